This design comes from an exercise in tuning for small area on the open sky130 flow, not from production work. Only simulation tests tie the RTL to the original design; equivalence was not proved. Runs are listed by start time; runs that overlapped did not see each other's results, and the first one shown may already differ from the original design. Not every run is shown, and edits may drop behaviour that the tests do not exercise. Power is estimated from default activity; no workload was simulated.

--- flow/config.mk ---
export PLATFORM = sky130hd
export DESIGN_NAME = video_output_ctrl
export DESIGN_NICKNAME = video_output_ctrl
export VERILOG_FILES = /design/flow/design.v
export SDC_FILE = /design/flow/constraint.sdc
export NUM_CORES = 4
export LEC_CHECK = 0
export CAP_MARGIN = 20
export CORE_MARGIN = 2
export CORE_UTILIZATION = 40
export SLEW_MARGIN = 20
--- flow/constraint.sdc ---
create_clock -name core_clock -period 6.0 [get_ports {clk_pix}]
set_input_delay 1.2000 -clock core_clock [delete_from_list [all_inputs] [get_ports {clk_pix}]]
set_output_delay 1.2000 -clock core_clock [all_outputs]
set_load 0.01 [all_outputs]
--- flow/design.v ---
`timescale 1ns / 1ps
module color_balance #(
	parameter INT_GAIN_RED = 4'd4,
	parameter INT_GAIN_GREEN = 4'd4,
	parameter INT_GAIN_BLUE = 4'd4,
	parameter SHIFT_DIV = 2'd2
 )(
	input clk,
	input [23:0] rgb_in,
	input rgb_in_valid,
	output reg [23:0] rgb_out,
	output reg rgb_out_valid
);
	reg valid_in_reg;	 
	wire[8:0] pre_red, pre_green, pre_blue;
	wire [7:0] red, green, blue;
	assign pre_red = (rgb_in[23:16] >> SHIFT_DIV) * INT_GAIN_RED;
	assign pre_green = (rgb_in[15:8] >> SHIFT_DIV) * INT_GAIN_GREEN;
	assign pre_blue = (rgb_in[7:0] >> SHIFT_DIV) * INT_GAIN_BLUE;
	assign red = (pre_red[8]) ? 8'hFF : pre_red;
	assign green = (pre_green[8]) ? 8'hFF : pre_green;
	assign blue = (pre_blue[8]) ? 8'hFF : pre_blue;
	always@(posedge clk) begin
		valid_in_reg <= rgb_in_valid;
		if (valid_in_reg) begin
			rgb_out <= {red, green, blue};
			rgb_out_valid <= 1;
		end
		else begin
			rgb_out <= 24'd0;
			rgb_out_valid <= 0;
		end		
	end
endmodule
module tmds_pre_encoder(
	input [7:0] i_data,
	output [8:0] qm_o
);
	wire [8:0] dat_xor_s, dat_xnor_s;
	assign dat_xor_s[0] = i_data[0];
	assign dat_xnor_s[0] = i_data[0];
	assign dat_xor_s[8] = 1'b1;
	assign dat_xnor_s[8] = 1'b0;
	genvar l_inst;
	generate
	for (l_inst = 1; l_inst < 8; l_inst = l_inst + 1) begin
		assign dat_xor_s[l_inst]  = i_data[l_inst] ^ dat_xor_s[l_inst-1];
		assign dat_xnor_s[l_inst] = ~(i_data[l_inst] ^ dat_xnor_s[l_inst-1]);
	end
	endgenerate	
	wire [3:0] N1_in = i_data[0] + i_data[1] + i_data[2] + i_data[3] +
					i_data[4] + i_data[5] + i_data[6] + i_data[7];
	wire [8:0] q_m = (N1_in > 4 || (N1_in == 4 && i_data[0] == 0))?dat_xnor_s : dat_xor_s;
	assign qm_o = q_m;
	endmodule
module vga_core #(
	parameter
		HSZ = 10,   
		VSZ = 9     
) (
	input  wire           clk_i,
	input  wire           rst_i,
	output wire [HSZ-1:0] hcount_o,
	output wire [VSZ-1:0] vcount_o,
	output reg            de_o,
	output reg            vsync_o,
	output reg            hsync_o
);
	localparam
		H_RES  = 640,
		H_FP   = 16,
		H_SYNC = 96,
		H_BP   = 48,
		V_RES  = 480,
		V_FP   = 10,
		V_SYNC = 2,
		V_BP   = 33;
	localparam
		H_START_SYNC = H_RES + H_FP,
		H_END_SYNC   = H_START_SYNC + H_SYNC,
		H_MAX_COUNT  = H_END_SYNC + H_BP,
		HMAX_SZ      = $clog2(H_MAX_COUNT),
		V_START_SYNC = V_RES + V_FP,
		V_END_SYNC   = V_START_SYNC + V_SYNC,
		V_MAX_COUNT  = V_END_SYNC + V_BP,
		VMAX_SZ      = $clog2(V_MAX_COUNT);
	reg  [HMAX_SZ-1:0] hcount_s;
	wire hsync_s        = ~(hcount_s >= H_START_SYNC && hcount_s < H_END_SYNC);
	wire clear_hcount_s = (hcount_s == H_MAX_COUNT-1);
	reg  [VMAX_SZ-1:0] vcount_s;
	wire vsync_s        = ~(vcount_s >= V_START_SYNC && vcount_s < V_END_SYNC);
	wire clear_vcount_s = (vcount_s == V_MAX_COUNT-1);
	wire de_s           = (hcount_s <= H_RES-1 && vcount_s <= V_RES-1);
	always @(posedge clk_i) begin
		hsync_o <= hsync_s;
		vsync_o <= vsync_s;
		de_o    <= de_s;
		hcount_s <= hcount_s + 1'b1;
		if (rst_i || clear_hcount_s)
			hcount_s <= 0;
		if (clear_hcount_s)
			vcount_s <= (clear_vcount_s) ? 0 : vcount_s + 1'b1;
		if (rst_i)
			vcount_s <= 0;
	end
	assign hcount_o = hcount_s[HSZ-1:0];
	assign vcount_o = vcount_s[VSZ-1:0];
endmodule
module TMDS_encoder (
	input  wire       i_clk,
	input  wire       i_rst_n,
	input  wire [8:0] i_qm,
	input  wire       i_c0,
	input  wire       i_c1,
	input  wire       i_de,
	output reg  [9:0] o_data
);
	wire [8:0] q_m;
	assign q_m = i_qm;
	wire [8:0] q_m_n = ~q_m;
	wire signed [4:0] N1 = q_m[0] + q_m[1]
			+ q_m[2] + q_m[3] + q_m[4]
			+ q_m[5] + q_m[6] + q_m[7];
	wire signed [4:0] disparity = (N1 << 1) - 5'b0100;
	reg signed [4:0] cntTm;
	always @(posedge i_clk) begin
		if (cntTm == 5'b0 || disparity == 5'b0) begin		
			if (q_m[8] == 1'b1) begin
				o_data <= {2'b01, q_m[7:0]};
				cntTm <= cntTm + disparity;					
			end else begin
				o_data <= {2'b10, q_m_n[7:0]};
				cntTm <= cntTm - disparity;
			end
		end else if (cntTm[4] ^ disparity[4]) begin			
			o_data <= {1'b0, q_m};
			cntTm <= cntTm - $signed({3'b0, q_m_n[8], 1'b0})
					+ disparity;								
		end else begin
			o_data <= {1'b1, q_m[8], q_m_n[7:0]};
			cntTm <= cntTm + {3'b0, q_m[8], 1'b0}
					- disparity;							
		end
		if (!i_de) begin
			case ({i_c1,i_c0})
			2'b00:
				o_data <= 10'b1101010100;  
			2'b01:
				o_data <= 10'b0010101011;  
			2'b10:
				o_data <= 10'b0101010100;  
			2'b11:
				o_data <= 10'b1010101011;  
			endcase
			cntTm <= 5'b0;
		end
		if (!i_rst_n)
			cntTm <= 5'b0;
	end
endmodule
`timescale 1ns / 1ps
module video_output_ctrl (
	input clk_pix,
	input RST_N,
	input[23:0] RGB_data_in,
	input RGB_in_valid,
	output pixel_request,
	output hsync_s, vsync_s,
	output [9:0] tmds_r, tmds_g, tmds_b
);	
    wire[8:0] r_qm, g_qm, b_qm;
    wire de_s;
    wire rst;
    wire [8:0] v_count;
	wire [9:0] h_count;
	reg soft_rst;
	assign rst = (soft_rst | !RST_N);
	reg startup_hold;
	reg [8:0] qm_r, qm_g, qm_b;
	assign pixel_request = de_s;	 
	wire[23:0] RGB_data_cor;
	wire rgb_out_vld;
	color_balance #(
		.INT_GAIN_RED(4'h6),	 
		.INT_GAIN_GREEN(4'h4),	 
		.INT_GAIN_BLUE(4'h6),	 
		.SHIFT_DIV(2'h2)		 
	) color_correct (
		.clk(clk_pix),
		.rgb_in(RGB_data_in),
		.rgb_in_valid(RGB_in_valid),
		.rgb_out(RGB_data_cor),
		.rgb_out_valid(rgb_out_vld)
	);
	tmds_pre_encoder pre_encod_r(
		.i_data(RGB_data_cor[23:16]),
		.qm_o(r_qm)
	);
	tmds_pre_encoder pre_encod_g(
		.i_data(RGB_data_cor[15:8]),
		.qm_o(g_qm)
	);
	tmds_pre_encoder pre_encod_b(
		.i_data(RGB_data_cor[7:0]),
		.qm_o(b_qm)
	);
	localparam
		HRES = 640,
		HSZ  = $clog2(HRES),
		VRES = 480,
		VSZ  = $clog2(VRES);
   vga_core #(
		.HSZ(HSZ), .VSZ(VSZ)
	) vga_inst (.clk_i(clk_pix), .rst_i (rst),
		.hcount_o(h_count), .vcount_o(v_count),
		.de_o(de_s),
		.vsync_o(vsync_s), .hsync_o(hsync_s)
	);
	TMDS_encoder encod_blue (
		.i_clk(clk_pix), .i_rst_n(RST_N), .i_de(de_s),
		.i_qm(qm_b), .i_c0(hsync_s), .i_c1(vsync_s), .o_data(tmds_b));
	TMDS_encoder encod_green (
		.i_clk(clk_pix), .i_rst_n(RST_N), .i_de(de_s),
		.i_qm(qm_g), .i_c0(1'b0), .i_c1(1'b0), .o_data(tmds_g));
	TMDS_encoder encod_red (
		.i_clk(clk_pix), .i_rst_n(RST_N), .i_de(de_s),
		.i_qm(qm_r), .i_c0(1'b0), .i_c1(1'b0), .o_data(tmds_r));
always@(posedge clk_pix) begin
	if (!RST_N) begin
		startup_hold <= 0;
		soft_rst <= 1;
		qm_r <= 0;
		qm_g <= 0;
		qm_b <= 0;
	end
	else if (startup_hold) begin
		qm_r <= r_qm;
		qm_g <= g_qm;
		qm_b <= b_qm;
	end	 
	else begin  
		soft_rst <= 1;
		if (RGB_in_valid) begin
			startup_hold <= 1;
			soft_rst <= 0;
		end
	end
end
endmodule
--- flow/run.sh ---
#!/bin/bash
# synth_recipe.tcl (not shown) runs the flow's synth.tcl, then flattens the netlist and writes it again
# the make line also repeats each setting of config.mk as NAME=value (left out here)
make -C /OpenROAD-flow-scripts/flow DESIGN_CONFIG=/design/flow/config.mk WORK_HOME=/design/flow/orfs CLKGATE_MAP_FILE= SYNTH_SCRIPT=/design/flow/synth_recipe.tcl finish
==> results.sh, run 1 <==
export IMPL_dr_pass1_iters=4
export IMPL_initial_utilization_pct=40.4
export IMPL_post_route_util_pct=47.8
export IMPL_status="no timing/DRC/antenna violations"
export IMPL_ant_nets=0
export IMPL_synth_ff_type="dfxtp_1"
export IMPL_critPathCaptureType="register"
export IMPL_diodes=0
export IMPL_avgSynthCellArea_sq_um=9.51
export IMPL_hp_start="soft_rst$_SDFFE_PN1N_"
export IMPL_port_buffers=53
export IMPL_final_common_cell="dfxtp_1"
export IMPL_vias=5202
export IMPL_rr_worst_depth=14
export IMPL_largest_register_ffs=22
export IMPL_synthesis_nets=928
export IMPL_fin_setup_tns_ns=0
export IMPL_p_leak_nw=3.99
export IMPL_cap_violations=0
export IMPL_top_register="color_correct.rgb_out"
export IMPL_clkTransAtPathRegs_ns=0.06
export IMPL_vias_per_cell=4.75
export IMPL_cts_resized=0
export IMPL_synth_top_family_by_area="adder cells"
export IMPL_hold_path_class="register to register"
export IMPL_place_hpwl_um=10600
export IMPL_synth_xor_area_share_pct=10.4
export IMPL_tightestPinTransition_ns=0.821
export IMPL_whs_path_depth=2
export IMPL_async_reset_ff_share_pct=0
export IMPL_syn_inst=790
export IMPL_wl_um=13700
export IMPL_crit_path_start_kind="register"
export IMPL_p_per_area_nw_per_um2=593
export IMPL_synthSimpleGateAreaFrac_pct=13.4
export IMPL_grt_pass1_vias=5146
export IMPL_layout_common_cells="116 x dfxtp_1, 104 x inv_1, 72 x ha_1"
export IMPL_max_freq_mhz=214
export IMPL_slew_headroom_pct=44.9
export IMPL_finalPower_mw=5.26
export IMPL_path_buf_inv=2
export IMPL_numCtsBuffers=17
export IMPL_dieArea_sq_um=19900
export IMPL_critPathMaxStageDelay_ns=0.60
export IMPL_ir_drop_mv=0.256
export IMPL_setup_viol_count_final=0
export IMPL_hold_path_end="soft_rst$_SDFFE_PN1N_"
export IMPL_synth_edf_count=0
export IMPL_synthToLayoutAreaGrowth_pct=18.2
export IMPL_path_delay_family="adder cells"
export IMPL_fin_crit_ns=4.68
export IMPL_cp_common_cell="fa_1"
export IMPL_placementRows=50
export IMPL_seq_area_frac_synth_pct=30.9
export IMPL_cts_tree="built"
export IMPL_post_synth_mux_area_share_pct=5.18
export IMPL_track_usage_pct=15.1
export IMPL_clk_path_buf_depth=2
export IMPL_critical_path_max_fanout=17
export IMPL_reg2reg_setup_slack_ns=1.32
export IMPL_critical_path_arrival_ns=4.96
export IMPL_place_congestion=0.793
export IMPL_hold_buffers=0
export IMPL_yosysUniqueCellTypes=59
export IMPL_yosys_register_bits=116
export IMPL_synthAdderAreaFrac_pct=22.4
export IMPL_clock_sinks=116
export IMPL_grt_overflow_total=0
export IMPL_antenna_found_initial=0
export IMPL_rsz0062_at_grt="false"
export IMPL_yosysWarnings=4
export IMPL_skew_ns=0.00673
export IMPL_grt_pass1_wl_um=24400
export IMPL_drv_slew=0
export IMPL_clock_tree_root_cell="clkbuf_16"
export IMPL_drc=0
export IMPL_crit_slowest_cell="a21oi_2"
export IMPL_htreeDepth=4
export IMPL_period_share_pct=78.0
export IMPL_fp_dieH_um=141
export IMPL_cts_setup_buffers=0
export IMPL_ios=60
export IMPL_syn_area_sq_um=7510
export IMPL_crit_start="qm_b[0]$_SDFFE_PN0P_"
export IMPL_timing_rr_end="encod_blue.o_data[6]$_DFF_P_"
export IMPL_worstPathCellList="ha_1 -> inv_1 -> fa_1 -> fa_1 -> fa_1 -> fa_1 -> inv_1 -> ha_1 -> nor2b_1 -> nor2_1 -> nand3_1 -> a21oi_2 -> nor3_1 -> o31ai_1"
export IMPL_drt_iter0_drc=159
export IMPL_detail_route_wl_per_cell_um=12.5
export IMPL_fin_nets=986
export IMPL_required_ns=6.28
export IMPL_drive_gt1_share_pct=6.97
export IMPL_hold_viol=0
export IMPL_crit_type="register to register"
export IMPL_grt_max_degree=32
export IMPL_r2r_start="qm_b[0]$_SDFFE_PN0P_"
export IMPL_die_w_um=141
export IMPL_synth_compound_area_share_pct=11.4
export IMPL_core_area_sq_um=18600
export IMPL_clock_latency_ns=0.42
==> worst register-to-register path, cell delays in order (launching register included) <==
cell	delay (ns)
dfxtp_1	0.34
ha_1	0.28
inv_1	0.04
fa_1	0.51
fa_1	0.43
fa_1	0.46
fa_1	0.55
inv_1	0.10
ha_1	0.38
nor2b_1	0.12
nor2_1	0.10
nand3_1	0.09
a21oi_2	0.61
nor3_1	0.11
o31ai_1	0.41
==> worst max path at each step <==
stage | endpoint | slack (ns) | cells after the start
after floorplan | encod_red.cntTm[4]$_SDFF_PN0_ | 1.71 | 16
after global placement | encod_red.cntTm[4]$_SDFF_PN0_ | 1.43 | 16
after detailed placement | encod_blue.o_data[4]$_DFF_P_ | 1.36 | 14
after CTS | encod_blue.o_data[4]$_DFF_P_ | 1.35 | 14
after global routing | encod_blue.o_data[4]$_DFF_P_ | 1.06 | 14
final | encod_blue.o_data[6]$_DFF_P_ | 1.32 | 14
==> cell usage after synthesis (12+ instances only) <==
master | number | area share [%]
xnor2_1 | 51 | 5.9
nor3_1 | 15 | 1.0
a21oi_1 | 27 | 1.8
fa_1 | 39 | 10
nor2_1 | 41 | 2.0
nor2b_1 | 22 | 1.8
dfxtp_1 | 116 | 31
mux2i_1 | 31 | 4.1
ha_1 | 72 | 12
a211oi_1 | 12 | 1.2
xor2_1 | 31 | 3.6
inv_1 | 104 | 5.2
o21ai_0 | 28 | 1.9
nand2_1 | 62 | 3.1
==> power by group <==
group          total [mW]  internal, mW  switching (mW)
sequential           1.10         0.974           0.129
clock                1.03         0.656           0.372
combinational        3.13          1.51            1.62
==> cell families (layout without fill, tap and decap cells) <==
kind of cell / after synthesis / after routing
AOI/OAI and AO/OA: 125 / 125
xor gates and xnor gates: 85 / 85
adders and majority gates: 111 / 111
buffers and inverters: 121 / 192
DFF: 116 / 116
muxes: 37 / 37
and+or+nand+nor: 195 / 195
==> per-layer routing <==
| metal | wire, um | vias to the layer above | share of wire, % | global-route usage [%] |
|---|---|---|---|---|
| met5 | 0 | - | 0 | 0 |
| li1 | - | 2724 | - | - |
| met1 | 7090 | 2404 | 52 | 20.5 |
| met4 | 222 | 0 | 1.6 | 5.37 |
| met3 | 378 | 16 | 2.8 | 3.40 |
| met2 | 6020 | 58 | 44 | 23.8 |
==> stage by stage <==
stage	instance area [sq um]	worst slack, ns	hold WS [ns]	instances
finish	8880	1.32	0.480	1095
global route	8880	1.06	0.494	1095
CTS	8880	1.35	0.474	1095
detailed placement	8270	1.36	0.458	1063
global placement	8270	1.43	0.456	1063
floorplan	7510	1.71	0.440	790
==> cell type report <==
cell class	instances	area, sq um
inverter	104	390
clock inverter	14	175
sequential	116	2320
clock buffer	18	429
fill	1801	9700
tap	234	293
timing repair buffer	56	553
multi-input combinational	553	4720
==> run 2: changes to the inputs <==
==> flow/design.v (replaced) <==
module tmds_dec_rb(
	input  [5:0] a,
	output [8:0] qm,
	output [3:0] n1
);
	localparam [63:0] Q0 = 64'hfffff80000000000;
	localparam [63:0] Q1 = 64'hfffffd544c940c8a;
	localparam [63:0] Q2 = 64'hfffffccccccccccc;
	localparam [63:0] Q3 = 64'hffffff869e46de58;
	localparam [63:0] Q4 = 64'hffffff40bf40bf40;
	localparam [63:0] Q5 = 64'hffffff7ea1411ea0;
	localparam [63:0] Q6 = 64'hffffff7f47404080;
	localparam [63:0] Q7 = 64'hffffff7e5ebee6a0;
	localparam [63:0] Q8 = 64'h0000000119c159df;
	localparam [63:0] N0 = 64'h0000062119e119de;
	localparam [63:0] N1 = 64'h000005e4359a3468;
	localparam [63:0] N2 = 64'h0000075ece44ce80;
	localparam [63:0] N3 = 64'hfffff80000000000;
	assign qm = {Q8[a], Q7[a], Q6[a], Q5[a], Q4[a], Q3[a], Q2[a], Q1[a], Q0[a]};
	assign n1 = {N3[a], N2[a], N1[a], N0[a]};
endmodule
module tmds_dec_g(
	input  [5:0] a,
	output [8:0] qm,
	output [3:0] n1
);
	localparam [63:0] Q0 = 64'h0000000000000000;
	localparam [63:0] Q1 = 64'hfee8e880e8808000;
	localparam [63:0] Q2 = 64'haaaaaaaaaaaaaaaa;
	localparam [63:0] Q3 = 64'h988e8ee68ee6e666;
	localparam [63:0] Q4 = 64'h9696969696969696;
	localparam [63:0] Q5 = 64'h977e81168116e996;
	localparam [63:0] Q6 = 64'h9669699696696996;
	localparam [63:0] Q7 = 64'h977e7ee97ee9e996;
	localparam [63:0] Q8 = 64'h0117177f177f7fff;
	localparam [63:0] N0 = 64'hcc33cc3333cc33cc;
	localparam [63:0] N1 = 64'hbb1855f8f05d8722;
	localparam [63:0] N2 = 64'h96eeaa868ea2e896;
	localparam [63:0] N3 = 64'h0000000000000000;
	assign qm = {Q8[a], Q7[a], Q6[a], Q5[a], Q4[a], Q3[a], Q2[a], Q1[a], Q0[a]};
	assign n1 = {N3[a], N2[a], N1[a], N0[a]};
endmodule
module vga_core (
	input  wire clk_i,
	input  wire rst_i,       
	output wire de_o,
	output wire vsync_o,
	output wire hsync_o
);
	reg [9:0] h, v;
	wire hend = h[9] & h[8] & h[4] & h[3] & h[2] & h[1] & h[0];       
	wire vend = v[9] & v[3] & v[2];                                   
	always @(posedge clk_i) begin
		if (rst_i || hend) h <= 10'd0;
		else h <= h + 10'd1;
		if (rst_i || (hend && vend)) v <= 10'd0;
		else v <= v + {9'd0, hend};
	end
	assign de_o = ~(h[9] & (h[8] | h[7])) & ~(v[9] | (v[8] & v[7] & v[6] & v[5]));
	assign hsync_o = ~(h[9] & ~h[8] & h[7] & (h[6] | h[5] | h[4]) & ~(h[6] & h[5] & h[4]));
	assign vsync_o = ~(v[8] & v[7] & v[6] & v[5] & ~v[4] & v[3] & ~v[2] & v[1]);
endmodule
module TMDS_encoder (
	input  wire       i_clk,
	input  wire       i_cnt_en,    
	input  wire [8:0] i_qm,
	input  wire [3:0] i_n1,        
	input  wire       i_c0,
	input  wire       i_c1,
	input  wire       i_de,
	output wire [9:0] o_data
);
	wire [3:0] d = i_n1 - 4'd2;           
	reg  [3:0] cnt;
	wire inv = (cnt == 4'd0 || i_n1 == 4'd2) ? ~i_qm[8] : ~(cnt[3] ^ d[3]);
	assign o_data = i_de ? {inv, i_qm[8], i_qm[7:0] ^ {8{inv}}}
	                     : {~(i_c1 ^ i_c0), ~i_c0, 8'h54 ^ {8{i_c0}}};
	always @(posedge i_clk) begin
		if (!i_cnt_en)
			cnt <= 4'd0;
		else
			cnt <= inv ? cnt + {3'd0, i_qm[8]} - d : cnt + d - {3'd0, ~i_qm[8]};
	end
endmodule
module video_output_ctrl (
	input clk_pix,
	input RST_N,
	input[23:0] RGB_data_in,
	input RGB_in_valid,
	output pixel_request,
	output hsync_s, vsync_s,
	output [9:0] tmds_r, tmds_g, tmds_b
);
	reg vreg, g1, g2;
	reg sh;                  
	reg qz, qz3;             
	reg de1, hs1, vs1;       
	reg cnt_en;
	reg [5:0] s1r, s1g, s1b, s2r, s2g, s2b, ar, ag, ab;
	wire de, hs, vs;
	wire load = g2 & ~qz;
	always @(posedge clk_pix) begin
		vreg <= RGB_in_valid;
		g1 <= vreg;
		g2 <= g1;
		s1r <= RGB_data_in[23:18];
		s1g <= RGB_data_in[15:10];
		s1b <= RGB_data_in[7:2];
		s2r <= s1r;
		s2g <= s1g;
		s2b <= s1b;
		ar <= load ? s2r : 6'd0;
		ag <= load ? s2g : 6'd0;
		ab <= load ? s2b : 6'd0;
		sh <= RST_N & (sh | RGB_in_valid);
		qz <= ~(RST_N & sh);
		qz3 <= qz;
		de1 <= de;
		hs1 <= hs;
		vs1 <= vs;
		cnt_en <= RST_N & de;
	end
	vga_core vga_inst (.clk_i(clk_pix), .rst_i(qz), .de_o(de), .vsync_o(vs), .hsync_o(hs));
	assign pixel_request = de;
	assign hsync_s = hs;
	assign vsync_s = vs;
	wire [8:0] qr, qg, qb;
	wire [3:0] nr, ng, nb;
	tmds_dec_rb dr (.a(ar), .qm(qr), .n1(nr));
	tmds_dec_g  dg (.a(ag), .qm(qg), .n1(ng));
	tmds_dec_rb db (.a(ab), .qm(qb), .n1(nb));
	TMDS_encoder encod_blue (.i_clk(clk_pix), .i_cnt_en(cnt_en), .i_de(de1),
		.i_qm({qb[8] & ~qz3, qb[7:0]}), .i_n1(nb), .i_c0(hs1), .i_c1(vs1), .o_data(tmds_b));
	TMDS_encoder encod_green (.i_clk(clk_pix), .i_cnt_en(cnt_en), .i_de(de1),
		.i_qm({qg[8] & ~qz3, qg[7:0]}), .i_n1(ng), .i_c0(1'b0), .i_c1(1'b0), .o_data(tmds_g));
	TMDS_encoder encod_red (.i_clk(clk_pix), .i_cnt_en(cnt_en), .i_de(de1),
		.i_qm({qr[8] & ~qz3, qr[7:0]}), .i_n1(nr), .i_c0(1'b0), .i_c1(1'b0), .o_data(tmds_r));
endmodule
==> results.sh, run 2 <==
export IMPL_status="no timing/DRC/antenna violations"
export IMPL_die_w_um=133
export IMPL_cts_resized=0
export IMPL_synthToLayoutAreaGrowth_pct=13.9
export IMPL_cts_tree="built"
export IMPL_numCtsBuffers=9
export IMPL_synth_ff_type="dfxtp_1"
export IMPL_grt_overflow_total=0
export IMPL_required_ns=4.80
export IMPL_slew_headroom_pct=43.7
export IMPL_clkTransAtPathRegs_ns=0.07
export IMPL_drc=0
export IMPL_detail_route_wl_per_cell_um=13.2
export IMPL_seq_area_frac_synth_pct=28.8
export IMPL_diodes=0
export IMPL_crit_slowest_cell="dfxtp_1"
export IMPL_hold_buffers=0
export IMPL_rsz0062_at_grt="false"
export IMPL_clockPowerShare_pct=22.3
export IMPL_ant_nets=0
export IMPL_skew_ns=0.0122
export IMPL_async_reset_ff_share_pct=0
export IMPL_synth_most_common_cell="dfxtp_1"
export IMPL_hold_path_class="register to register"
export IMPL_hold_viol=0
export IMPL_dieArea_sq_um=17800
export IMPL_period_share_pct=92.2
export IMPL_placementRows=47
export IMPL_pwr_share_comb_pct=48.2
export IMPL_yosys_register_bits=96
export IMPL_critPathMaxStageDelay_ns=0.61
export IMPL_p_leak_nw=3.09
export IMPL_placed_area_sq_um=7330
export IMPL_cp_common_cell="xnor2_1"
export IMPL_grt_max_degree=26
export IMPL_critical_path_arrival_ns=4.33
export IMPL_crit_path_start_kind="register"
export IMPL_syn_inst=808
export IMPL_p_per_area_nw_per_um2=329
export IMPL_power_switching_uw=882
export IMPL_tightestPinTransition_ns=0.843
export IMPL_fin_nets=925
export IMPL_synth_area_leaders="dfxtp_1 29%, ha_1 11%, xnor2_1 5.8%, nor2_1 4.3%, a21oi_1 4.1%"
export IMPL_clock_tree_root_cell="clkbuf_16"
export IMPL_vias_per_cell=5.13
export IMPL_ir_drop_mv=0.160
export IMPL_p_seq_share_pct=29.5
export IMPL_place_congestion=0.853
export IMPL_synth_top_cells_by_count="96 x dfxtp_1, 77 x nor2_1, 63 x nand2_1, 58 x ha_1"
export IMPL_drt_iter0_drc=373
export IMPL_synth_edf_count=0
export IMPL_p_int_mw=1.62
export IMPL_syn_area_sq_um=6680
export IMPL_drv_slew=0
export IMPL_clock_latency_ns=0.35
export IMPL_critPathCaptureType="output pin"
export IMPL_grt_pass1_wl_um=23700
export IMPL_yosysWarnings=3
export IMPL_drive_gt1_share_pct=6.78
export IMPL_htreeDepth=3
export IMPL_max_freq_mhz=181
export IMPL_vias=5443
export IMPL_ios=60
export IMPL_fin_crit_ns=5.53
export IMPL_cts_setup_buffers=0
export IMPL_clk_path_buf_depth=2
export IMPL_cap_violations=0
export IMPL_core_area_sq_um=16500
export IMPL_synthesis_nets=897
export IMPL_crit_type="register to output pin"
export IMPL_finalPower_mw=2.51
export IMPL_dr_pass1_iters=5
export IMPL_wl_um=14000
export IMPL_switching_share_pct=35.2
export IMPL_track_usage_pct=16.0
export IMPL_yosysUniqueCellTypes=76
export IMPL_port_buffers=53
export IMPL_fin_area_sq_um=7620
export IMPL_clock_sinks=96
export IMPL_setup_viol_count_final=0
export IMPL_fp_dieH_um=133
export IMPL_final_common_cell="dfxtp_1"
export IMPL_place_hpwl_um=10100
export IMPL_layout_common_cells="96 x dfxtp_1, 77 x nor2_1, 63 x nand2_1"
export IMPL_netlist_top_cell_by_area="dfxtp_1"
export IMPL_critical_path_max_fanout=12
export IMPL_avgSynthCellArea_sq_um=8.27
export IMPL_grt_pass1_vias=4919
export IMPL_antenna_found_initial=0
export IMPL_worstPathCellList="inv_1 -> ha_1 -> nand2_2 -> o21ai_0 -> a221oi_2 -> o22a_2 -> inv_2 -> ha_1 -> xnor2_1 -> xnor2_1 -> mux2i_2 -> buf_4 -> xnor2_1 -> mux2_2 -> clkdlybuf4s50_1"
export IMPL_top_regs="vga_inst.h: 10 flops, vga_inst.v: 10 flops"
export IMPL_fin_setup_tns_ns=0
export IMPL_yosys_area_top_type_share_pct=28.8
export IMPL_initial_utilization_pct=40.6
-- run 2: stage by stage --
step	util [%]	hold WS, ns	cells	worst slack [ns]
final	46.3	0.325	1061	0.470
after global routing	46.3	0.331	1061	0.0827
after CTS	46.3	0.328	1061	0.425
after detailed placement	44.5	0.312	1045	0.812
after global placement	44.5	0.310	1045	0.810
after floorplan	-	0.310	808	1.83
-- run 2: cell families after synthesis --
logic type | count (synthesis) | share of synthesized area [%]
and+or+nand+nor | 258 | 18.5
AOI/OAI and AO/OA | 180 | 18.2
buffers and inverters | 109 | 7.30
DFF | 96 | 28.8
xor gates and xnor gates | 70 | 9.17
adders and majority gates | 66 | 12.7
muxes | 29 | 5.39
-- run 2: area by class of cell --
cell class,instances,area [sq um]
Clock inverter,6,58.8
Inverter,59,221
Timing Repair Buffer,67,636
Fill cell,1632,8850
Tap cell,220,275
Sequential cell,96,1920
Multi-Input combinational cell,603,4270
Clock buffer,10,229
-- run 2: worst paths after layout --
path | endpoint | startpoint | slack, ns | cells after the start
worst max-delay path | tmds_b[1] | ab[0]$_SDFF_PN0_ | 0.47 | 15
worst min-delay path | s2g[2]$_DFF_P_ | s1g[2]$_DFF_P_ | 0.33 | 0
worst max register to register | encod_red.cnt[3]$_SDFF_PN0_ | ar[0]$_SDFF_PN0_ | 1.74 | 15
worst min register to register | s2g[2]$_DFF_P_ | s1g[2]$_DFF_P_ | 0.33 | 0
-- run 2: per-layer routing --
layer	share of wire, %	vias up	GRT usage (%)
met4	1.2	0	4.43
met5	0	-	0
met2	47	115	26.1
li1	-	2830	-
met3	3.7	12	2.36
met1	48	2486	22.2
-- run 2: worst max-delay path, delay by kind of cell (launching register included) --
family	cells	cell delay (ns)
simple gates	1	0.10
compound gates	3	0.61
buf+inv	4	0.98
xor+xnor	3	0.40
flops	1	0.61
mux	2	0.70
fa+ha+maj	2	0.58
-- run 2: power groups by stage --
stage	clock (mW)	combinational, mW	sequential (mW)
after floorplan	0	0.838	0.732
after global placement	0	1.21	0.755
after global routing	0.606	1.35	0.749
after detailed placement	0	1.22	0.755
after CTS	0.579	1.23	0.740
final	0.559	1.21	0.740
==> run 3: changes to the inputs <==
==> flow/flow/run.sh (new file) <==
#!/bin/bash
# Own layout flow: the standard layout (standard.sh) with
#  - synthesis through flow/synth.tcl (area-oriented abc script flow/area.abc),
#  - port buffers of sky130_fd_sc_hd__buf_1.
# make's full output goes to flow_make.log in the work folder; ORFS keeps each
# step's log under orfs/logs/.
set -euo pipefail
W=$(pwd)
export MY_ABC_SCRIPT=$W/flow/area.abc
bash standard.sh SYNTH_SCRIPT=$W/flow/synth.tcl \
  "BUFFER_PORTS_ARGS=-buffer_cell sky130_fd_sc_hd__buf_1" finish > $W/flow_make.log 2>&1
==> flow/flow/area.abc (new file) <==
strash; &get -n; &deepsyn -T 30; &put; dch -f; map -a; topo; stime
==> flow/flow/synth.tcl (new file) <==
# synth_recipe.tcl (the standard synthesis) with two changes: abc maps the logic
# with the area script in flow/area.abc instead of ORFS's speed script, and
# adders are left to abc instead of being mapped to ha/fa cells first.
# Registers are mapped by dfflibmap before abc, exactly as in the standard
# synthesis, so their names and cells are unchanged.
proc synth {args} { yosys synth -nofsm -noshare {*}$args }
proc abc {args} {
  set i [lsearch -exact $args -script]
  if {$i >= 0} {
    set args [lreplace $args $i [expr {$i + 1}] -script $::env(MY_ABC_SCRIPT)]
  }
  yosys abc {*}$args
}
unset -nocomplain ::env(ADDER_MAP_FILE)
source $::env(SCRIPTS_DIR)/synth.tcl
# left out here: clear keep_hierarchy, flatten, clean up, hide names made inside functions, write 1_2_yosys.v
==> flow/standard.sh (new file) <==
#!/bin/bash
# synth_recipe.tcl (not shown) runs the flow's synth.tcl, then flattens the netlist and writes it again
# the make line also repeats each setting of config.mk as NAME=value (left out here)
make -C /OpenROAD-flow-scripts/flow DESIGN_CONFIG=/design/flow/config.mk WORK_HOME=/design/flow/orfs CLKGATE_MAP_FILE= SYNTH_SCRIPT=/design/flow/synth_recipe.tcl "${@:-finish}"
removed: flow/run.sh
==> results.sh, run 3 <==
export IMPL_skew_ns=0.00474
export IMPL_seq_area_frac_synth_pct=40.5
export IMPL_clk_path_buf_depth=2
export IMPL_layout_common_cells="153 x nor2_1, 122 x clkinv_1, 96 x dfxtp_1"
export IMPL_numCtsBuffers=9
export IMPL_critical_path_arrival_ns=4.14
export IMPL_fin_nets=803
export IMPL_cts_tree="built"
export IMPL_top_regs="vga_inst.h: 10 flops, vga_inst.v: 10 flops"
export IMPL_place_hpwl_um=9300
export IMPL_avgSynthCellArea_sq_um=6.67
export IMPL_yosys_register_bits=96
export IMPL_drt_iter0_drc=219
export IMPL_drv_slew=0
export IMPL_rsz0062_at_grt="false"
export IMPL_placementRows=39
export IMPL_cts_resized=0
export IMPL_yosysWarnings=3
export IMPL_switching_share_pct=35.6
export IMPL_cap_violations=0
export IMPL_fin_setup_tns_ns=0
export IMPL_period_share_pct=89.0
export IMPL_final_common_cell="nor2_1"
export IMPL_vias=4845
export IMPL_crit_path_start_kind="register"
export IMPL_setup_viol_count_final=0
export IMPL_required_ns=4.80
export IMPL_drive_gt1_share_pct=3.07
export IMPL_slew_headroom_pct=39.6
export IMPL_synthToLayoutAreaGrowth_pct=15.8
export IMPL_clock_latency_ns=0.33
export IMPL_dr_wl_met3_um=834
export IMPL_power_switching_uw=780
export IMPL_hold_buffers=0
export IMPL_yosysUniqueCellTypes=34
export IMPL_async_reset_ff_share_pct=0
export IMPL_synth_area_leaders="dfxtp_1 41%, nor2_1 12%, clkinv_1 9.7%, nand2_1 7.4%, o21ai_0 6.1%"
export IMPL_crit_type="register to output pin"
export IMPL_detail_route_wl_per_cell_um=12.9
export IMPL_antenna_found_initial=0
export IMPL_wl_um=11900
export IMPL_clkTransAtPathRegs_ns=0.06
export IMPL_grt_pass1_wl_um=20300
export IMPL_drt_met1_wl_um=5250
export IMPL_dieArea_sq_um=12700
export IMPL_tightestPinTransition_ns=0.895
export IMPL_synth_top_cells_by_count="154 x nor2_1, 122 x clkinv_1, 96 x dfxtp_1, 94 x nand2_1, 58 x o21ai_0"
export IMPL_p_leak_nw=2.05
export IMPL_synthesis_nets=738
export IMPL_initial_utilization_pct=41.2
export IMPL_holdWs_ns=0.322
export IMPL_routed_top_layer="met4"
export IMPL_die_w_um=113
export IMPL_critical_path_max_fanout=11
export IMPL_hold_viol=0
export IMPL_ios=60
export IMPL_hold_path_class="register to register"
export IMPL_p_int_mw=1.41
export IMPL_syn_inst=711
export IMPL_port_buffers=53
export IMPL_routed_wl_met2_um=5590
export IMPL_max_freq_mhz=187
export IMPL_fin_crit_ns=5.34
export IMPL_grt_overflow_total=0
export IMPL_core_area_sq_um=11500
export IMPL_yosys_area_top_type_share_pct=40.5
export IMPL_synth_ff_type="dfxtp_1"
export IMPL_clock_sinks=96
export IMPL_cts_setup_buffers=0
export IMPL_p_per_area_nw_per_um2=398
export IMPL_dr_pass1_iters=16
export IMPL_diodes=0
export IMPL_pre_cts_slack_ns=0.940
export IMPL_ant_nets=0
export IMPL_status="no timing/DRC/antenna violations"
export IMPL_pwr_share_comb_pct=35.3
export IMPL_clockPowerShare_pct=30.7
export IMPL_ir_drop_mv=0.222
export IMPL_fp_dieH_um=113
export IMPL_track_usage_pct=19.1
export IMPL_vias_per_cell=5.24
export IMPL_drc=0
export IMPL_grt_pass1_vias=4491
export IMPL_p_seq_share_pct=34.0
export IMPL_synth_edf_count=0
export IMPL_critPathCaptureType="output pin"
export IMPL_synth_most_common_cell="nor2_1"
export IMPL_fin_ws_ns=0.658
export IMPL_grt_max_degree=19
export IMPL_place_congestion=0.953
export IMPL_netlist_top_cell_by_area="dfxtp_1"
export IMPL_htreeDepth=3
export IMPL_clock_tree_root_cell="clkbuf_16"
export IMPL_syn_area_sq_um=4740
==> run 3: worst max-delay path, cell delays in order (launching register included) <==
cell and delay [ns]:
dfxtp_1 0.43, nor2_1 0.44, clkinv_1 0.18, nor2_1 0.22, a21oi_1 0.11, nor2_1 0.16
nand3_1 0.13, o2111ai_1 0.14, nand2_1 0.14, clkinv_1 0.08, nor2_1 0.06, nand4_1 0.12
nand3_1 0.19, nand3b_1 0.14, nand3_1 0.08, nand2_1 0.16, clkinv_1 0.13, nor2_2 0.28
clkinv_1 0.14, a21oi_1 0.13, a21oi_1 0.07, o211ai_1 0.10, buf_1 0.17
==> run 3: cell families (layout without fill, tap and decap cells) <==
kind of cell,count (synthesis),count (layout),share of synthesized area (%)
compound gates,158,158,19.3
simple gates,321,321,27.9
buf+inv,122,192,9.65
flops,96,96,40.5
xor+xnor,14,14,2.58
==> run 3: power groups by stage <==
stage / clock network [mW] / registers (mW) / logic, mW
finish: 0.672 / 0.743 / 0.773
detailed placement: 0 / 0.756 / 0.769
CTS: 0.691 / 0.742 / 0.773
global placement: 0 / 0.756 / 0.755
global route: 0.715 / 0.750 / 0.886
floorplan: 0 / 0.744 / 0.562
==> run 3: per-stage QoR <==
| step | instances | cell area [sq um] | total power [mW] | utilization, % |
|---|---|---|---|---|
| final | 924 | 5490 | 2.19 | 47.7 |
| after floorplan | 711 | 4740 | 1.31 | - |
| after global placement | 908 | 5130 | 1.51 | 44.5 |
| after CTS | 924 | 5490 | 2.21 | 47.7 |
| after detailed placement | 908 | 5130 | 1.53 | 44.5 |
| after global routing | 924 | 5490 | 2.35 | 47.7 |
==> run 3: final timing paths <==
kind                    start                          end  slack (ns)  cells past startpoint
max          ar[0]$_SDFF_PN0_                    tmds_r[7]        0.66                     22
min            s1b[5]$_DFF_P_               s2b[5]$_DFF_P_        0.32                      0
max reg2reg  ar[0]$_SDFF_PN0_  encod_red.cnt[3]$_SDFF_PN0_        1.81                     23
min reg2reg    s1b[5]$_DFF_P_               s2b[5]$_DFF_P_        0.32                      0
==> run 3: cell type report <==
cell class,count,area (sq um)
clock buffer,11,233
clock inverter,5,129
fill,1196,6020
inverter,122,458
multi-input combinational,493,2370
timing repair buffer,54,206
tap,143,179
sequential,96,1920
==> run 3: layer usage <==
| layer | vias to the layer above | global-route usage, % |
|---|---|---|
| met2 | 182 | 31.6 |
| met3 | 28 | 2.79 |
| met5 | - | 0 |
| met4 | 0 | 9.02 |
| li1 | 2481 | - |
| met1 | 2154 | 24.8 |
==> run 4: changes to the inputs <==
==> flow/design.v (replaced) <==
module tmds_pre_encoder #(
	parameter GAIN6 = 1      
) (
	input  [5:0] a,
	output [8:0] qm,
	output [3:0] m
);
	wire [8:0] p = GAIN6 ? {a, 2'b0} + {1'b0, a, 1'b0} : {1'b0, a, 2'b0};
	wire [7:0] v = p[8] ? 8'hFF : p[7:0];
	wire [7:0] x;
	assign x[0] = v[0];
	genvar i;
	generate for (i = 1; i < 8; i = i + 1) begin : g_x
		assign x[i] = v[i] ^ x[i-1];
	end endgenerate
	wire [3:0] nv = v[0] + v[1] + v[2] + v[3] + v[4] + v[5] + v[6] + v[7];
	wire sel = nv > 4 || (nv == 4 && v[0] == 0);
	assign qm = {~sel, x ^ {4{sel, 1'b0}}};
	assign m = 4'd2 - qm[0] - qm[1] - qm[2] - qm[3] - qm[4] - qm[5] - qm[6] - qm[7];
endmodule
module vga_core (
	input  wire clk_i,
	input  wire rst_i,       
	output wire de_o,
	output wire vsync_o,
	output wire hsync_o
);
	reg [9:0] h, v;
	wire hend = h[9] & h[8] & h[4] & h[3] & h[2] & h[1] & h[0];       
	wire vend = v[9] & v[3] & v[2];                                   
	always @(posedge clk_i) begin
		if (rst_i || hend) h <= 10'd0;
		else h <= h + 10'd1;
		if (rst_i || (hend && vend)) v <= 10'd0;
		else v <= v + {9'd0, hend};
	end
	assign de_o = ~(h[9] & (h[8] | h[7])) & ~(v[9] | (v[8] & v[7] & v[6] & v[5]));
	assign hsync_o = ~(h[9] & ~h[8] & h[7] & (h[6] | h[5] | h[4]) & ~(h[6] & h[5] & h[4]));
	assign vsync_o = ~(v[8] & v[7] & v[6] & v[5] & ~v[4] & v[3] & ~v[2] & v[1]);
endmodule
module TMDS_encoder (
	input  wire       i_clk,
	input  wire       i_cnt_en,    
	input  wire [8:0] i_qm,
	input  wire [3:0] i_m,
	input  wire       i_c0,
	input  wire       i_c1,
	input  wire       i_de,
	output wire [9:0] o_data
);
	reg  [3:0] cnt;
	wire inv = (cnt == 4'd0 || i_m == 4'd0) ? ~i_qm[8]
	         : ~(cnt[3] ^ (~i_m[3] & (i_m[1] | i_m[0])));
	assign o_data = i_de ? {inv, i_qm[8], i_qm[7:0] ^ {8{inv}}}
	                     : {~(i_c1 ^ i_c0), ~i_c0, 8'h54 ^ {8{i_c0}}};
	always @(posedge i_clk) begin
		if (!i_cnt_en)
			cnt <= 4'd0;
		else
			cnt <= cnt + (i_m ^ {4{~inv}}) + {3'd0, i_qm[8]};
	end
endmodule
module video_output_ctrl (
	input clk_pix,
	input RST_N,
	input[23:0] RGB_data_in,
	input RGB_in_valid,
	output pixel_request,
	output hsync_s, vsync_s,
	output [9:0] tmds_r, tmds_g, tmds_b
);
	reg vreg, g1, g2;
	reg sh;                  
	reg qz, qz3;             
	reg de1, hs1, vs1;       
	reg cnt_en;
	reg [5:0] s1r, s1g, s1b, s2r, s2g, s2b, ar, ag, ab;
	wire de, hs, vs;
	wire load = g2 & ~qz;
	always @(posedge clk_pix) begin
		vreg <= RGB_in_valid;
		g1 <= vreg;
		g2 <= g1;
		s1r <= RGB_data_in[23:18];
		s1g <= RGB_data_in[15:10];
		s1b <= RGB_data_in[7:2];
		s2r <= s1r;
		s2g <= s1g;
		s2b <= s1b;
		ar <= load ? s2r : 6'd0;
		ag <= load ? s2g : 6'd0;
		ab <= load ? s2b : 6'd0;
		sh <= RST_N & (sh | RGB_in_valid);
		qz <= ~(RST_N & sh);
		qz3 <= qz;
		de1 <= de;
		hs1 <= hs;
		vs1 <= vs;
		cnt_en <= RST_N & de;
	end
	vga_core vga_inst (.clk_i(clk_pix), .rst_i(qz), .de_o(de), .vsync_o(vs), .hsync_o(hs));
	assign pixel_request = de;
	assign hsync_s = hs;
	assign vsync_s = vs;
	wire [8:0] qr, qg, qb;
	wire [3:0] nr, ng, nb;
	tmds_pre_encoder #(.GAIN6(1)) dr (.a(ar), .qm(qr), .m(nr));
	tmds_pre_encoder #(.GAIN6(0)) dg (.a(ag), .qm(qg), .m(ng));
	tmds_pre_encoder #(.GAIN6(1)) db (.a(ab), .qm(qb), .m(nb));
	TMDS_encoder encod_blue (.i_clk(clk_pix), .i_cnt_en(cnt_en), .i_de(de1),
		.i_qm({qb[8] & ~qz3, qb[7:0]}), .i_m(nb), .i_c0(hs1), .i_c1(vs1), .o_data(tmds_b));
	TMDS_encoder encod_green (.i_clk(clk_pix), .i_cnt_en(cnt_en), .i_de(de1),
		.i_qm({qg[8] & ~qz3, qg[7:0]}), .i_m(ng), .i_c0(1'b0), .i_c1(1'b0), .o_data(tmds_g));
	TMDS_encoder encod_red (.i_clk(clk_pix), .i_cnt_en(cnt_en), .i_de(de1),
		.i_qm({qr[8] & ~qz3, qr[7:0]}), .i_m(nr), .i_c0(1'b0), .i_c1(1'b0), .o_data(tmds_r));
endmodule
==> flow/flow/run.sh (replaced) <==
#!/bin/bash
# Own layout flow: the standard layout (standard.sh) with
#  - synthesis through flow/synth.tcl: abc maps the logic with the
#    area-oriented script flow/area.abc; registers are mapped as in the
#    standard synthesis,
#  - port buffers of sky130_fd_sc_hd__buf_1,
#  - a clock tree of sky130_fd_sc_hd__clkbuf_8 without dummy loads.
# make's full output goes to flow_make.log in the work folder; ORFS keeps each
# step's own log under orfs/logs/.
set -euo pipefail
W=$(pwd)
export MY_ABC_SCRIPT=$W/flow/area.abc
bash standard.sh SYNTH_SCRIPT=$W/flow/synth.tcl \
  "BUFFER_PORTS_ARGS=-buffer_cell sky130_fd_sc_hd__buf_1" \
  "CTS_ARGS=-sink_clustering_enable -repair_clock_nets -dont_use_dummy_load -buf_list sky130_fd_sc_hd__clkbuf_8 -root_buf sky130_fd_sc_hd__clkbuf_8 -tree_buf sky130_fd_sc_hd__clkbuf_8" \
  finish > $W/flow_make.log 2>&1
==> flow/flow/area.abc (replaced) <==
strash; &get -n; &deepsyn -T 60; &put; dch -f; amap; topo; stime
==> results.sh, run 4 <==
export IMPL_netlist_top_cell_by_area="dfxtp_1"
export IMPL_vias=4843
export IMPL_cts_tree="built"
export IMPL_fin_crit_ns=6.53
export IMPL_dieArea_sq_um=11300
export IMPL_crit_path_start_kind="register"
export IMPL_whs_path_depth=0
export IMPL_fin_cells=932
export IMPL_hold_viol=0
export IMPL_critPathMaxStageDelay_ns=0.40
export IMPL_layout_common_cells="151 x buf_4, 88 x dfxtp_1, 69 x nor2_1"
export IMPL_hold_buffers=0
export IMPL_dr_pass1_iters=4
export IMPL_async_reset_ff_share_pct=0
export IMPL_use_met2_pct=37.1
export IMPL_synth_edf_count=0
export IMPL_p_per_area_nw_per_um2=372
export IMPL_synthToLayoutAreaGrowth_pct=63.3
export IMPL_placed_area_sq_um=5500
export IMPL_diodes=0
export IMPL_cap_violations=0
export IMPL_r2r_start="ar[2]$_SDFF_PN0_"
export IMPL_critical_path_arrival_ns=5.33
export IMPL_fp_dieH_um=107
export IMPL_fin_ws_ns=-0.534
export IMPL_placementRows=37
export IMPL_htreeDepth=3
export IMPL_ant_nets=0
export IMPL_grtUsageMet1_pct=25.7
export IMPL_hold_path_class="register to register"
export IMPL_hp_start="s1b[2]$_DFF_P_"
export IMPL_seqCellArea_sq_um=1940
export IMPL_p_leak_nw=2.77
export IMPL_reg2reg_setup_slack_ns=0.23
export IMPL_antenna_found_initial=0
export IMPL_numCtsBuffers=9
export IMPL_clk_path_buf_depth=2
export IMPL_hold_path_end="s2b[2]$_DFF_P_"
export IMPL_place_inst=836
export IMPL_timing_rr_end="encod_red.cnt[2]$_SDFF_PN0_"
export IMPL_grt_pass1_wl_um=19600
export IMPL_clkTransAtPathRegs_ns=0.09
export IMPL_post_route_util_pct=66.8
export IMPL_fin_setup_tns_ns=-7.10
export IMPL_final_common_cell="buf_4"
export IMPL_fin_area_sq_um=6860
export IMPL_grt_max_degree=19
export IMPL_critPathCaptureType="output pin"
export IMPL_wl_um=12800
export IMPL_slew_headroom_pct=47.1
export IMPL_track_usage_pct=21.1
export IMPL_port_buffers=53
export IMPL_detail_route_wl_per_cell_um=13.7
export IMPL_avgSynthCellArea_sq_um=7.38
export IMPL_yosysUniqueCellTypes=32
export IMPL_synthesis_nets=597
export IMPL_drive_gt1_share_pct=43.6
export IMPL_skew_ns=0.0206
export IMPL_rr_worst_depth=43
export IMPL_ios=60
export IMPL_place_hpwl_um=7820
export IMPL_synth_area_leaders="dfxtp_1 46%, nor2_1 8.8%, o21ai_0 7.5%, clkinv_1 6.0%, a21oi_1 5.8%"
export IMPL_vias_per_cell=5.20
export IMPL_fin_nets=825
export IMPL_ir_drop_mv=0.263
export IMPL_crit_type="register to output pin"
export IMPL_clock_sinks=96
export IMPL_grt_busiest_layer="met2"
export IMPL_rsz0062_at_grt="true"
export IMPL_multi_input_area_sq_um=2800
export IMPL_max_freq_mhz=153
export IMPL_synth_top_cells_by_count="99 x nor2_1, 96 x dfxtp_1, 67 x clkinv_1, 63 x o21ai_0, 62 x nand2_1"
export IMPL_drv_slew=0
export IMPL_yosys_area_top_type_share_pct=45.7
export IMPL_fillCellCount=830
export IMPL_synth_most_common_cell="nor2_1"
export IMPL_crit_slowest_cell="dfxtp_4"
export IMPL_synth_ff_type="dfxtp_1"
export IMPL_syn_area_sq_um=4200
export IMPL_place_congestion=0.880
export IMPL_path_buf_inv=11
export IMPL_die_w_um=107
export IMPL_required_ns=4.80
export IMPL_cp_common_cell="clkinv_2"
export IMPL_seq_area_frac_synth_pct=45.7
export IMPL_grt_pass1_vias=4510
export IMPL_period_share_pct=109
export IMPL_drt_iter0_drc=241
export IMPL_yosys_register_bits=96
export IMPL_clock_tree_root_cell="clkbuf_8"
export IMPL_grt_overflow_total=0
export IMPL_use_met3_pct=2.88
export IMPL_setup_viol_count_final=18
export IMPL_tightestPinTransition_ns=0.794
export IMPL_so_faults="negative setup slack"
export IMPL_syn_inst=570
export IMPL_clock_latency_ns=0.35
export IMPL_core_area_sq_um=10300
export IMPL_path_delay_family="compound AO/OA/AOI/OAI gates"
export IMPL_drc=0
export IMPL_yosysWarnings=3
export IMPL_critical_path_max_fanout=7
export IMPL_initial_utilization_pct=40.9
export IMPL_top_regs="vga_inst.h: 10 flops, vga_inst.v: 10 flops"
export IMPL_status="finished with violations"
==> run 4: cell count changes after synthesis, moves of 19 or more <==
cell | previous run | this run
nand3_1 | 23 | 4
nand2_1 | 94 | 62
nor2b_1 | 0 | 22
o22ai_1 | 4 | 30
clkinv_1 | 122 | 67
nor2_1 | 154 | 99
==> run 4: report_power, final <==
group | internal, mW | switching, mW | total (mW)
Clock | 0.135 | 0.179 | 0.313
Combinational | 0.726 | 0.776 | 1.50
Sequential | 0.692 | 0.0447 | 0.737
Total | 1.55 | 0.999 | 2.55
==> run 4: cells by family after synthesis <==
logic type / Yosys count / synth area share [%]
and+or+nand+nor: 228 / 23.8
buffers and inverters: 67 / 5.98
DFF: 96 / 45.7
AOI/OAI and AO/OA: 179 / 24.5
==> run 4: worst max path at each step <==
stage / startpoint / end / slack [ns] / depth (start not counted)
floorplan: ar[1]$_SDFF_PN0_ / tmds_r[0] / 0.008 / 34
global placement: ab[2]$_SDFF_PN0_ / tmds_b[5] / -0.02 / 36
detailed placement: ab[2]$_SDFF_PN0_ / tmds_b[5] / -0.17 / 39
CTS: ab[2]$_SDFF_PN0_ / tmds_b[5] / -0.28 / 37
global route: ab[2]$_SDFF_PN0_ / tmds_b[5] / -0.82 / 38
finish: ab[2]$_SDFF_PN0_ / tmds_b[5] / -0.53 / 39
==> run 4: layout make-up <==
cell class	instances	area share, %
multi-input cells	407	40.8
flip-flops and latches	96	28.3
repair buffers	217	22.2
inverters	67	4.45
well taps	136	2.48
clock buffers	9	1.80
==> run 4: what timing repair did <==
item	CTS	global route
buffers inserted	82	19
pin swaps	46	35
endpoints found under the setup margin	27	32
gates resized for setup	79	97
==> run 4: metal layers <==
metal	up-vias	wire length [um]
met5	-	0
met4	0	254
met3	24	507
met2	134	6590
met1	2249	5400
li1	2436	-
==> run 4: through the flow <==
step / power (mW) / hold slack (ns) / setup WS [ns]
final: 2.55 / 0.314 / -0.534
after global routing: 2.72 / 0.326 / -0.818
after CTS: 2.38 / 0.321 / -0.278
after detailed placement: 1.82 / 0.312 / -0.170
after global placement: 1.79 / 0.310 / -0.0222
after floorplan: 1.45 / 0.310 / 0.00778
==> run 5: changes to the inputs <==
--- a/flow/design.v
+++ b/flow/design.v
@@ -41,5 +41,5 @@
 module TMDS_encoder (
 	input  wire       i_clk,
-	input  wire       i_cnt_en,    
+	input  wire       i_rst_n,
 	input  wire [8:0] i_qm,
 	input  wire [3:0] i_m,
@@ -47,16 +47,19 @@
 	input  wire       i_c1,
 	input  wire       i_de,
-	output wire [9:0] o_data
+	output reg  [9:0] o_data
 );
 	reg  [3:0] cnt;
 	wire inv = (cnt == 4'd0 || i_m == 4'd0) ? ~i_qm[8]
 	         : ~(cnt[3] ^ (~i_m[3] & (i_m[1] | i_m[0])));
-	assign o_data = i_de ? {inv, i_qm[8], i_qm[7:0] ^ {8{inv}}}
-	                     : {~(i_c1 ^ i_c0), ~i_c0, 8'h54 ^ {8{i_c0}}};
 	always @(posedge i_clk) begin
-		if (!i_cnt_en)
+		if (!i_de) begin
+			o_data <= {~(i_c1 ^ i_c0), ~i_c0, 8'h54 ^ {8{i_c0}}};
 			cnt <= 4'd0;
-		else
+		end else begin
+			o_data <= {inv, i_qm[8], i_qm[7:0] ^ {8{inv}}};
 			cnt <= cnt + (i_m ^ {4{~inv}}) + {3'd0, i_qm[8]};
+		end
+		if (!i_rst_n)
+			cnt <= 4'd0;
 	end
 endmodule
@@ -72,14 +75,10 @@
 	reg vreg, g1, g2;
 	reg sh;                  
-	reg qz, qz3;             
-	reg de1, hs1, vs1;       
-	reg cnt_en;
-	reg [5:0] s1r, s1g, s1b, s2r, s2g, s2b, ar, ag, ab;
-	wire de, hs, vs;
-	wire load = g2 & ~qz;
+	reg qz;                  
+	reg [5:0] s1r, s1g, s1b, s2r, s2g, s2b;
 	always @(posedge clk_pix) begin
 		vreg <= RGB_in_valid;
 		g1 <= vreg;
-		g2 <= g1;
+		g2 <= g1 & RST_N & sh;
 		s1r <= RGB_data_in[23:18];
 		s1g <= RGB_data_in[15:10];
@@ -88,15 +87,8 @@
 		s2g <= s1g;
 		s2b <= s1b;
-		ar <= load ? s2r : 6'd0;
-		ag <= load ? s2g : 6'd0;
-		ab <= load ? s2b : 6'd0;
 		sh <= RST_N & (sh | RGB_in_valid);
 		qz <= ~(RST_N & sh);
-		qz3 <= qz;
-		de1 <= de;
-		hs1 <= hs;
-		vs1 <= vs;
-		cnt_en <= RST_N & de;
 	end
+	wire de, hs, vs;
 	vga_core vga_inst (.clk_i(clk_pix), .rst_i(qz), .de_o(de), .vsync_o(vs), .hsync_o(hs));
 	assign pixel_request = de;
@@ -104,13 +96,13 @@
 	assign vsync_s = vs;
 	wire [8:0] qr, qg, qb;
-	wire [3:0] nr, ng, nb;
-	tmds_pre_encoder #(.GAIN6(1)) dr (.a(ar), .qm(qr), .m(nr));
-	tmds_pre_encoder #(.GAIN6(0)) dg (.a(ag), .qm(qg), .m(ng));
-	tmds_pre_encoder #(.GAIN6(1)) db (.a(ab), .qm(qb), .m(nb));
-	TMDS_encoder encod_blue (.i_clk(clk_pix), .i_cnt_en(cnt_en), .i_de(de1),
-		.i_qm({qb[8] & ~qz3, qb[7:0]}), .i_m(nb), .i_c0(hs1), .i_c1(vs1), .o_data(tmds_b));
-	TMDS_encoder encod_green (.i_clk(clk_pix), .i_cnt_en(cnt_en), .i_de(de1),
-		.i_qm({qg[8] & ~qz3, qg[7:0]}), .i_m(ng), .i_c0(1'b0), .i_c1(1'b0), .o_data(tmds_g));
-	TMDS_encoder encod_red (.i_clk(clk_pix), .i_cnt_en(cnt_en), .i_de(de1),
-		.i_qm({qr[8] & ~qz3, qr[7:0]}), .i_m(nr), .i_c0(1'b0), .i_c1(1'b0), .o_data(tmds_r));
+	wire [3:0] mr, mg, mb;
+	tmds_pre_encoder #(.GAIN6(1)) dr (.a(g2 ? s2r : 6'd0), .qm(qr), .m(mr));
+	tmds_pre_encoder #(.GAIN6(0)) dg (.a(g2 ? s2g : 6'd0), .qm(qg), .m(mg));
+	tmds_pre_encoder #(.GAIN6(1)) db (.a(g2 ? s2b : 6'd0), .qm(qb), .m(mb));
+	TMDS_encoder encod_blue (.i_clk(clk_pix), .i_rst_n(RST_N), .i_de(de),
+		.i_qm({qb[8] & ~qz, qb[7:0]}), .i_m(mb), .i_c0(hs), .i_c1(vs), .o_data(tmds_b));
+	TMDS_encoder encod_green (.i_clk(clk_pix), .i_rst_n(RST_N), .i_de(de),
+		.i_qm({qg[8] & ~qz, qg[7:0]}), .i_m(mg), .i_c0(1'b0), .i_c1(1'b0), .o_data(tmds_g));
+	TMDS_encoder encod_red (.i_clk(clk_pix), .i_rst_n(RST_N), .i_de(de),
+		.i_qm({qr[8] & ~qz, qr[7:0]}), .i_m(mr), .i_c0(1'b0), .i_c1(1'b0), .o_data(tmds_r));
 endmodule
==> flow/flow/area.abc (replaced) <==
strash; &get -n; &deepsyn -T 60; &put; dch -f; amap; topo; buffer -p; upsize -D 4500; dnsize -D 4500; stime
==> results.sh, run 5 <==
export IMPL_crit_path_start_kind="register"
export IMPL_clkTransAtPathRegs_ns=0.09
export IMPL_synthToLayoutAreaGrowth_pct=12.9
export IMPL_synthesis_nets=587
export IMPL_rr_worst_depth=30
export IMPL_crit_slowest_cell="a311oi_2"
export IMPL_ir_drop_mv=0.219
export IMPL_place_hpwl_um=6610
export IMPL_placementRows=37
export IMPL_wl_um=8770
export IMPL_diodes=0
export IMPL_synth_top_cells_by_count="113 x nor2_1, 103 x dfxtp_1, 75 x inv_1, 49 x o21ai_0"
export IMPL_status="no timing/DRC/antenna violations"
export IMPL_post_synth_mux_area_share_pct=0
export IMPL_critPathCaptureType="register"
export IMPL_yosys_area_top_type_share_pct=48.6
export IMPL_fin_setup_tns_ns=0
export IMPL_cts_tree="built"
export IMPL_whs_path_depth=0
export IMPL_synth_area_leaders="dfxtp_1 49%, nor2_1 10%, inv_1 6.6%, o21ai_0 5.8%, a21oi_1 5.2%"
export IMPL_dr_pass1_iters=4
export IMPL_grt_pass1_wl_um=15000
export IMPL_syn_inst=560
export IMPL_path_buf_inv=7
export IMPL_drt_iter0_drc=168
export IMPL_post_route_util_pct=46.4
export IMPL_cap_violations=0
export IMPL_fin_crit_ns=5.36
export IMPL_core_area_sq_um=10300
export IMPL_vias=3806
export IMPL_final_common_cell="nor2_1"
export IMPL_initial_utilization_pct=41.1
export IMPL_detail_route_wl_per_cell_um=11.6
export IMPL_finalPower_mw=1.94
export IMPL_max_freq_mhz=187
export IMPL_seq_area_frac_synth_pct=48.6
export IMPL_track_usage_pct=16.1
export IMPL_vias_per_cell=5.04
export IMPL_grt_max_degree=17
export IMPL_synth_top_family_by_area="compound AO/OA/AOI/OAI gates"
export IMPL_critical_path_arrival_ns=5.65
export IMPL_antenna_found_initial=0
export IMPL_skew_ns=0.0258
export IMPL_drv_slew=0
export IMPL_synth_most_common_cell="nor2_1"
export IMPL_port_buffers=53
export IMPL_die_w_um=107
export IMPL_clock_sinks=103
export IMPL_syn_area_sq_um=4240
export IMPL_place_congestion=0.857
export IMPL_synth_ff_type="dfxtp_1"
export IMPL_cts_setup_buffers=0
export IMPL_clk_path_buf_depth=2
export IMPL_setup_viol_count_final=0
export IMPL_hold_buffers=0
export IMPL_clock_latency_ns=0.36
export IMPL_fp_dieH_um=107
export IMPL_path_delay_family="compound AO/OA/AOI/OAI gates"
export IMPL_grt_pass1_vias=3545
export IMPL_yosysWarnings=3
export IMPL_drc=0
export IMPL_hold_viol=0
export IMPL_reg2reg_setup_slack_ns=0.64
export IMPL_timing_rr_end="encod_green.cnt[3]$_SDFF_PN0_"
export IMPL_clock_tree_root_cell="clkbuf_8"
export IMPL_critPathMaxStageDelay_ns=0.49
export IMPL_synth_compound_area_share_pct=23.8
export IMPL_synthAdderAreaFrac_pct=0
export IMPL_synthSimpleGateAreaFrac_pct=20.5
export IMPL_period_share_pct=89.3
export IMPL_ios=60
export IMPL_required_ns=6.29
export IMPL_avgSynthCellArea_sq_um=7.58
export IMPL_yosysUniqueCellTypes=36
export IMPL_crit_type="register to register"
export IMPL_slew_headroom_pct=56.3
export IMPL_grt_overflow_total=0
export IMPL_synth_edf_count=0
export IMPL_async_reset_ff_share_pct=0
export IMPL_drive_gt1_share_pct=4.20
export IMPL_dieArea_sq_um=11500
export IMPL_hold_path_class="register to register"
export IMPL_p_leak_nw=1.92
export IMPL_yosys_register_bits=103
export IMPL_tightestPinTransition_ns=0.652
export IMPL_r2r_start="s2g[1]$_DFF_P_"
export IMPL_critical_path_max_fanout=7
export IMPL_cp_common_cell="inv_1"
export IMPL_p_per_area_nw_per_um2=404
export IMPL_cts_resized=0
export IMPL_hold_path_end="g1$_DFF_P_"
export IMPL_numCtsBuffers=9
export IMPL_htreeDepth=3
export IMPL_hp_start="vreg$_DFF_P_"
export IMPL_layout_common_cells="111 x nor2_1, 103 x dfxtp_1, 75 x inv_1"
export IMPL_ant_nets=0
export IMPL_netlist_top_cell_by_area="dfxtp_1"
export IMPL_synth_xor_area_share_pct=0
export IMPL_fin_nets=648
run 5: changes by cell type in the layout (fill, tap and decap cells not counted), sizes merged, moves of 12 or more:
cell / previous run / this run
buf: 217 / 56
clkinv: 53 / 0
inv: 14 / 75
nand2: 62 / 44
nor2: 99 / 113
nor2b: 22 / 6
o21ai: 63 / 51
run 5: per-stage QoR:
stage / hold slack, ns / cells / worst slack [ns] / area [sq um]
2_1_floorplan: 0.310 / 560 / 1.33 / 4240
3_5_place_dp: 0.312 / 746 / 0.337 / 4610
4_1_cts: 0.323 / 755 / 0.295 / 4740
5_1_grt: 0.326 / 755 / -0.0196 / 4790
6_report: 0.317 / 755 / 0.642 / 4790
3_3_place_gp: 0.310 / 746 / 0.452 / 4610
run 5: how the worst max path moves through the flow:
stage / from / endpoint / slack (ns) / cells after the start
2_1_floorplan: s2b[1]$_DFF_P_ / encod_blue.cnt[3]$_SDFF_PN0_ / 1.33 / 32
3_3_place_gp: s2b[1]$_DFF_P_ / encod_blue.cnt[3]$_SDFF_PN0_ / 0.45 / 29
3_5_place_dp: s2b[1]$_DFF_P_ / encod_blue.cnt[2]$_SDFF_PN0_ / 0.34 / 32
4_1_cts: s2b[1]$_DFF_P_ / encod_blue.cnt[2]$_SDFF_PN0_ / 0.29 / 32
5_1_grt: s2r[1]$_DFF_P_ / encod_red.cnt[2]$_SDFF_PN0_ / -0.02 / 27
6_report: s2g[1]$_DFF_P_ / encod_green.cnt[3]$_SDFF_PN0_ / 0.64 / 30
run 5: cells by family after synthesis:
logic type / after synthesis
flops: 103
compound gates: 170
simple gates: 206
buf+inv: 81
run 5: area by class of cell:
class	count	area, sq um
timing repair buffer	56	221
fill	1067	5530
clock buffer	9	124
tap	136	170
inverter	75	282
sequential	103	2060
multi-input combinational	376	1930
run 5: layer usage:
metal	up-vias	global-route usage [%]	share of wire [%]	wire length [um]
met2	69	27.9	47	4140
met5	-	0	0	0
li1	2032	-	-	-
met3	14	4.44	4.4	389
met1	1691	19.1	47	4110
met4	0	5.38	1.5	133
run 5: power by group:
part / internal (mW) / switching, mW / total (mW)
clock: 0.135 / 0.196 / 0.330
combinational: 0.249 / 0.457 / 0.706
sequential: 0.839 / 0.0630 / 0.902
total: 1.22 / 0.716 / 1.94
==> run 6: changes to the inputs <==
--- a/flow/design.v
+++ b/flow/design.v
@@ -52,4 +52,6 @@
 	wire inv = (cnt == 4'd0 || i_m == 4'd0) ? ~i_qm[8]
 	         : ~(cnt[3] ^ (~i_m[3] & (i_m[1] | i_m[0])));
+	wire [3:0] cnt_i = cnt + i_m + {3'd0, i_qm[8]};
+	wire [3:0] cnt_n = cnt + ~i_m + {3'd0, i_qm[8]};
 	always @(posedge i_clk) begin
 		if (!i_de) begin
@@ -58,5 +60,5 @@
 		end else begin
 			o_data <= {inv, i_qm[8], i_qm[7:0] ^ {8{inv}}};
-			cnt <= cnt + (i_m ^ {4{~inv}}) + {3'd0, i_qm[8]};
+			cnt <= inv ? cnt_i : cnt_n;
 		end
 		if (!i_rst_n)
--- a/flow/flow/run.sh
+++ b/flow/flow/run.sh
@@ -2,6 +2,6 @@
 # Own layout flow: the standard layout (standard.sh) with
 #  - synthesis through flow/synth.tcl: abc maps the logic with the
-#    area-oriented script flow/area.abc; registers are mapped as in the
-#    standard synthesis,
+#    area-oriented script flow/area.abc (best of several &deepsyn seeds);
+#    registers are mapped as in the standard synthesis,
 #  - port buffers of sky130_fd_sc_hd__buf_1,
 #  - a clock tree of sky130_fd_sc_hd__clkbuf_8 without dummy loads.
@@ -11,4 +11,5 @@
 W=$(pwd)
 export MY_ABC_SCRIPT=$W/flow/area.abc
+export MY_ABC_SEEDS="1 2 3 4"
 bash standard.sh SYNTH_SCRIPT=$W/flow/synth.tcl \
   "BUFFER_PORTS_ARGS=-buffer_cell sky130_fd_sc_hd__buf_1" \
==> flow/flow/area.abc (replaced) <==
strash; &get -n; &deepsyn -T 40 -S @SEED@; &put; dch -f; amap; topo; buffer -p; upsize -D 4500; dnsize -D 4500; stime
==> flow/flow/synth.tcl (replaced) <==
# synth_recipe.tcl (the standard synthesis) with two changes: abc maps the logic
# with the area-oriented script flow/area.abc instead of ORFS's speed script,
# trying several random seeds of its &deepsyn step and keeping the smallest
# result; and adders are left to abc instead of being mapped to ha/fa cells
# first. Registers are mapped by dfflibmap before abc, exactly as in the
# standard synthesis, so their names and cells are unchanged.
proc synth {args} { yosys synth -nofsm -noshare {*}$args }
proc abc {args} {
  set i [lsearch -exact $args -script]
  if {$i < 0} { yosys abc {*}$args; return }
  set template [read [open $::env(MY_ABC_SCRIPT) r]]
  set lib [lindex $::env(LIB_FILES) 0]
  yosys design -save my_pre_abc
  set best -1
  foreach seed $::env(MY_ABC_SEEDS) {
    yosys design -load my_pre_abc
    set f $::env(RESULTS_DIR)/abc_seed$seed.script
    set fh [open $f w]
    puts $fh [string map [list @SEED@ $seed] $template]
    close $fh
    yosys abc {*}[lreplace $args $i [expr {$i + 1}] -script $f]
    yosys tee -q -o $::env(RESULTS_DIR)/abc_seed$seed.stat stat -liberty $lib
    set fh [open $::env(RESULTS_DIR)/abc_seed$seed.stat r]
    set area -1
    foreach line [split [read $fh] "\n"] {
      if {[regexp {Chip area for module .*: ([0-9.]+)} $line -> a]} { set area $a }
    }
    close $fh
    puts "abc seed $seed: area $area"
    if {$area > 0 && ($best < 0 || $area < $best)} {
      set best $area
      yosys design -save my_best_abc
    }
  }
  puts "abc: keeping area $best"
  yosys design -load my_best_abc
}
unset -nocomplain ::env(ADDER_MAP_FILE)
source $::env(SCRIPTS_DIR)/synth.tcl
# left out here: clear keep_hierarchy, flatten, clean up, hide names made inside functions, write 1_2_yosys.v
==> results.sh, run 6 <==
export IMPL_track_usage_pct=16.5
export IMPL_grt_pass1_wl_um=15400
export IMPL_setup_viol_count_final=0
export IMPL_p_seq_share_pct=46.9
export IMPL_clock_latency_ns=0.36
export IMPL_p_int_mw=1.21
export IMPL_async_reset_ff_share_pct=0
export IMPL_diodes=0
export IMPL_seq_area_frac_synth_pct=48.6
export IMPL_synth_top_cells_by_count="116 x nor2_1, 103 x dfxtp_1, 79 x inv_1, 55 x o21ai_0, 53 x nand2_1"
export IMPL_clock_tree_root_cell="clkbuf_8"
export IMPL_placementRows=37
export IMPL_hold_viol=0
export IMPL_pwr_share_comb_pct=35.5
export IMPL_fillCellCount=1056
export IMPL_drt_met1_wl_um=3970
export IMPL_netlist_top_cell_by_area="dfxtp_1"
export IMPL_place_hpwl_um=6810
export IMPL_cts_tree="built"
export IMPL_synth_area_leaders="dfxtp_1 49%, nor2_1 10%, inv_1 7.0%, o21ai_0 6.5%, a21oi_1 4.7%"
export IMPL_die_w_um=107
export IMPL_port_buffers=53
export IMPL_initial_utilization_pct=41.1
export IMPL_routed_wl_met2_um=4390
export IMPL_clkTransAtPathRegs_ns=0.09
export IMPL_post_route_util_pct=46.3
export IMPL_grt_overflow_total=0
export IMPL_drv_slew=0
export IMPL_clk_path_buf_depth=2
export IMPL_detail_route_wl_per_cell_um=11.7
export IMPL_multi_input_area_sq_um=1900
export IMPL_fp_dieH_um=107
export IMPL_critical_path_max_fanout=5
export IMPL_yosysUniqueCellTypes=36
export IMPL_dr_pass1_iters=5
export IMPL_ir_drop_mv=0.167
export IMPL_ios=60
export IMPL_layout_common_cells="115 x nor2_1, 103 x dfxtp_1, 79 x inv_1"
export IMPL_critPathCaptureType="register"
export IMPL_synth_ff_type="dfxtp_1"
export IMPL_status="no timing/DRC/antenna violations"
export IMPL_core_area_sq_um=10300
export IMPL_syn_area_sq_um=4240
export IMPL_hold_path_class="register to register"
export IMPL_vias_per_cell=5.13
export IMPL_max_freq_mhz=189
export IMPL_clock_sinks=103
export IMPL_cap_violations=0
export IMPL_avgSynthCellArea_sq_um=7.52
export IMPL_slew_headroom_pct=59.6
export IMPL_yosysWarnings=3
export IMPL_wl_um=8930
export IMPL_fin_nets=656
export IMPL_drc=0
export IMPL_synthesis_nets=591
export IMPL_critical_path_arrival_ns=5.55
export IMPL_crit_path_start_kind="register"
export IMPL_final_common_cell="nor2_1"
export IMPL_p_leak_nw=1.98
export IMPL_synth_edf_count=0
export IMPL_synthToLayoutAreaGrowth_pct=12.7
export IMPL_synth_most_common_cell="nor2_1"
export IMPL_fin_setup_tns_ns=0
export IMPL_ant_nets=0
export IMPL_drive_gt1_share_pct=3.35
export IMPL_power_switching_uw=694
export IMPL_drt_iter0_drc=189
export IMPL_period_share_pct=88.2
export IMPL_grt_max_degree=17
export IMPL_yosys_register_bits=103
export IMPL_routed_top_layer="met4"
export IMPL_clockPowerShare_pct=17.6
export IMPL_fin_crit_ns=5.29
export IMPL_numCtsBuffers=9
export IMPL_dieArea_sq_um=11500
export IMPL_required_ns=6.26
export IMPL_yosys_area_top_type_share_pct=48.6
export IMPL_grt_pass1_vias=3573
export IMPL_antenna_found_initial=0
export IMPL_holdWs_ns=0.310
export IMPL_crit_type="register to register"
export IMPL_place_congestion=0.903
export IMPL_p_per_area_nw_per_um2=397
export IMPL_htreeDepth=3
export IMPL_syn_inst=564
export IMPL_seqCellArea_sq_um=2060
export IMPL_switching_share_pct=36.5
export IMPL_vias=3918
export IMPL_skew_ns=0.0200
export IMPL_dr_wl_met3_um=444
export IMPL_tightestPinTransition_ns=0.604
export IMPL_hold_buffers=0
export IMPL_rsz0062_at_grt="false"
==> run 6: changes by cell type after synthesis, sizes merged, moves of 4 or more <==
cell,before,now
inv,75,79
nand2,44,53
a21oi,44,40
a31oi,8,4
o21ai,51,56
clkbuf,6,2
==> run 6: area by class of cell <==
cell class	instances	share of cell area [%]
clock buffer	9	2.59
sequential	103	43.1
timing repair buffer	56	4.63
inverter	80	6.28
tap	136	3.56
multi-input combinational	379	39.8
==> run 6: worst paths after layout <==
kind | from | end | slack [ns] | depth (start not counted)
hold / removal | s1b[4]$_DFF_P_ | s2b[4]$_DFF_P_ | 0.31 | 0
setup / recovery | s2b[1]$_DFF_P_ | encod_blue.cnt[2]$_SDFF_PN0_ | 0.71 | 27
setup reg to reg | s2b[1]$_DFF_P_ | encod_blue.cnt[2]$_SDFF_PN0_ | 0.71 | 27
hold reg to reg | s1b[4]$_DFF_P_ | s2b[4]$_DFF_P_ | 0.31 | 0
==> run 6: critical path, stage by stage (launching register included) <==
cell	delay, ns
dfxtp_1	0.41
inv_1	0.10
nor2_1	0.13
nor2_1	0.09
o21ai_0	0.24
nor2_1	0.07
a21oi_1	0.23
inv_1	0.11
o221ai_1	0.33
nor2_1	0.09
a21oi_1	0.31
o21ai_0	0.20
o21ai_0	0.39
inv_1	0.11
a32oi_1	0.20
nand2_1	0.09
nand2_1	0.11
nand2_1	0.09
o21ai_0	0.30
a22oi_1	0.14
o21ai_0	0.32
nor2_1	0.07
o21ai_0	0.25
nor2_1	0.10
a21oi_1	0.16
a21oi_1	0.10
or3_1	0.36
o21ai_0	0.10
==> run 6: logic make-up (layout without fill, tap and decap cells) <==
group | after synthesis | count (layout) | synth area share [%]
DFF | 103 | 103 | 48.6
AOI/OAI and AO/OA | 165 | 165 | 23.2
and+or+nand+nor | 214 | 214 | 21.0
buffers and inverters | 82 | 145 | 7.25
==> run 6: repair_timing <==
action                                  4_1_cts  5_1_grt
hold endpoints to repair                      0        0
setup buffers                                 0        0
endpoints found under the setup margin        0        5
gates resized for setup                       0        8
==> run 6: metal layers <==
layer,global-route usage (%),vias to the layer above
met1,19.8,1762
li1,-,2054
met5,0,-
met3,3.77,12
met4,5.66,0
met2,28.8,90
==> run 6: metrics by stage <==
stage               power [mW]  cell area (sq um)  setup slack (ns)  cells
floorplan                 1.39               4240              1.39    564
global placement          1.56               4630             0.600    754
detailed placement        1.57               4630             0.523    754
CTS                       1.91               4750             0.484    763
global route              2.06               4780           0.00915    763
finish                    1.90               4780             0.711    763
==> run 6: power groups by stage <==
stage | Combinational, mW | Clock [mW] | Sequential [mW]
after floorplan | 0.443 | 0 | 0.952
after global placement | 0.651 | 0 | 0.907
after detailed placement | 0.663 | 0 | 0.908
after CTS | 0.666 | 0.353 | 0.893
after global routing | 0.776 | 0.374 | 0.906
final | 0.673 | 0.334 | 0.892
==> run 7: changes to the inputs <==
--- a/flow/design.v
+++ b/flow/design.v
@@ -17,5 +17,7 @@
 	wire sel = nv > 4 || (nv == 4 && v[0] == 0);
 	assign qm = {~sel, x ^ {4{sel, 1'b0}}};
-	assign m = 4'd2 - qm[0] - qm[1] - qm[2] - qm[3] - qm[4] - qm[5] - qm[6] - qm[7];
+	wire [2:0] ne = x[0] + x[2] + x[4] + x[6];
+	wire [2:0] no = x[1] + x[3] + x[5] + x[7];
+	assign m = 4'd2 - ne - (sel ? 4'd4 - no : {1'b0, no});
 endmodule
 module vga_core (
--- a/flow/flow/run.sh
+++ b/flow/flow/run.sh
@@ -11,5 +11,5 @@
 W=$(pwd)
 export MY_ABC_SCRIPT=$W/flow/area.abc
-export MY_ABC_SEEDS="1 2 3 4"
+export MY_ABC_SEEDS="1 2 3 4 5 6"
 bash standard.sh SYNTH_SCRIPT=$W/flow/synth.tcl \
   "BUFFER_PORTS_ARGS=-buffer_cell sky130_fd_sc_hd__buf_1" \
==> results.sh, run 7 <==
export IMPL_status="no timing/DRC/antenna violations"
export IMPL_critical_path_max_fanout=6
export IMPL_clock_sinks=103
export IMPL_numCtsBuffers=9
export IMPL_synth_xor_area_share_pct=0
export IMPL_vias=3860
export IMPL_yosys_register_bits=103
export IMPL_max_freq_mhz=187
export IMPL_drt_iter0_drc=265
export IMPL_drc=0
export IMPL_port_buffers=53
export IMPL_synthesis_nets=578
export IMPL_fin_crit_ns=5.36
export IMPL_dieArea_sq_um=11300
export IMPL_clk_path_buf_depth=2
export IMPL_wl_um=8910
export IMPL_dr_pass1_iters=5
export IMPL_syn_area_sq_um=4200
export IMPL_holdWs_ns=0.325
export IMPL_ant_nets=0
export IMPL_ios=60
export IMPL_vias_per_cell=5.14
export IMPL_synth_top_cells_by_count="114 x nor2_1, 103 x dfxtp_1, 82 x inv_1, 46 x a21oi_1, 45 x o21ai_0"
export IMPL_layout_common_cells="114 x nor2_1, 103 x dfxtp_1, 82 x inv_1"
export IMPL_antenna_found_initial=0
export IMPL_synth_compound_area_share_pct=22.8
export IMPL_die_w_um=106
export IMPL_seq_area_frac_synth_pct=49.2
export IMPL_cts_tree="built"
export IMPL_place_congestion=0.881
export IMPL_critPathMaxStageDelay_ns=0.35
export IMPL_post_synth_mux_area_share_pct=0
export IMPL_required_ns=6.25
export IMPL_cap_violations=0
export IMPL_grt_overflow_total=0
export IMPL_synth_edf_count=0
export IMPL_synthToLayoutAreaGrowth_pct=13.0
export IMPL_yosysUniqueCellTypes=40
export IMPL_grt_pass1_wl_um=15100
export IMPL_drive_gt1_share_pct=4.23
export IMPL_finalPower_mw=1.94
export IMPL_crit_slowest_cell="dfxtp_1"
export IMPL_pre_cts_slack_ns=0.513
export IMPL_synth_most_common_cell="nor2_1"
export IMPL_clock_latency_ns=0.37
export IMPL_setup_viol_count_final=0
export IMPL_fin_ws_ns=0.641
export IMPL_track_usage_pct=16.7
export IMPL_fin_nets=644
export IMPL_async_reset_ff_share_pct=0
export IMPL_crit_path_start_kind="register"
export IMPL_cp_common_cell="nor2_1"
export IMPL_hold_viol=0
export IMPL_place_hpwl_um=6740
export IMPL_avgSynthCellArea_sq_um=7.61
export IMPL_synth_ff_type="dfxtp_1"
export IMPL_final_common_cell="nor2_1"
export IMPL_ir_drop_mv=0.186
export IMPL_core_area_sq_um=10200
export IMPL_pwr_share_comb_pct=36.3
export IMPL_grt_max_degree=18
export IMPL_tightestPinTransition_ns=0.690
export IMPL_critPathCaptureType="register"
export IMPL_hold_path_class="register to register"
export IMPL_drv_slew=0
export IMPL_fp_dieH_um=106
export IMPL_synthAdderAreaFrac_pct=0
export IMPL_synth_area_leaders="dfxtp_1 49%, nor2_1 10%, inv_1 7.3%, a21oi_1 5.5%, o21ai_0 5.4%"
export IMPL_period_share_pct=89.3
export IMPL_diodes=0
export IMPL_initial_utilization_pct=41.0
export IMPL_yosysWarnings=3
export IMPL_switching_share_pct=37.0
export IMPL_clock_tree_root_cell="clkbuf_8"
export IMPL_placed_area_sq_um=4580
export IMPL_fin_area_sq_um=4740
export IMPL_synthSimpleGateAreaFrac_pct=20.3
export IMPL_placementRows=37
export IMPL_htreeDepth=3
export IMPL_power_switching_uw=718
export IMPL_detail_route_wl_per_cell_um=11.9
export IMPL_clkTransAtPathRegs_ns=0.08
export IMPL_p_int_mw=1.22
export IMPL_critical_path_arrival_ns=5.61
export IMPL_clockPowerShare_pct=17.0
export IMPL_p_per_area_nw_per_um2=410
export IMPL_skew_ns=0.0179
export IMPL_grt_pass1_vias=3433
export IMPL_hold_buffers=0
export IMPL_crit_type="register to register"
export IMPL_p_leak_nw=1.97
export IMPL_syn_inst=551
export IMPL_yosys_area_top_type_share_pct=49.2
export IMPL_p_seq_share_pct=46.7
export IMPL_synth_top_family_by_area="compound AO/OA/AOI/OAI gates"
export IMPL_path_buf_inv=10
export IMPL_netlist_top_cell_by_area="dfxtp_1"
export IMPL_path_delay_family="compound AO/OA/AOI/OAI gates"
export IMPL_slew_headroom_pct=53.5
-- run 7: changes by cell type after synthesis, moves of 3 or more --
cell and change:
nand2_1 -12, o21ai_0 -10, a21oi_1 +6, a211oi_1 -3
inv_1 +3, nor3_1 +3, o221ai_1 +3, o41ai_1 -3
or3_1 -3
-- run 7: power groups by stage --
stage          Combinational, mW  Clock, mW  Sequential, mW
3_3_place_gp               0.662          0           0.918
6_report                   0.705      0.331           0.907
3_5_place_dp               0.676          0           0.922
5_1_grt                    0.816      0.376           0.924
2_1_floorplan              0.451          0           0.961
4_1_cts                    0.682      0.351           0.906
-- run 7: kinds of logic after synthesis --
family | count (synthesis)
AOI/OAI and AO/OA | 159
DFF | 103
buffers and inverters | 87
and+or+nand+nor | 202
-- run 7: timing repair --
action	4_1_cts	5_1_grt
setup buffers	0	2
hold endpoints to repair	0	0
gates resized for setup	0	5
endpoints found under the setup margin	0	3
-- run 7: layout make-up --
| type | instances | area [sq um] |
|---|---|---|
| clock buffers | 9 | 124 |
| fillers | 1025 | 5490 |
| inverters | 83 | 312 |
| multi-input cells | 361 | 1830 |
| flip-flops and latches | 103 | 2060 |
| well taps | 136 | 170 |
| repair buffers | 59 | 244 |
-- run 7: per-layer routing --
| layer | wire (um) | global-route usage, % | up-vias |
|---|---|---|---|
| met4 | 214 | 6.59 | 0 |
| met3 | 519 | 5.52 | 18 |
| li1 | - | - | 2006 |
| met1 | 4270 | 21.4 | 1748 |
| met2 | 3900 | 25.9 | 88 |
| met5 | 0 | 0 | - |
-- run 7: final timing paths --
path                                                    end  slack (ns)  cells after the start            from
worst min-delay path                         s2b[4]$_DFF_P_        0.33                      0  s1b[4]$_DFF_P_
worst max-delay path            encod_red.cnt[3]$_SDFF_PN0_        0.64                     40  s2r[1]$_DFF_P_
worst max register to register  encod_red.cnt[3]$_SDFF_PN0_        0.64                     40  s2r[1]$_DFF_P_
worst min register to register               s2b[4]$_DFF_P_        0.33                      0  s1b[4]$_DFF_P_
-- run 7: worst register-to-register path, delay by kind of cell (launching register included) --
| kind | cells | cell delay [ns] |
|---|---|---|
| AOI/OAI and AO/OA | 16 | 2.10 |
| and+or+nand+nor | 14 | 1.66 |
| buffers and inverters | 10 | 1.15 |
| DFF | 1 | 0.35 |
-- run 7: metrics by stage --
step | util [%] | setup TNS [ns] | cells
final | 46.3 | 0 | 751
after CTS | 46.0 | 0 | 749
after global routing | 46.3 | -0.136 | 751
after floorplan | - | 0 | 551
after global placement | 44.8 | 0 | 740
after detailed placement | 44.8 | 0 | 740
==> run 8: changes to the inputs <==
--- a/flow/flow/run.sh
+++ b/flow/flow/run.sh
@@ -2,5 +2,5 @@
 # Own layout flow: the standard layout (standard.sh) with
 #  - synthesis through flow/synth.tcl: abc maps the logic with the
-#    area-oriented script flow/area.abc (best of several &deepsyn seeds);
+#    area-oriented script flow/area*.abc (best of several &deepsyn seeds);
 #    registers are mapped as in the standard synthesis,
 #  - port buffers of sky130_fd_sc_hd__buf_1,
@@ -10,5 +10,5 @@
 set -euo pipefail
 W=$(pwd)
-export MY_ABC_SCRIPT=$W/flow/area.abc
+export MY_ABC_SCRIPTS="$W/flow/area.abc $W/flow/area2.abc"
 export MY_ABC_SEEDS="1 2 3 4 5 6"
 bash standard.sh SYNTH_SCRIPT=$W/flow/synth.tcl \
==> flow/flow/area2.abc (new file) <==
strash; &get -n; &deepsyn -T 40 -S @SEED@; &put; dc2; dch -f; amap; topo; buffer -p; upsize -D 4500; dnsize -D 4500; stime
==> flow/flow/synth.tcl (replaced) <==
# synth_recipe.tcl (the standard synthesis) with two changes: abc maps the logic
# with the area-oriented scripts flow/area*.abc instead of ORFS's speed script,
# trying each with several random seeds of its &deepsyn step and keeping the
# smallest result; and adders are left to abc instead of being mapped to ha/fa cells
# first. Registers are mapped by dfflibmap before abc, exactly as in the
# standard synthesis, so their names and cells are unchanged.
proc synth {args} { yosys synth -nofsm -noshare {*}$args }
proc abc {args} {
  set i [lsearch -exact $args -script]
  if {$i < 0} { yosys abc {*}$args; return }
  set lib [lindex $::env(LIB_FILES) 0]
  yosys design -save my_pre_abc
  set best -1
  set k 0
  foreach script $::env(MY_ABC_SCRIPTS) {
  set template [read [open $script r]]
  foreach seed $::env(MY_ABC_SEEDS) {
    incr k
    yosys design -load my_pre_abc
    set f $::env(RESULTS_DIR)/abc_try$k.script
    set fh [open $f w]
    puts $fh [string map [list @SEED@ $seed] $template]
    close $fh
    yosys abc {*}[lreplace $args $i [expr {$i + 1}] -script $f]
    yosys tee -q -o $::env(RESULTS_DIR)/abc_try$k.stat stat -liberty $lib
    set fh [open $::env(RESULTS_DIR)/abc_try$k.stat r]
    set area -1
    foreach line [split [read $fh] "\n"] {
      if {[regexp {Chip area for module .*: ([0-9.]+)} $line -> a]} { set area $a }
    }
    close $fh
    puts "abc [file tail $script] seed $seed: area $area"
    if {$area > 0 && ($best < 0 || $area < $best)} {
      set best $area
      yosys design -save my_best_abc
    }
  }
  }
  puts "abc: keeping area $best"
  yosys design -load my_best_abc
}
unset -nocomplain ::env(ADDER_MAP_FILE)
source $::env(SCRIPTS_DIR)/synth.tcl
# left out here: clear keep_hierarchy, flatten, clean up, hide names made inside functions, write 1_2_yosys.v
==> results.sh, run 8 <==
export IMPL_placementRows=37
export IMPL_fin_setup_tns_ns=0
export IMPL_ant_nets=0
export IMPL_initial_utilization_pct=40.8
export IMPL_clk_path_buf_depth=2
export IMPL_fillCellCount=1051
export IMPL_setup_viol_count_final=0
export IMPL_clock_tree_root_cell="clkbuf_8"
export IMPL_p_per_area_nw_per_um2=410
export IMPL_synthesis_nets=574
export IMPL_synth_area_leaders="dfxtp_1 49%, nor2_1 10%, inv_1 6.5%, a21oi_1 6.4%, nand2_1 4.8%"
export IMPL_skew_ns=0.0275
export IMPL_track_usage_pct=16.1
export IMPL_p_seq_share_pct=46.2
export IMPL_status="no timing/DRC/antenna violations"
export IMPL_dieArea_sq_um=11300
export IMPL_hold_path_class="register to register"
export IMPL_whs_path_depth=0
export IMPL_synthAdderAreaFrac_pct=0
export IMPL_finalPower_mw=1.94
export IMPL_crit_slowest_cell="o41ai_2"
export IMPL_hold_viol=0
export IMPL_clkTransAtPathRegs_ns=0.09
export IMPL_final_common_cell="nor2_1"
export IMPL_fin_area_sq_um=4730
export IMPL_post_synth_mux_area_share_pct=0
export IMPL_rsz0062_at_grt="false"
export IMPL_synth_edf_count=0
export IMPL_holdWs_ns=0.329
export IMPL_fin_crit_ns=5.27
export IMPL_fin_nets=640
export IMPL_place_congestion=0.874
export IMPL_p_leak_nw=1.92
export IMPL_synthSimpleGateAreaFrac_pct=20.0
export IMPL_fp_dieH_um=106
export IMPL_p_int_mw=1.23
export IMPL_ios=60
export IMPL_critical_path_max_fanout=6
export IMPL_async_reset_ff_share_pct=0
export IMPL_critPathMaxStageDelay_ns=0.41
export IMPL_required_ns=6.23
export IMPL_yosys_register_bits=103
export IMPL_path_delay_family="compound AO/OA/AOI/OAI gates"
export IMPL_placed_area_sq_um=4570
export IMPL_cts_tree="built"
export IMPL_path_buf_inv=5
export IMPL_pwr_share_comb_pct=36.7
export IMPL_clock_latency_ns=0.37
export IMPL_seq_area_frac_synth_pct=49.4
export IMPL_avgSynthCellArea_sq_um=7.62
export IMPL_yosysWarnings=3
export IMPL_slew_headroom_pct=54.3
export IMPL_max_freq_mhz=190
export IMPL_rr_worst_depth=34
export IMPL_port_buffers=53
export IMPL_yosysUniqueCellTypes=35
export IMPL_core_area_sq_um=10200
export IMPL_diodes=0
export IMPL_drv_slew=0
export IMPL_synth_top_cells_by_count="115 x nor2_1, 103 x dfxtp_1, 72 x inv_1, 53 x a21oi_1, 53 x nand2_1"
export IMPL_layout_common_cells="113 x nor2_1, 102 x dfxtp_1, 72 x inv_1"
export IMPL_drive_gt1_share_pct=4.26
export IMPL_cp_depth=34
export IMPL_crit_path_start_kind="register"
export IMPL_cp_common_cell="nor2_1"
export IMPL_drt_iter0_drc=140
export IMPL_antenna_found_initial=0
export IMPL_power_switching_uw=714
export IMPL_grt_overflow_total=0
export IMPL_detail_route_wl_per_cell_um=11.6
export IMPL_synth_ff_type="dfxtp_1"
export IMPL_critPathCaptureType="register"
export IMPL_period_share_pct=87.9
export IMPL_grt_max_degree=19
export IMPL_syn_inst=547
export IMPL_crit_type="register to register"
export IMPL_clock_sinks=103
export IMPL_netlist_top_cell_by_area="dfxtp_1"
export IMPL_wl_um=8640
export IMPL_ir_drop_mv=0.149
export IMPL_place_hpwl_um=6650
export IMPL_switching_share_pct=36.8
export IMPL_syn_area_sq_um=4170
export IMPL_critical_path_arrival_ns=5.51
export IMPL_cap_violations=0
export IMPL_die_w_um=106
export IMPL_drc=0
export IMPL_yosys_area_top_type_share_pct=49.4
export IMPL_hold_buffers=0
export IMPL_synthToLayoutAreaGrowth_pct=13.4
export IMPL_grt_pass1_wl_um=14700
export IMPL_htreeDepth=3
export IMPL_grt_pass1_vias=3457
export IMPL_vias=3788
export IMPL_dr_pass1_iters=5
export IMPL_tightestPinTransition_ns=0.684
export IMPL_numCtsBuffers=9
export IMPL_vias_per_cell=5.07
export IMPL_synth_compound_area_share_pct=23.6
export IMPL_clockPowerShare_pct=17.1
export IMPL_synth_xor_area_share_pct=0.210
export IMPL_synth_most_common_cell="nor2_1"
export IMPL_synth_top_family_by_area="compound AO/OA/AOI/OAI gates"
-- run 8: cell types whose count changed in the layout (fill, tap and decap cells not counted), moves of 3 or more --
cell / delta
nand2_1: +12
a211oi_1: +6
a21oi_1: +8
o22ai_1: -5
o21ai_0: -6
inv_1: -10
nor4_1: +3
nor3_1: -4
nand3_1: -3
-- run 8: through the flow --
step / worst slack, ns / util [%] / instances
after floorplan: 1.36 / - / 547
after global placement: 0.686 / 44.6 / 737
after detailed placement: 0.520 / 44.6 / 737
after CTS: 0.472 / 45.9 / 746
after global routing: 0.00987 / 46.2 / 747
final: 0.726 / 46.2 / 747
-- run 8: logic make-up (layout without fill, tap and decap cells) --
logic type | Yosys count | count (layout)
and+or+nand+nor | 204 | 204
buffers and inverters | 76 | 140
DFF | 103 | 103
AOI/OAI and AO/OA | 163 | 163
xor gates and xnor gates | 1 | 1
-- run 8: metal layers --
metal	GRT usage, %	wire length [um]	vias to the layer above
met5	0	0	-
met4	6.67	127	0
met3	2.51	329	11
met2	28.3	4170	80
met1	19.5	4010	1696
li1	-	-	2001
-- run 8: repair_timing --
action | 4_1_cts | 5_1_grt
endpoints found under the setup margin | 0 | 2
endpoints found under the hold margin | 0 | 0
buffers inserted | 0 | 1
resized for setup | 0 | 7
-- run 8: path summary, 6_finish.rpt --
| kind | to | startpoint | slack, ns |
|---|---|---|---|
| hold / removal | s2g[1]$_DFF_P_ | s1g[1]$_DFF_P_ | 0.33 |
| setup / recovery | encod_red.cnt[2]$_SDFF_PN0_ | s2r[2]$_DFF_P_ | 0.73 |
| hold reg to reg | s2g[1]$_DFF_P_ | s1g[1]$_DFF_P_ | 0.33 |
| setup reg to reg | encod_red.cnt[2]$_SDFF_PN0_ | s2r[2]$_DFF_P_ | 0.73 |
-- run 8: worst register-to-register path, delay by kind of cell, from the launching register on --
family          cells  cell delay, ns
compound gates     17            3.01
buf+inv             5            0.59
flops               1            0.40
simple gates       12            1.16
-- run 8: power groups by stage --
stage	registers (mW)	clock network [mW]	logic, mW
finish	0.896	0.332	0.713
global route	0.914	0.378	0.817
CTS	0.897	0.351	0.703
detailed placement	0.913	0	0.700
global placement	0.910	0	0.685
floorplan	0.958	0	0.473
-- run 8: cell type report --
class	count	area, sq um	share of cell area, %
flip-flops and latches	103	2060	43.6
multi-input cells	368	1860	39.3
clock buffers	9	124	2.62
repair buffers	59	244	5.16
inverters	72	270	5.71
well taps	136	170	3.60
==> run 9: changes to the inputs <==
--- a/flow/config.mk
+++ b/flow/config.mk
@@ -8,4 +8,4 @@
 export CAP_MARGIN = 20
 export CORE_MARGIN = 2
-export CORE_UTILIZATION = 40
+export CORE_UTILIZATION = 55
 export SLEW_MARGIN = 20
==> results.sh, run 9 <==
export IMPL_synth_edf_count=0
export IMPL_synth_xor_area_share_pct=0.210
export IMPL_syn_inst=547
export IMPL_clock_latency_ns=0.36
export IMPL_skew_ns=0.0269
export IMPL_max_freq_mhz=184
export IMPL_htreeDepth=3
export IMPL_tightestPinTransition_ns=0.565
export IMPL_yosysWarnings=3
export IMPL_fillCellCount=643
export IMPL_crit_slowest_cell="dfxtp_1"
export IMPL_hold_viol=0
export IMPL_post_route_util_pct=63.9
export IMPL_seq_area_frac_synth_pct=49.4
export IMPL_drc=0
export IMPL_required_ns=6.22
export IMPL_yosys_area_top_type_share_pct=49.4
export IMPL_pre_cts_slack_ns=0.583
export IMPL_p_leak_nw=1.91
export IMPL_drv_slew=0
export IMPL_fin_setup_tns_ns=0
export IMPL_grt_pass1_vias=3457
export IMPL_synth_area_leaders="dfxtp_1 49%, nor2_1 10%, inv_1 6.5%, a21oi_1 6.4%, nand2_1 4.8%"
export IMPL_hold_buffers=0
export IMPL_die_w_um=91.1
export IMPL_fin_cells=709
export IMPL_placed_area_sq_um=4520
export IMPL_grt_overflow_total=0
export IMPL_async_reset_ff_share_pct=0
export IMPL_path_buf_inv=6
export IMPL_grt_max_degree=19
export IMPL_ir_drop_mv=0.233
export IMPL_cts_setup_buffers=0
export IMPL_syn_area_sq_um=4170
export IMPL_fp_dieH_um=91.1
export IMPL_dieArea_sq_um=8290
export IMPL_core_area_sq_um=7290
export IMPL_synthesis_nets=574
export IMPL_yosys_register_bits=103
export IMPL_place_hpwl_um=6480
export IMPL_drive_gt1_share_pct=3.61
export IMPL_synthSimpleGateAreaFrac_pct=20.0
export IMPL_hold_path_class="register to register"
export IMPL_port_buffers=53
export IMPL_synthToLayoutAreaGrowth_pct=11.8
export IMPL_layout_common_cells="114 x nor2_1, 103 x dfxtp_1, 72 x inv_1"
export IMPL_placementRows=31
export IMPL_path_delay_family="compound AO/OA/AOI/OAI gates"
export IMPL_yosysUniqueCellTypes=35
export IMPL_antenna_found_initial=0
export IMPL_fin_area_sq_um=4660
export IMPL_synth_compound_area_share_pct=23.6
export IMPL_setup_viol_count_final=0
export IMPL_cap_violations=0
export IMPL_dr_pass1_iters=5
export IMPL_initial_utilization_pct=57.2
export IMPL_diodes=0
export IMPL_ant_nets=0
export IMPL_fin_nets=639
export IMPL_track_usage_pct=20.9
export IMPL_clkTransAtPathRegs_ns=0.08
export IMPL_ios=60
export IMPL_vias=3845
export IMPL_crit_type="register to register"
export IMPL_synth_most_common_cell="nor2_1"
export IMPL_cts_tree="built"
export IMPL_vias_per_cell=5.42
export IMPL_critical_path_max_fanout=6
export IMPL_clock_sinks=103
export IMPL_drt_iter0_drc=152
export IMPL_grt_pass1_wl_um=14300
export IMPL_numCtsBuffers=9
export IMPL_cp_common_cell="nor2_1"
export IMPL_synth_top_cells_by_count="115 x nor2_1, 103 x dfxtp_1, 72 x inv_1, 53 x a21oi_1, 53 x nand2_1"
export IMPL_status="no timing/DRC/antenna violations"
export IMPL_period_share_pct=90.8
export IMPL_critical_path_arrival_ns=5.66
export IMPL_place_congestion=0.856
export IMPL_detail_route_wl_per_cell_um=12.1
export IMPL_clock_tree_root_cell="clkbuf_8"
export IMPL_place_inst=700
export IMPL_netlist_top_cell_by_area="dfxtp_1"
export IMPL_critPathCaptureType="register"
export IMPL_avgSynthCellArea_sq_um=7.62
export IMPL_final_common_cell="nor2_1"
export IMPL_synth_ff_type="dfxtp_1"
export IMPL_critPathMaxStageDelay_ns=0.37
export IMPL_wl_um=8590
export IMPL_clk_path_buf_depth=2
export IMPL_synth_top_family_by_area="compound AO/OA/AOI/OAI gates"
export IMPL_holdWs_ns=0.321
export IMPL_synthAdderAreaFrac_pct=0
export IMPL_fin_ws_ns=0.553
export IMPL_fin_crit_ns=5.45
export IMPL_p_per_area_nw_per_um2=415
export IMPL_finalPower_mw=1.94
export IMPL_slew_headroom_pct=62.1
export IMPL_crit_path_start_kind="register"
export IMPL_post_synth_mux_area_share_pct=0
==> run 9: cell counts after synthesis <==
No cell type changed its count.
==> run 9: what timing repair did <==
action,4_1_cts,5_1_grt
resized for setup,0,4
hold endpoints to repair,0,0
setup endpoints to repair,0,2
==> run 9: cell families after synthesis <==
family          count (synthesis)
xor+xnor                        1
compound gates                163
simple gates                  204
flops                         103
buf+inv                        76
==> run 9: per-layer routing <==
metal  global-route usage (%)  wire length (um)
met1                     25.7              4100
met2                     35.4              3950
met3                     4.65               319
met4                     8.84               213
met5                        0                 0
==> run 9: worst reg2reg max path, delay by kind of cell, from the launching register on <==
| family | cells | cell delay, ns |
|---|---|---|
| AO/OA/AOI/OAI | 16 | 2.60 |
| flip-flops | 1 | 0.37 |
| AND/OR/NAND/NOR | 14 | 1.65 |
| buffers and inverters | 6 | 0.72 |
==> run 9: power by group <==
group	internal [mW]	total (mW)	switching [mW]	leakage [nW]
registers	0.839	0.901	0.0625	0.860
clock network	0.135	0.326	0.191	0.0647
logic	0.251	0.709	0.458	0.991
total	1.22	1.94	0.712	1.91
==> run 9: final cells by class <==
type,count,area [sq um],area share [%]
Clock buffer,9,124,2.66
Inverter,72,270,5.80
Multi-Input combinational cell,368,1850,39.6
Timing Repair Buffer,58,236,5.07
Sequential cell,103,2060,44.2
Tap cell,99,124,2.66
==> run 9: worst paths after layout <==
check	slack (ns)	end	startpoint	depth (start not counted)
setup / recovery	0.55	encod_red.cnt[3]$_SDFF_PN0_	s2r[1]$_DFF_P_	36
setup reg to reg	0.55	encod_red.cnt[3]$_SDFF_PN0_	s2r[1]$_DFF_P_	36
hold reg to reg	0.32	s2b[2]$_DFF_P_	s1b[2]$_DFF_P_	0
hold / removal	0.32	s2b[2]$_DFF_P_	s1b[2]$_DFF_P_	0
==> run 10: changes to the inputs <==
--- a/flow/config.mk
+++ b/flow/config.mk
@@ -8,4 +8,5 @@
 export CAP_MARGIN = 20
 export CORE_MARGIN = 2
-export CORE_UTILIZATION = 55
+export CORE_UTILIZATION = 65
+export PLACE_DENSITY = 0.78
 export SLEW_MARGIN = 20
==> results.sh, run 10 <==
export IMPL_synth_edf_count=0
export IMPL_synthToLayoutAreaGrowth_pct=11.3
export IMPL_detail_route_wl_per_cell_um=12.2
export IMPL_grt_overflow_total=0
export IMPL_placementRows=29
export IMPL_required_ns=6.22
export IMPL_grt_max_degree=18
export IMPL_drt_iter0_drc=172
export IMPL_switching_share_pct=36.7
export IMPL_clock_latency_ns=0.36
export IMPL_dr_pass1_iters=5
export IMPL_ios=60
export IMPL_use_met3_pct=6.43
export IMPL_track_usage_pct=24.1
export IMPL_initial_utilization_pct=66.4
export IMPL_p_per_area_nw_per_um2=417
export IMPL_setup_viol_count_final=0
export IMPL_port_buffers=53
export IMPL_fin_crit_ns=5.36
export IMPL_tightestPinTransition_ns=0.622
export IMPL_synth_top_cells_by_count="115 x nor2_1, 103 x dfxtp_1, 72 x inv_1, 53 x a21oi_1, 53 x nand2_1"
export IMPL_cap_violations=0
export IMPL_layout_common_cells="112 x nor2_1, 103 x dfxtp_1, 72 x inv_1"
export IMPL_fin_ws_ns=0.638
export IMPL_fin_nets=640
export IMPL_path_delay_family="compound AO/OA/AOI/OAI gates"
export IMPL_fp_dieH_um=84.1
export IMPL_hold_viol=0
export IMPL_dieArea_sq_um=7070
export IMPL_yosysWarnings=3
export IMPL_vias=3821
export IMPL_yosysUniqueCellTypes=35
export IMPL_p_int_mw=1.22
export IMPL_critPathMaxStageDelay_ns=0.33
export IMPL_use_met2_pct=42.4
export IMPL_period_share_pct=89.4
export IMPL_fillCellCount=514
export IMPL_pwr_share_comb_pct=36.5
export IMPL_synth_ff_type="dfxtp_1"
export IMPL_finalPower_mw=1.93
export IMPL_hold_path_class="register to register"
export IMPL_yosys_area_top_type_share_pct=49.4
export IMPL_syn_inst=547
export IMPL_power_switching_uw=709
export IMPL_synth_area_leaders="dfxtp_1 49%, nor2_1 10%, inv_1 6.5%, a21oi_1 6.4%, nand2_1 4.8%"
export IMPL_place_congestion=0.880
export IMPL_clock_sinks=103
export IMPL_htreeDepth=3
export IMPL_place_hpwl_um=6270
export IMPL_vias_per_cell=5.55
export IMPL_yosys_register_bits=103
export IMPL_async_reset_ff_share_pct=0
export IMPL_grt_busiest_layer="met2"
export IMPL_skew_ns=0.0234
export IMPL_ir_drop_mv=0.287
export IMPL_clk_path_buf_depth=2
export IMPL_drive_gt1_share_pct=3.76
export IMPL_numCtsBuffers=9
export IMPL_grt_pass1_vias=3395
export IMPL_cp_common_cell="nor2_1"
export IMPL_critPathCaptureType="register"
export IMPL_synthesis_nets=574
export IMPL_wl_um=8390
export IMPL_clock_tree_root_cell="clkbuf_8"
export IMPL_drc=0
export IMPL_drv_slew=0
export IMPL_synth_most_common_cell="nor2_1"
export IMPL_antenna_found_initial=0
export IMPL_syn_area_sq_um=4170
export IMPL_die_w_um=84.1
export IMPL_grt_pass1_wl_um=14100
export IMPL_ant_nets=0
export IMPL_status="no timing/DRC/antenna violations"
export IMPL_clkTransAtPathRegs_ns=0.08
export IMPL_critical_path_arrival_ns=5.58
export IMPL_core_area_sq_um=6280
export IMPL_slew_headroom_pct=58.1
export IMPL_final_common_cell="nor2_1"
export IMPL_clockPowerShare_pct=16.9
export IMPL_crit_type="register to register"
export IMPL_cts_tree="built"
export IMPL_max_freq_mhz=187
export IMPL_path_buf_inv=6
export IMPL_netlist_top_cell_by_area="dfxtp_1"
export IMPL_seq_area_frac_synth_pct=49.4
export IMPL_fin_setup_tns_ns=0
export IMPL_p_leak_nw=1.92
export IMPL_grtUsageMet1_pct=29.5
export IMPL_p_seq_share_pct=46.5
export IMPL_diodes=0
export IMPL_crit_path_start_kind="register"
export IMPL_pre_cts_slack_ns=0.558
export IMPL_crit_slowest_cell="dfxtp_1"
export IMPL_avgSynthCellArea_sq_um=7.62
export IMPL_critical_path_max_fanout=6
export IMPL_holdWs_ns=0.322
[run 10: cell counts after synthesis]
Identical to the previous run, type by type.
[run 10: cell families (layout without fill, tap and decap cells)]
logic type	after synthesis	in the layout	share of synthesized area (%)
simple gates	204	204	20.0
flops	103	103	49.4
xor+xnor	1	1	0.210
compound gates	163	163	23.6
buf+inv	76	140	6.84
[run 10: what timing repair did]
action | CTS | global route
resized for setup | 0 | 5
hold endpoints to repair | 0 | 0
setup endpoints to repair | 0 | 2
hold buffers | 0 | 0
setup buffers | 0 | 1
[run 10: final timing paths]
| kind | start | end | slack [ns] | cells past startpoint |
|---|---|---|---|---|
| setup / recovery | s2r[1]$_DFF_P_ | encod_red.cnt[2]$_SDFF_PN0_ | 0.64 | 36 |
| setup reg to reg | s2r[1]$_DFF_P_ | encod_red.cnt[2]$_SDFF_PN0_ | 0.64 | 36 |
| hold reg to reg | s1r[3]$_DFF_P_ | s2r[3]$_DFF_P_ | 0.32 | 0 |
| hold / removal | s1r[3]$_DFF_P_ | s2r[3]$_DFF_P_ | 0.32 | 0 |
[run 10: metal layers]
layer	vias up	routed length (um)
met2	103	4130
met4	0	83
met3	13	476
met5	-	0
li1	1995	-
met1	1710	3690
[run 10: cell type report]
cell class | instances | area (sq um) | share of cell area [%]
clock buffer | 9 | 124 | 2.67
inverter | 72 | 270 | 5.83
timing repair buffer | 59 | 244 | 5.26
tap | 77 | 96.3 | 2.08
multi-input combinational | 368 | 1840 | 39.7
sequential | 103 | 2060 | 44.4
[run 10: stage by stage]
stage,cell area (sq um),std cells,utilization [%]
CTS,4610,687,73.5
detailed placement,4490,678,71.5
global route,4640,688,73.9
floorplan,4170,547,-
finish,4640,688,73.9
global placement,4490,678,71.5
[run 10: worst reg2reg max path, delay by kind of cell (launching register included)]
family	cells	cell delay, ns
AO/OA/AOI/OAI	16	2.63
buffers and inverters	6	0.79
flip-flops	1	0.33
AND/OR/NAND/NOR	14	1.49
[run 10: power by group through the flow]
stage / Sequential [mW] / Combinational [mW] / Clock [mW]
3_3_place_gp: 0.911 / 0.671 / 0
5_1_grt: 0.915 / 0.804 / 0.358
3_5_place_dp: 0.916 / 0.692 / 0
6_report: 0.900 / 0.706 / 0.327
4_1_cts: 0.900 / 0.697 / 0.335
2_1_floorplan: 0.958 / 0.473 / 0
==> run 11: changes to the inputs <==
--- a/flow/flow/run.sh
+++ b/flow/flow/run.sh
@@ -11,5 +11,5 @@
 W=$(pwd)
 export MY_ABC_SCRIPTS="$W/flow/area.abc $W/flow/area2.abc"
-export MY_ABC_SEEDS="1 2 3 4 5 6"
+export MY_ABC_SEEDS="1 2 3 4 5 6 7 8 9 10 11 12"
 bash standard.sh SYNTH_SCRIPT=$W/flow/synth.tcl \
   "BUFFER_PORTS_ARGS=-buffer_cell sky130_fd_sc_hd__buf_1" \
--- a/flow/config.mk
+++ b/flow/config.mk
@@ -8,5 +8,4 @@
 export CAP_MARGIN = 20
 export CORE_MARGIN = 2
-export CORE_UTILIZATION = 65
-export PLACE_DENSITY = 0.78
+export CORE_UTILIZATION = 55
 export SLEW_MARGIN = 20
==> results.sh, run 11 <==
export IMPL_status="no timing/DRC/antenna violations"
export IMPL_synth_most_common_cell="nor2_1"
export IMPL_clock_latency_ns=0.36
export IMPL_drt_iter0_drc=152
export IMPL_drive_gt1_share_pct=3.61
export IMPL_p_seq_share_pct=46.6
export IMPL_clockPowerShare_pct=16.8
export IMPL_netlist_top_cell_by_area="dfxtp_1"
export IMPL_fp_dieH_um=91.1
export IMPL_dr_pass1_iters=5
export IMPL_cts_setup_buffers=0
export IMPL_detail_route_wl_per_cell_um=12.1
export IMPL_die_w_um=91.1
export IMPL_clk_path_buf_depth=2
export IMPL_placementRows=31
export IMPL_antenna_found_initial=0
export IMPL_synth_top_cells_by_count="115 x nor2_1, 103 x dfxtp_1, 72 x inv_1, 53 x a21oi_1, 53 x nand2_1"
export IMPL_switching_share_pct=36.8
export IMPL_yosys_register_bits=103
export IMPL_fin_cells=709
export IMPL_holdWs_ns=0.321
export IMPL_fillCellCount=643
export IMPL_required_ns=6.22
export IMPL_hold_buffers=0
export IMPL_drc=0
export IMPL_synth_xor_area_share_pct=0.210
export IMPL_synthAdderAreaFrac_pct=0
export IMPL_fin_nets=639
export IMPL_fin_crit_ns=5.45
export IMPL_tightestPinTransition_ns=0.565
export IMPL_htreeDepth=3
export IMPL_crit_type="register to register"
export IMPL_fin_ws_ns=0.553
export IMPL_p_int_mw=1.22
export IMPL_yosysWarnings=3
export IMPL_cts_tree="built"
export IMPL_yosysUniqueCellTypes=35
export IMPL_synth_top_family_by_area="compound AO/OA/AOI/OAI gates"
export IMPL_critical_path_arrival_ns=5.66
export IMPL_synth_edf_count=0
export IMPL_synthToLayoutAreaGrowth_pct=11.8
export IMPL_dieArea_sq_um=8290
export IMPL_clock_tree_root_cell="clkbuf_8"
export IMPL_syn_inst=547
export IMPL_setup_viol_count_final=0
export IMPL_yosys_area_top_type_share_pct=49.4
export IMPL_grt_pass1_wl_um=14300
export IMPL_pwr_share_comb_pct=36.6
export IMPL_place_congestion=0.856
export IMPL_seqCellArea_sq_um=2060
export IMPL_grt_pass1_vias=3457
export IMPL_core_area_sq_um=7290
export IMPL_synth_ff_type="dfxtp_1"
export IMPL_numCtsBuffers=9
export IMPL_pre_cts_slack_ns=0.583
export IMPL_max_freq_mhz=184
export IMPL_critical_path_max_fanout=6
export IMPL_synthesis_nets=574
export IMPL_critPathCaptureType="register"
export IMPL_syn_area_sq_um=4170
export IMPL_avgSynthCellArea_sq_um=7.62
export IMPL_post_synth_mux_area_share_pct=0
export IMPL_crit_path_start_kind="register"
export IMPL_async_reset_ff_share_pct=0
export IMPL_ir_drop_mv=0.233
export IMPL_hold_viol=0
export IMPL_cp_common_cell="nor2_1"
export IMPL_synthSimpleGateAreaFrac_pct=20.0
export IMPL_place_hpwl_um=6480
export IMPL_clkTransAtPathRegs_ns=0.08
export IMPL_cap_violations=0
export IMPL_clock_sinks=103
export IMPL_p_per_area_nw_per_um2=415
export IMPL_critPathMaxStageDelay_ns=0.37
export IMPL_synth_area_leaders="dfxtp_1 49%, nor2_1 10%, inv_1 6.5%, a21oi_1 6.4%, nand2_1 4.8%"
export IMPL_ant_nets=0
export IMPL_cts_resized=0
export IMPL_p_leak_nw=1.91
export IMPL_period_share_pct=90.8
export IMPL_vias_per_cell=5.42
export IMPL_final_common_cell="nor2_1"
export IMPL_vias=3845
export IMPL_port_buffers=53
export IMPL_layout_common_cells="114 x nor2_1, 103 x dfxtp_1, 72 x inv_1"
export IMPL_multi_input_area_sq_um=1850
export IMPL_power_switching_uw=712
export IMPL_skew_ns=0.0269
export IMPL_synth_compound_area_share_pct=23.6
export IMPL_drv_slew=0
export IMPL_wl_um=8590
export IMPL_hold_path_class="register to register"
export IMPL_crit_slowest_cell="dfxtp_1"
export IMPL_track_usage_pct=20.9
export IMPL_ios=60
export IMPL_initial_utilization_pct=57.2
export IMPL_slew_headroom_pct=62.1
export IMPL_seq_area_frac_synth_pct=49.4
export IMPL_diodes=0
export IMPL_place_inst=700
export IMPL_grt_overflow_total=0
export IMPL_grt_max_degree=19
## run 11: changes by cell type in the layout (fill, tap and decap cells not counted), sizes merged
cell	before	now
buf	59	58
## run 11: path summary, 6_finish.rpt
| path | from | end | slack, ns | depth (start not counted) |
|---|---|---|---|---|
| max | s2r[1]$_DFF_P_ | encod_red.cnt[3]$_SDFF_PN0_ | 0.55 | 36 |
| min | s1b[2]$_DFF_P_ | s2b[2]$_DFF_P_ | 0.32 | 0 |
| max reg2reg | s2r[1]$_DFF_P_ | encod_red.cnt[3]$_SDFF_PN0_ | 0.55 | 36 |
| min reg2reg | s1b[2]$_DFF_P_ | s2b[2]$_DFF_P_ | 0.32 | 0 |
## run 11: cell type report
class / instances / share of cell area [%]
multi-input combinational: 368 / 39.6
timing repair buffer: 58 / 5.07
inverter: 72 / 5.80
sequential: 103 / 44.2
tap: 99 / 2.66
clock buffer: 9 / 2.66
## run 11: layer usage
layer	routed length [um]	share of wire, %	track usage, %	vias up
met5	0	0	0	-
met4	213	2.5	8.84	0
met3	319	3.7	4.65	25
met2	3950	46	35.4	87
met1	4100	48	25.7	1728
li1	-	-	-	2005
## run 11: worst max-delay path, delay by kind of cell (launching register included)
| family | cells | cell delay, ns |
|---|---|---|
| flops | 1 | 0.37 |
| simple gates | 14 | 1.65 |
| buf+inv | 6 | 0.71 |
| compound gates | 16 | 2.59 |
## run 11: cells by family (layout without fill, tap and decap cells)
kind of cell | Yosys count | after routing
simple gates | 204 | 204
compound gates | 163 | 163
flops | 103 | 103
buf+inv | 76 | 139
xor+xnor | 1 | 1
## run 11: power by group through the flow
stage	Sequential (mW)	Clock [mW]	Combinational, mW
CTS	0.902	0.342	0.699
floorplan	0.958	0	0.473
global route	0.915	0.359	0.812
global placement	0.912	0	0.678
detailed placement	0.917	0	0.696
finish	0.901	0.326	0.709
## run 11: through the flow
stage	util, %	setup TNS (ns)	power (mW)	area (sq um)
after floorplan	-	0	1.43	4170
after global placement	62.0	0	1.59	4520
after detailed placement	62.0	0	1.61	4520
after CTS	63.7	0	1.94	4650
after global routing	63.9	-0.120	2.09	4660
final	63.9	0	1.94	4660

separate check: timing with driven ports:
No port has a modelled driver above. Below, the same layouts with a new extraction and two added sets of constraints.
Step 1 (the two cells are an assumption about what drives the block):
set clk [get_ports {clk_pix}]
set_driving_cell -lib_cell sky130_fd_sc_hd__clkbuf_16 $clk
set_driving_cell -lib_cell sky130_fd_sc_hd__buf_2 [delete_from_list [all_inputs] $clk]
Step 2 adds t to the input delays and takes it off the output delays; t is the mean of the earliest and latest rising clock arrival at the registers after step 1. Input paths then give back, and output paths get back, about the clock's delay inside the block.
a / b / c = ideal ports / drivers / drivers and shift; a / b = the first two.
run	t, ns	setup WS [ns]	pins driven straight from the clock port
run 1	0.458	1.322 / 1.322 / 1.322	1
run 2	0.383	0.470 / 0.428 / 0.811	1
run 3	0.364	0.658 / 0.624 / 0.988	1
run 4	0.371	-0.534 / -0.566 / -0.194	1
run 5	0.381	0.642 / 0.642 / 0.642	1
run 6	0.380	0.711 / 0.711 / 0.711	1
run 7	0.398	0.641 / 0.641 / 0.641	1
run 8	0.386	0.726 / 0.726 / 0.726	1
run 9	0.381	0.553 / 0.553 / 0.553	1
run 10	0.377	0.638 / 0.638 / 0.638	1
run 11	0.381	0.553 / 0.553 / 0.553	1
